Context: an optimization exercise on an open-source flow, tuned for small area, a short achievable clock period and few clock cycles. The choices shown serve that exercise and are no tape-out recipe. Where RTL was checked, it was by simulation tests only, not by an equivalence proof against the original. Runs are listed by start time; runs that overlapped did not see each other's results, and the first one shown may already differ from the original design. The series may have gaps, and a smaller design here may also do less where the tests do not look. Function not checked in run 1: the RTL went through the layout flow alone. Power and IR drop assume default switching activity.

==> flow/config.mk <==
export PLATFORM = sky130hd
export DESIGN_NAME = top
export DESIGN_NICKNAME = top
export VERILOG_FILES = /design/flow/design.v
export SDC_FILE = /design/flow/constraint.sdc
export NUM_CORES = 4
export LEC_CHECK = 0
export CAP_MARGIN = 20
export CORE_MARGIN = 2
export CORE_UTILIZATION = 40
export SLEW_MARGIN = 20
==> flow/constraint.sdc <==
create_clock -name core_clock -period 10.0 [get_ports {clk}]
set_input_delay 2.0000 -clock core_clock [delete_from_list [all_inputs] [get_ports {clk}]]
set_output_delay 2.0000 -clock core_clock [all_outputs]
set_load 0.01 [all_outputs]
==> flow/design.v <==
`timescale 1ns/1ps
module compress_utility #(
    parameter SUM_WIDTH = 20
)(
    input signed [SUM_WIDTH-1:0] sum_accum,
    output reg signed [7:0] ans
);
    wire gt,lt;
    assign gt = ($signed(sum_accum[SUM_WIDTH-1:8]) > 127);
    assign lt = ($signed(sum_accum[SUM_WIDTH-1:8]) < -128);
    always @(*) begin
        case ({gt, lt})
            {1'd1, 1'd0}: ans =  8'd127;
            {1'd0, 1'd1}: ans =  -8'd128;
            default: ans = $signed(sum_accum[15:8]);
        endcase
    end
endmodule
`timescale 1ns/1ps
module inner_dot_T2_utility #(
    parameter SUM_WIDTH = 20
)(
    input clk,
    input rst_n,
    input in_vld,
    input signed [7:0] data0,
    input signed [7:0] data1,
    input signed [7:0] data2,
    input signed [7:0] data3,
    input signed [7:0] data4,
    input signed [7:0] data5,
    input signed [7:0] data6,
    input signed [7:0] data7,
    input signed [7:0] data8,
    input signed [7:0] weight0,
    input signed [7:0] weight1,
    input signed [7:0] weight2,
    input signed [7:0] weight3,
    input signed [7:0] weight4,
    input signed [7:0] weight5,
    input signed [7:0] weight6,
    input signed [7:0] weight7,
    input signed [7:0] weight8,
    output signed [SUM_WIDTH-1:0] ans
);
    wire signed [15:0] product0,product1,product2,product3,product4,product5,product6,product7,product8;
    assign product0 = data0 * weight0;
    assign product1 = data1 * weight1;
    assign product2 = data2 * weight2;
    assign product3 = data3 * weight3;
    assign product4 = data4 * weight4;
    assign product5 = data5 * weight5;
    assign product6 = data6 * weight6;
    assign product7 = data7 * weight7;
    assign product8 = data8 * weight8;
    reg signed [15:0] product8_reg;
    always @(posedge clk, negedge rst_n) begin
        if(~rst_n) begin
            product8_reg <= 0;
        end
        else if(in_vld)begin
            product8_reg <= product8;
        end
    end
    wire signed [SUM_WIDTH-1:0] sum0,sum1,sum2,sum3;
    assign sum0 = product0 + product1;
    assign sum1 = product2 + product3;
    assign sum2 = product4 + product5;
    assign sum3 = product6 + product7;
    reg signed [SUM_WIDTH-1:0] sum0_reg;
    reg signed [SUM_WIDTH-1:0] sum1_reg;
    reg signed [SUM_WIDTH-1:0] sum2_reg;
    reg signed [SUM_WIDTH-1:0] sum3_reg;
    always @(posedge clk, negedge rst_n) begin
        if(~rst_n) begin
            sum0_reg <= 0;
            sum1_reg <= 0;
            sum2_reg <= 0;
            sum3_reg <= 0;
        end
        else if(in_vld) begin
            sum0_reg <= sum0;
            sum1_reg <= sum1;
            sum2_reg <= sum2;
            sum3_reg <= sum3;
        end
    end
    wire signed [SUM_WIDTH-1:0] sum00,sum11;
    assign sum00 = sum0_reg + sum1_reg;
    assign sum11 = sum2_reg + sum3_reg;
    wire signed [SUM_WIDTH-1:0] sum000;
    assign sum000 = sum00 + sum11;
    assign ans = sum000 + product8_reg;
endmodule
`timescale 1ns/1ps
module inner_dot_T9_utility #(
    parameter SUM_WIDTH = 20
)(
    input clk,
    input rst_n,
    input en,
    input accum_clr,
    input signed [7:0] data,
    input signed [7:0] weight,
    output signed [SUM_WIDTH-1:0] ans
);
    wire signed [15:0] product;
    assign product = data * weight;
    reg signed [SUM_WIDTH-1:0] sum_accum;
    always @(posedge clk, negedge rst_n) begin
        if(~rst_n)
            sum_accum <= 0;
        else if(en) begin
            if(accum_clr)   
                sum_accum <= product;
            else
                sum_accum <= sum_accum + product;
        end
    end
    assign ans = sum_accum;
endmodule
`timescale 1ns/1ps
module conv_storage (
    input clk,
    input rst_n,
    input in_vld,
    input [$clog2(68)-1:0] cnt,
    input [7:0] ans_D1,
    input [7:0] ans_D2,
    input [7:0] ans_D3,
    output reg [7:0] conv_D1_reg,
    output reg [7:0] conv_D2_reg,
    output reg [7:0] conv_D3_reg
);
    always @(posedge clk, negedge rst_n) begin
        if(~rst_n) begin
            conv_D1_reg <= 0;
            conv_D2_reg <= 0;
            conv_D3_reg <= 0;
        end
        else if(((cnt>=20 && cnt<=25) ||
                (cnt>=28 && cnt<=33) ||
                (cnt>=36 && cnt<=41) ||
                (cnt>=44 && cnt<=49) ||
                (cnt>=52 && cnt<=57) ||
                (cnt>=60 && cnt<=65)) && in_vld) begin
            conv_D1_reg <= ans_D1;
            conv_D2_reg <= ans_D2;
            conv_D3_reg <= ans_D3;
        end
    end
endmodule
`timescale 1ns/1ps
module pool_2x2(
    input clk,
    input rst_n,
    input in_vld,
    input [$clog2(68)-1:0] cnt,
    input signed [7:0] conv,
    output [3*8-1:0] pool_lin_reg
);
    reg signed [7:0] data0;
    reg signed [7:0] data1;
    reg signed [7:0] data2;
    always @(posedge clk, negedge rst_n) begin
        if(~rst_n) begin
            data0 <= 0;
            data1 <= 0;
            data2 <= 0;
        end
        else if(in_vld)begin
            case (cnt)
                21,37,53: data0 <= conv;
                22,29,30, 38,45,46, 54,61,62: data0 <= (conv > data0) ? conv : data0;
                23,39,55: data1 <= conv;
                24,31,32, 40,47,48, 56,63,64: data1 <= (conv > data1) ? conv : data1;
                25,41,57: data2 <= conv;
                26,33,34, 42,49,50, 58,65,66: data2 <= (conv > data2) ? conv : data2;
            endcase
        end
    end
    assign pool_lin_reg[0*8 +: 8] = $unsigned(data0);
    assign pool_lin_reg[1*8 +: 8] = $unsigned(data1);
    assign pool_lin_reg[2*8 +: 8] = $unsigned(data2);
endmodule
`timescale 1ns/1ps
module pool_module (
    input clk,
    input rst_n,
    input in_vld,
    input [$clog2(68)-1:0] cnt,
    input [7:0] conv_D1,
    input [7:0] conv_D2,
    input [7:0] conv_D3,
    output [3*8-1:0] pool_lin_D1,
    output [3*8-1:0] pool_lin_D2,
    output [3*8-1:0] pool_lin_D3
);
    pool_2x2 u_pool_2x2_D1(
        .clk(clk),
        .rst_n(rst_n),
        .in_vld(in_vld),
        .cnt(cnt),
        .conv(conv_D1),
        .pool_lin_reg(pool_lin_D1)
    );
    pool_2x2 u_pool_2x2_D2(
        .clk(clk),
        .rst_n(rst_n),
        .in_vld(in_vld),
        .cnt(cnt),
        .conv(conv_D2),
        .pool_lin_reg(pool_lin_D2)
    );
    pool_2x2 u_pool_2x2_D3(
        .clk(clk),
        .rst_n(rst_n),
        .in_vld(in_vld),
        .cnt(cnt),
        .conv(conv_D3),
        .pool_lin_reg(pool_lin_D3)
    );
endmodule
`timescale 1ns/1ps
module connect_inner_dot (
    input clk,
    input rst_n,
    input in_vld,
    input [$clog2(68)-1:0] cnt,
    input [7:0] data_c0,
    input [7:0] data_c1,
    input [7:0] data_c2,
    input [7:0] weight0,
    input [7:0] weight1,
    input [7:0] weight2,
    input [7:0] weight3,
    input [7:0] weight4,
    input [7:0] weight5,
    input [7:0] weight6,
    input [7:0] weight7,
    input [7:0] weight8,
    output [20:0] dot
);
    wire accum_clr;
    assign accum_clr = (cnt == 31);
    wire en;
    assign en = (cnt==31 || cnt==33 || cnt==35 || cnt==47 || cnt==49 || cnt==51 || cnt==63  || cnt==65 || cnt==67) && in_vld;
    reg [7:0] data_in;
    always @(*) begin
        case (cnt)
            31,47,63: data_in = data_c0;
            33,49,65: data_in = data_c1;
            35,51,67: data_in = data_c2;
            default: data_in = 0;
        endcase
    end
    reg [7:0] weight_in;
    always @(*) begin
        case (cnt)
            31: weight_in = weight0;
            33: weight_in = weight1;
            35: weight_in = weight2;
            47: weight_in = weight3;
            49: weight_in = weight4;
            51: weight_in = weight5;
            63: weight_in = weight6;
            65: weight_in = weight7;
            67: weight_in = weight8;
            default: weight_in = 0;
        endcase
    end
    inner_dot_T9_utility #(
        .SUM_WIDTH(21)
    ) u_connect_inner_dot_T9 (
        .clk(clk),
        .rst_n(rst_n),
        .en(en),
        .accum_clr(accum_clr),
        .data(data_in),
        .weight(weight_in),
        .ans(dot)
    );
endmodule
`timescale 1ns/1ps
module connect_sum_all (
    input clk,
    input rst_n,
    input [$clog2(68)-1:0] cnt,
    input signed [20:0] dot_D1,
    input signed [20:0] dot_D2,
    input signed [20:0] dot_D3,
    output reg [7:0] ans_reg
);
    wire signed [20:0] sum_all;
    assign sum_all = dot_D1 + dot_D2 + dot_D3;
    wire [7:0] compress;
    compress_utility #(
        .SUM_WIDTH(21)
    ) u_conv_3x3_compress_D3(
        .sum_accum(sum_all),
        .ans(compress)
    );
    always @(posedge clk, negedge rst_n) begin
        if(~rst_n)
            ans_reg <= 0;
        else if(cnt == 68)
            ans_reg <= compress;
    end
endmodule
`timescale 1ns/1ps
module control (
    input clk,
    input rst_n,
    input in_vld,
    output reg [$clog2(68)-1:0] cnt,
    output reg out_data_flag
);
    reg [2:0] cnt_side;
    always @(posedge clk, negedge rst_n) begin
        if(~rst_n)
            cnt <= 0;
        else if(cnt == 68) begin
            if(in_vld)
                cnt <= cnt_side + 1;
            else
                cnt <= {4'b0000, cnt_side};
        end
        else if(cnt >= 64)
            cnt <= cnt + 1;
        else if(in_vld)
            cnt <= cnt + 1;
    end
    always @(posedge clk, negedge rst_n) begin
        if(~rst_n)
            cnt_side <= 0;
        else if(cnt >= 64) begin
            if(in_vld)
                cnt_side <= cnt_side + 1;
            else
                cnt_side <= cnt_side;
        end
        else
            cnt_side <= 0;
    end
    always @(posedge clk, negedge rst_n) begin
        if(~rst_n)
            out_data_flag <= 0;
        else if(cnt == 68)
            out_data_flag <= 1;
        else
            out_data_flag <= 0;
    end
endmodule
`timescale 1ns/1ps
module data_ram (
    input clk,
    input rst_n,
    input wen,
    input [7:0] din,
    output reg [19*8-1:0] dout
);
    integer j,k;
    reg [7:0] mem [19-1:0];
    always @(posedge clk, negedge rst_n) begin
        if(~rst_n) begin
            for(k = 0; k <= 18; k = k + 1)
                mem[k] <= 0;
        end
        else if(wen) begin
            for(j = 0; j <= 17; j = j + 1)
                mem[j] <= mem[j + 1];    
            mem[18] <= din;
        end
    end
    integer i;
    always @(*) begin
        for(i = 0; i <= (19-1); i = i + 1) begin
            dout[(i*8) +: 8] = mem[i];
        end
    end
endmodule
`timescale 1ns/1ps
module weight_ram (
    input clk,
    input rst_n,
    input wen,
    input [7:0] din,
    output reg [3*3*3*2*8-1:0] dout
);
    integer j,k;
    reg [7:0] mem [3*3*3*2-1:0];
    always @(posedge clk, negedge rst_n) begin
        if(~rst_n) begin
            for(k = 0; k <= 3*3*3*2-1; k = k + 1)
                mem[k] <= 0;
        end
        else if(wen) begin
            for(j = 0; j <= 3*3*3*2-2; j = j + 1)
                mem[j] <= mem[j + 1];    
            mem[3*3*3*2-1] <= din;
        end
    end
    integer i;
    always @(*) begin
        for(i = 0; i <= (3*3*3*2-1); i = i + 1) begin
            dout[(i*8) +: 8] = mem[i];
        end
    end
endmodule
`timescale 1ns/1ps
module ram_mux (
    input mode,
    input ram_en,
    output weight_ram_en,
    output data_ram_en
);
    assign data_ram_en = ram_en & ~mode;
    assign weight_ram_en = ram_en & mode;
endmodule
`timescale 1ns/1ps
module top (
    input clk,
    input rst_n,
    input mode,
    input [7:0] din,
    input ram_en,
    output [7:0] dout,
    output out_data_flag
);
    wire weight_ram_en;
    wire data_ram_en;
    ram_mux u_ram_mux (
        .mode(mode),
        .ram_en(ram_en),
        .weight_ram_en(weight_ram_en),
        .data_ram_en(data_ram_en)
    );
    wire [19*8-1:0] data_mem;
    data_ram u_data_ram(
        .clk(clk),
        .rst_n(rst_n),
        .wen(data_ram_en),
        .din(din),
        .dout(data_mem)
    );
    wire [3*3*3*2*8-1:0] weight_mem;
    weight_ram u_weight_ram(
        .clk(clk),
        .rst_n(rst_n),
        .wen(weight_ram_en),
        .din(din),
        .dout(weight_mem)
    );
    wire [$clog2(68)-1:0] cnt;
    control u_control(
        .clk(clk),
        .rst_n(rst_n),
        .in_vld(data_ram_en),
        .cnt(cnt),
        .out_data_flag(out_data_flag)
    );
    wire in_vld;
    assign in_vld = (data_ram_en || cnt >= 64);
    wire [19:0] conv_dot_D1;
    wire [19:0] conv_dot_D2;
    wire [19:0] conv_dot_D3;
    inner_dot_T2_utility #(
        .SUM_WIDTH(20)
    ) u_conv_inner_dot_D1 (
        .clk(clk),
        .rst_n(rst_n),
        .in_vld(in_vld),
        .data0(data_mem[ 0*8 +: 8]),
        .data1(data_mem[ 1*8 +: 8]),
        .data2(data_mem[ 2*8 +: 8]),
        .data3(data_mem[ 8*8 +: 8]),
        .data4(data_mem[ 9*8 +: 8]),
        .data5(data_mem[10*8 +: 8]),
        .data6(data_mem[16*8 +: 8]),
        .data7(data_mem[17*8 +: 8]),
        .data8(data_mem[18*8 +: 8]),
        .weight0(weight_mem[(0*9+0)*8 +: 8]),
        .weight1(weight_mem[(0*9+1)*8 +: 8]),
        .weight2(weight_mem[(0*9+2)*8 +: 8]),
        .weight3(weight_mem[(0*9+3)*8 +: 8]),
        .weight4(weight_mem[(0*9+4)*8 +: 8]),
        .weight5(weight_mem[(0*9+5)*8 +: 8]),
        .weight6(weight_mem[(0*9+6)*8 +: 8]),
        .weight7(weight_mem[(0*9+7)*8 +: 8]),
        .weight8(weight_mem[(0*9+8)*8 +: 8]),
        .ans(conv_dot_D1)
    );
    inner_dot_T2_utility #(
        .SUM_WIDTH(20)
    ) u_conv_inner_dot_D2 (
        .clk(clk),
        .rst_n(rst_n),
        .in_vld(in_vld),
        .data0(data_mem[ 0*8 +: 8]),
        .data1(data_mem[ 1*8 +: 8]),
        .data2(data_mem[ 2*8 +: 8]),
        .data3(data_mem[ 8*8 +: 8]),
        .data4(data_mem[ 9*8 +: 8]),
        .data5(data_mem[10*8 +: 8]),
        .data6(data_mem[16*8 +: 8]),
        .data7(data_mem[17*8 +: 8]),
        .data8(data_mem[18*8 +: 8]),
        .weight0(weight_mem[(1*9+0)*8 +: 8]),
        .weight1(weight_mem[(1*9+1)*8 +: 8]),
        .weight2(weight_mem[(1*9+2)*8 +: 8]),
        .weight3(weight_mem[(1*9+3)*8 +: 8]),
        .weight4(weight_mem[(1*9+4)*8 +: 8]),
        .weight5(weight_mem[(1*9+5)*8 +: 8]),
        .weight6(weight_mem[(1*9+6)*8 +: 8]),
        .weight7(weight_mem[(1*9+7)*8 +: 8]),
        .weight8(weight_mem[(1*9+8)*8 +: 8]),
        .ans(conv_dot_D2)
    );
    inner_dot_T2_utility #(
        .SUM_WIDTH(20)
    ) u_conv_inner_dot_D3 (
        .clk(clk),
        .rst_n(rst_n),
        .in_vld(in_vld),
        .data0(data_mem[ 0*8 +: 8]),
        .data1(data_mem[ 1*8 +: 8]),
        .data2(data_mem[ 2*8 +: 8]),
        .data3(data_mem[ 8*8 +: 8]),
        .data4(data_mem[ 9*8 +: 8]),
        .data5(data_mem[10*8 +: 8]),
        .data6(data_mem[16*8 +: 8]),
        .data7(data_mem[17*8 +: 8]),
        .data8(data_mem[18*8 +: 8]),
        .weight0(weight_mem[(2*9+0)*8 +: 8]),
        .weight1(weight_mem[(2*9+1)*8 +: 8]),
        .weight2(weight_mem[(2*9+2)*8 +: 8]),
        .weight3(weight_mem[(2*9+3)*8 +: 8]),
        .weight4(weight_mem[(2*9+4)*8 +: 8]),
        .weight5(weight_mem[(2*9+5)*8 +: 8]),
        .weight6(weight_mem[(2*9+6)*8 +: 8]),
        .weight7(weight_mem[(2*9+7)*8 +: 8]),
        .weight8(weight_mem[(2*9+8)*8 +: 8]),
        .ans(conv_dot_D3)
    );
    wire [7:0] conv_compress_D1;
    wire [7:0] conv_compress_D2;
    wire [7:0] conv_compress_D3;
    compress_utility #(
        .SUM_WIDTH(20)
    ) u_conv_3x3_compress_D1(
        .sum_accum(conv_dot_D1),
        .ans(conv_compress_D1)
    );
    compress_utility #(
        .SUM_WIDTH(20)
    ) u_conv_3x3_compress_D2(
        .sum_accum(conv_dot_D2),
        .ans(conv_compress_D2)
    );
    compress_utility #(
        .SUM_WIDTH(20)
    ) u_conv_3x3_compress_D3(
        .sum_accum(conv_dot_D3),
        .ans(conv_compress_D3)
    );
    wire [7:0] conv_D1;
    wire [7:0] conv_D2;
    wire [7:0] conv_D3;
    conv_storage u_conv_storage(
        .clk(clk),
        .rst_n(rst_n),
        .in_vld(in_vld),
        .cnt(cnt),
        .ans_D1(conv_compress_D1),
        .ans_D2(conv_compress_D2),
        .ans_D3(conv_compress_D3),
        .conv_D1_reg(conv_D1),
        .conv_D2_reg(conv_D2),
        .conv_D3_reg(conv_D3)
    );
    wire [3*8-1:0] pool_lin_D1;
    wire [3*8-1:0] pool_lin_D2;
    wire [3*8-1:0] pool_lin_D3;
    pool_module u_pool_module(
        .clk(clk),
        .rst_n(rst_n),
        .in_vld(in_vld),
        .cnt(cnt),
        .conv_D1(conv_D1),
        .conv_D2(conv_D2),
        .conv_D3(conv_D3),
        .pool_lin_D1(pool_lin_D1),
        .pool_lin_D2(pool_lin_D2),
        .pool_lin_D3(pool_lin_D3)
    );
    wire [20:0] connect_dot_D1;
    wire [20:0] connect_dot_D2;
    wire [20:0] connect_dot_D3;
    connect_inner_dot u_connect_inner_dot_D1(
        .clk(clk),
        .rst_n(rst_n),
        .in_vld(in_vld),
        .cnt(cnt),
        .data_c0(pool_lin_D1[0*8 +: 8]),
        .data_c1(pool_lin_D1[1*8 +: 8]),
        .data_c2(pool_lin_D1[2*8 +: 8]),
        .weight0(weight_mem[(27+0*9+0)*8 +: 8]),
        .weight1(weight_mem[(27+0*9+1)*8 +: 8]),
        .weight2(weight_mem[(27+0*9+2)*8 +: 8]),
        .weight3(weight_mem[(27+0*9+3)*8 +: 8]),
        .weight4(weight_mem[(27+0*9+4)*8 +: 8]),
        .weight5(weight_mem[(27+0*9+5)*8 +: 8]),
        .weight6(weight_mem[(27+0*9+6)*8 +: 8]),
        .weight7(weight_mem[(27+0*9+7)*8 +: 8]),
        .weight8(weight_mem[(27+0*9+8)*8 +: 8]),
        .dot(connect_dot_D1)
    );
    connect_inner_dot u_connect_inner_dot_D2(
        .clk(clk),
        .rst_n(rst_n),
        .in_vld(in_vld),
        .cnt(cnt),
        .data_c0(pool_lin_D2[0*8 +: 8]),
        .data_c1(pool_lin_D2[1*8 +: 8]),
        .data_c2(pool_lin_D2[2*8 +: 8]),
        .weight0(weight_mem[(27+1*9+0)*8 +: 8]),
        .weight1(weight_mem[(27+1*9+1)*8 +: 8]),
        .weight2(weight_mem[(27+1*9+2)*8 +: 8]),
        .weight3(weight_mem[(27+1*9+3)*8 +: 8]),
        .weight4(weight_mem[(27+1*9+4)*8 +: 8]),
        .weight5(weight_mem[(27+1*9+5)*8 +: 8]),
        .weight6(weight_mem[(27+1*9+6)*8 +: 8]),
        .weight7(weight_mem[(27+1*9+7)*8 +: 8]),
        .weight8(weight_mem[(27+1*9+8)*8 +: 8]),
        .dot(connect_dot_D2)
    );
    connect_inner_dot u_connect_inner_dot_D3(
        .clk(clk),
        .rst_n(rst_n),
        .in_vld(in_vld),
        .cnt(cnt),
        .data_c0(pool_lin_D3[0*8 +: 8]),
        .data_c1(pool_lin_D3[1*8 +: 8]),
        .data_c2(pool_lin_D3[2*8 +: 8]),
        .weight0(weight_mem[(27+2*9+0)*8 +: 8]),
        .weight1(weight_mem[(27+2*9+1)*8 +: 8]),
        .weight2(weight_mem[(27+2*9+2)*8 +: 8]),
        .weight3(weight_mem[(27+2*9+3)*8 +: 8]),
        .weight4(weight_mem[(27+2*9+4)*8 +: 8]),
        .weight5(weight_mem[(27+2*9+5)*8 +: 8]),
        .weight6(weight_mem[(27+2*9+6)*8 +: 8]),
        .weight7(weight_mem[(27+2*9+7)*8 +: 8]),
        .weight8(weight_mem[(27+2*9+8)*8 +: 8]),
        .dot(connect_dot_D3)
    );
    connect_sum_all u_connect_sum_all(
        .clk(clk),
        .rst_n(rst_n),
        .cnt(cnt),
        .dot_D1(connect_dot_D1),
        .dot_D2(connect_dot_D2),
        .dot_D3(connect_dot_D3),
        .ans_reg(dout)
    );
endmodule
==> flow/run.sh <==
#!/bin/bash
# synth_recipe.tcl (not shown) runs the flow's synth.tcl, then flattens the netlist and writes it again
# the make line also repeats each setting of config.mk as NAME=value (left out here)
make -C /OpenROAD-flow-scripts/flow DESIGN_CONFIG=/design/flow/config.mk WORK_HOME=/design/flow/orfs CLKGATE_MAP_FILE= SYNTH_SCRIPT=/design/flow/synth_recipe.tcl finish
==> results of run 1 <==
-- cell families after synthesis --
logic type,after synthesis,share of synthesized area [%]
XOR/XNOR,492,3.351
AND/OR/NAND/NOR,3547,13.13
flip-flops,1014,19.73
AO/OA/AOI/OAI,1250,6.178
buffers and inverters,2856,8.390
multiplexers,516,4.484
adder cells (fa/ha/maj),3262,44.74
-- area by class of cell --
cell class | count | area [µm²]
antenna | 6 | 15.01
clock buffer | 175 | 3909
clock inverter | 67 | 744.5
fill | 30880 | 182000
inverter | 2409 | 9042
multi-input combinational | 9067 | 92510
sequential | 1014 | 25380
tap | 4305 | 5386
timing repair buffer | 160 | 1369
-- per-stage QoR --
| stage | hold WS, ns | worst slack (ns) | instance area [µm²] |
|---|---|---|---|
| after floorplan | 0.4315 | 2.025 | 128600 |
| after global placement | 0.4465 | 1.224 | 133700 |
| after detailed placement | 0.4476 | 1.215 | 133700 |
| after CTS | 0.4633 | 1.140 | 138300 |
| after global routing | 0.4878 | 0.4653 | 138300 |
| final | 0.4599 | 1.144 | 138400 |
-- worst min-delay path by stage --
| stage | cells after the start | end | start |
|---|---|---|---|
| 2_1_floorplan | 2 | u_conv_inner_dot_D2.product8_reg[0]$_DFFE_PN0P_ | u_conv_inner_dot_D2.product8_reg[0]$_DFFE_PN0P_ |
| 3_3_place_gp | 2 | u_data_ram.mem[6][7]$_DFFE_PN0P_ | u_data_ram.mem[7][7]$_DFFE_PN0P_ |
| 3_5_place_dp | 2 | u_data_ram.mem[6][3]$_DFFE_PN0P_ | u_data_ram.mem[7][3]$_DFFE_PN0P_ |
| 4_1_cts | 2 | u_data_ram.mem[6][6]$_DFFE_PN0P_ | u_data_ram.mem[7][6]$_DFFE_PN0P_ |
| 5_1_grt | 2 | u_data_ram.mem[11][2]$_DFFE_PN0P_ | u_data_ram.mem[12][2]$_DFFE_PN0P_ |
| 6_report | 2 | u_data_ram.mem[3][6]$_DFFE_PN0P_ | u_data_ram.mem[4][6]$_DFFE_PN0P_ |
-- worst register-to-register path: cells and delay by family, from the launching register on --
family / cells / cell delay [ns]
DFF: 1 / 0.57
xor gates and xnor gates: 1 / 0.30
buffers and inverters: 5 / 0.75
adders and majority gates: 6 / 2.60
and+or+nand+nor: 8 / 2.91
AOI/OAI and AO/OA: 9 / 1.58
-- layer usage --
metal	routed length, µm	track usage (%)	part of all wire, %	vias up
li1	-	-	-	39750
met1	155200	31.24	46	44850
met2	154000	34.36	46	2000
met3	21270	3.395	6.3	353
met4	7604	4.443	2.2	2
met5	8	0	0.0024	-
-- synth_stat cells (20+ instances only) --
cell type	instances	area share (%)
and2_1	981	4.8
nand4_1	21	0.10
ha_1	1035	10
a221oi_1	25	0.17
xnor2_1	364	2.5
nor3_1	68	0.26
nor2b_1	25	0.12
clkbuf_1	396	1.2
fa_1	2227	35
nand2b_1	123	0.60
o211ai_1	21	0.12
nand3_1	96	0.37
nor2_1	569	1.7
o21bai_1	50	0.29
a211oi_1	38	0.22
a222oi_1	48	0.37
or2_1	23	0.11
dfrtp_1	1014	20
buf_1	20	0.058
mux2i_1	35	0.27
xor2_1	128	0.87
and3_1	44	0.21
mux2_1	24	0.21
a22oi_1	23	0.13
o21ai_0	251	0.98
o21a_1	49	0.29
inv_1	2386	7.0
a21oi_1	435	1.7
a31oi_1	40	0.19
nand2_1	1502	4.4
buf_2	25	0.097
a21o_1	103	0.60
or3_1	39	0.19
mux2_2	457	4.0
-- power breakdown --
part	switching [mW]	internal, mW
Clock	2.10	3.07
Combinational	8.85	6.02
Sequential	1.37	5.07
Total	12.3	14.2
==> results_dict.tcl, run 1 <==
set metrics [dict create \
    skew_ns 0.07677 \
    startpoint_type "flip-flop" \
    slowest_delay_ns 0.86 \
    critPathMaxFanout 18 \
    cts_setup_buffers 0 \
    crit_buf_inv 5 \
    start_util_pct 40.14 \
    fp.dieH_um 571.0 \
    io_buffers 20 \
    clock.fmax_ghz 0.1129 \
    path_class "flip-flop to flip-flop" \
    ff2ff_setup_slack_ns 1.14 \
    post_cts_resized 0 \
    drive_gt1_share_pct 7.105 \
    insertion_delay_ns 0.83 \
    synth-seq-cells 1014 \
    reg2reg_depth 29 \
    die_w_um 571.0 \
    synthCells 12940 \
    synth-edff-count 0 \
    synthArstFlopShare_pct 100.0 \
    final_util_pct 43.19 \
    path_delay_family "simple AND/OR/NAND/NOR gates" \
    post-place-cells 16960 \
    firstDrtPassIters 8 \
    p_total_mw 26.48 \
    ys_seq_area_share_pct 19.73 \
    cts_tree "built" \
    min_period_ns 8.856 \
    grt_max_degree 194 \
    period_share_pct 88.56 \
    drv_slew 0 \
    ctsLongestPathBuffers 4 \
    clock-sinks 1014 \
    end_kind "flip-flop" \
    grt_use_total_pct 21.63 \
    crit_arrival_ns 9.54 \
    finalHoldViolations 0 \
    first_iter_violations 6049 \
    worst_pin_slew_ns 1.081 \
    path_depth 29 \
    reg2reg_from "u_control.cnt[6]$_DFFE_PN0P_" \
    slew-limit-headroom_pct 27.91 \
    grt_pass1_vias 92400 \
    required_ns 10.68 \
    final_cell_mix "inv_1 (2386), fa_1 (2227), nand2_1 (1501)" \
    cp_slowest_cell "and3_1" \
    antenna_left 0 \
    drv_cap 0 \
    vdd_drop_max_mv 0.7004 \
    startpoint "u_control.cnt[6]$_DFFE_PN0P_" \
    core_mm2 0.3204 \
    status "timing/DRC/antenna clean" \
    reg_top3 "u_weight_ram.mem (432), u_data_ram.mem (152)" \
    synth_ff_type "dfrtp_1" \
    finalSetupViolCount 0 \
    fp-row-count 208 \
    yosys.cell_types.count 92 \
    avgSynthCellArea_um2 9.941 \
    vias_per_cell 5.055 \
    fin_setup_tns_ns 0 \
    die_area_mm2 0.3261 \
    htree_levels 4 \
    top_register "u_weight_ram.mem" \
    final_cells 17200 \
    cts_root_buf "clkbuf_16" \
    netlist_area_mm2 0.1286 \
    rsz0062_at_grt "false" \
    clkTransAtPathRegs_ns 0.06 \
    wl_per_cell_um 19.65 \
    ioPinCount 21 \
    routed_wl_um 338000 \
    final_common_cell "inv_1" \
    grt_pass1_wl_um 547400 \
    largest_reg_flops 432 \
    nets 16070 \
    antenna_found_initial 17 \
    leakage_nw 65.83 \
    finalWeightedCongestion 0.8829 \
    synth_nets 16210 \
    synth_warnings 13 \
    num_vias 86960 \
    hp-class "flip-flop to flip-flop" \
    syn_to_final_growth_pct 7.586 \
    power.density_mw_per_mm2 191.4 \
    hpwlAfterDp_um 265800 \
    cts_buffers 141 \
    gr-total-overflow 0 \
    drc_errors 0 \
    postCtsHoldBufs 0 \
]
## Run 2: large edit since run 1, in outline
flow/design.v: 665 -> 6457 lines; modules unchanged: 0
  fa: new, 10 lines
  top: edited, 245 -> 6445 lines, shown in part
  removed: compress_utility, inner_dot_T2_utility, inner_dot_T9_utility, conv_storage, pool_2x2, pool_module, connect_inner_dot, connect_sum_all, control, data_ram, weight_ram, ram_mux
  code outside the modules changed too, not shown
==> module fa as of run 2 <==
module fa (
    input a,
    input b,
    input c,
    output s,
    output co
);
    assign s = a ^ b ^ c;
    assign co = (a & b) | (a & c) | (b & c);
endmodule
==> module top as of run 2, first 83 of 6445 lines <==
module top (
    input clk,
    input rst_n,
    input mode,
    input [7:0] din,
    input ram_en,
    output reg [7:0] dout,
    output reg out_data_flag
);
    reg [7:0] din_q;
    reg pwe_q, wwe_q;
    always @(posedge clk) din_q <= din;
    always @(posedge clk, negedge rst_n) begin
        if (~rst_n) begin pwe_q <= 1'b0; wwe_q <= 1'b0; end
        else begin pwe_q <= ram_en & ~mode; wwe_q <= ram_en & mode; end
    end
    reg [7:0] lb0;
    reg [7:0] lb1;
    reg [7:0] lb2;
    reg [7:0] lb3;
    reg [7:0] lb4;
    reg [7:0] lb5;
    reg [7:0] lb6;
    reg [7:0] lb7;
    reg [7:0] lb8;
    reg [7:0] lb9;
    reg [7:0] lb10;
    reg [7:0] lb11;
    reg [7:0] lb12;
    reg [7:0] lb13;
    reg [7:0] lb14;
    reg [7:0] lb15;
    reg [7:0] lb16;
    reg [7:0] lb17;
    reg [7:0] lb18;
    always @(posedge clk) if (pwe_q) begin
        lb0 <= lb1;
        lb1 <= lb2;
        lb2 <= lb3;
        lb3 <= lb4;
        lb4 <= lb5;
        lb5 <= lb6;
        lb6 <= lb7;
        lb7 <= lb8;
        lb8 <= lb9;
        lb9 <= lb10;
        lb10 <= lb11;
        lb11 <= lb12;
        lb12 <= lb13;
        lb13 <= lb14;
        lb14 <= lb15;
        lb15 <= lb16;
        lb16 <= lb17;
        lb17 <= lb18;
        lb18 <= din_q;
    end
    reg [7:0] wm0;
    reg [7:0] wm1;
    reg [7:0] wm2;
    reg [7:0] wm3;
    reg [7:0] wm4;
    reg [7:0] wm5;
    reg [7:0] wm6;
    reg [7:0] wm7;
    reg [7:0] wm8;
    reg [7:0] wm9;
    reg [7:0] wm10;
    reg [7:0] wm11;
    reg [7:0] wm12;
    reg [7:0] wm13;
    reg [7:0] wm14;
    reg [7:0] wm15;
    reg [7:0] wm16;
    reg [7:0] wm17;
    reg [7:0] wm18;
    reg [7:0] wm19;
    reg [7:0] wm20;
    reg [7:0] wm21;
    reg [7:0] wm22;
    reg [7:0] wm23;
    reg [7:0] wm24;
    reg [7:0] wm25;
    reg [7:0] wm26;
--- a/flow/config.mk
+++ b/flow/config.mk
@@ -11 +11,2 @@
 export SLEW_MARGIN = 20
+export SYNTH_HIERARCHICAL = 1
==> results_dict.tcl, run 2 <==
set metrics [dict create \
    reg_top3 "acc_c (20), acc_s (20)" \
    fin_area_mm2 0.08613 \
    power.density_mw_per_mm2 344.2 \
    path_class "flip-flop to flip-flop" \
    synthArstFlopShare_pct 2.024 \
    antenna_left 0 \
    syn_to_final_growth_pct 8.888 \
    required_ns 10.68 \
    ff2ff_setup_slack_ns 4.87 \
    status "timing/DRC/antenna clean" \
    reg2reg_depth 15 \
    synth_common_cells "nand2_1 (1757), fa_1 (1676), edfxtp_1 (656)" \
    ctsLongestPathBuffers 3 \
    clkTransAtPathRegs_ns 0.07 \
    core_mm2 0.1970 \
    finalHoldViolations 0 \
    whs_ns 0.3250 \
    netlist_area_mm2 0.07910 \
    gr-total-overflow 0 \
    routed_wl_um 233000 \
    fp.dieH_um 448.7 \
    yosys.cell_types.count 69 \
    cts_tree "built" \
    insertion_delay_ns 0.82 \
    final_common_cell "nand2_1" \
    power.switching_mw 13.23 \
    p_total_mw 29.65 \
    synth_warnings 7 \
    fill_cells 17930 \
    slew-limit-headroom_pct 26.91 \
    antenna_found_initial 4 \
    yosysTopAreaCellShare_pct 42.42 \
    synthCells 6197 \
    vdd_drop_max_mv 0.6181 \
    final_util_pct 43.72 \
    firstDrtPassIters 8 \
    cts_root_buf "clkbuf_16" \
    drv_slew 0 \
    slowest_delay_ns 0.64 \
    end_kind "flip-flop" \
    clock.fmax_ghz 0.1950 \
    hpwlAfterDp_um 178500 \
    synth_ff_type "edfxtp_1" \
    crit_arrival_ns 5.81 \
    synth-seq-cells 1087 \
    cp_slowest_cell "o211ai_1" \
    cts_setup_buffers 0 \
    path_cells "inv_1 > fa_1 > fa_1 > inv_1 > fa_1 > inv_1 > ha_1 > and3_1 > or3b_1 > o22ai_1 > nor3_1 > o21bai_1 > mux2_2 > o211ai_1 > a21o_1" \
    die_area_mm2 0.2013 \
    critPathMaxFanout 7 \
    worst_pin_slew_ns 1.096 \
    internal_power_mw 16.42 \
    seqCellArea_mm2 0.02844 \
    post-place-cells 8573 \
    finalWeightedCongestion 0.9630 \
    min_period_ns 5.128 \
    fp-row-count 163 \
    hp-start "c1[1]$_DFF_P_" \
    reg2reg_from "k0_ra1189$_DFF_P_" \
    grt_pass1_vias 53100 \
    power_switching_share_pct 44.63 \
    start_util_pct 40.15 \
    p_comb_share_pct 62.1 \
    htree_levels 3 \
    grt_use_total_pct 23.77 \
    placed_cell_area_mm2 0.08191 \
    nets 7986 \
    wl_per_cell_um 26.49 \
    startpoint_type "flip-flop" \
    pwr-share-clk_pct 15.8 \
    ioPinCount 21 \
    avgSynthCellArea_um2 12.76 \
    synth_top_cell_by_area "fa_1" \
    fin_setup_tns_ns 0 \
    skew_ns 0.09460 \
    finalWorstSetupSlack_ns 4.872 \
    whs_path_depth 0 \
    pre_cts_ws_ns 4.895 \
    clock-sinks 1087 \
    final_cell_mix "nand2_1 (1757), fa_1 (1676), edfxtp_1 (656)" \
    multi_input_area_mm2 0.04779 \
    drc_errors 0 \
    leakage_nw 31.27 \
    final_cells 8798 \
    io_buffers 20 \
    die_w_um 448.7 \
    finalSetupViolCount 0 \
    drv_cap 0 \
    rsz0062_at_grt "false" \
    cts_buffers 117 \
    holdPathEnd "c2[1]$_DFF_P_" \
    period_share_pct 51.28 \
    ys_seq_area_share_pct 35.95 \
    r2r_end "cv0[6]$_SDFF_PP1_" \
    vias_per_cell 5.447 \
    yosysMostFrequentCell "nand2_1" \
    synth-edff-count 656 \
    grt_max_degree 127 \
    synth_nets 8130 \
    postCtsHoldBufs 0 \
    ys_top_cells_by_area "fa_1 (42%), edfxtp_1 (25%), dfxtp_1 (10%)" \
    grt_pass1_wl_um 352700 \
    num_vias 47920 \
    drive_gt1_share_pct 5.588 \
    p_seq_share_pct 22.1 \
    hp-class "flip-flop to flip-flop" \
    post_cts_resized 0 \
    first_iter_violations 4736 \
]
-- run 2: power groups by stage --
stage | Clock, mW | Combinational [mW] | Sequential [mW]
after global routing | 4.95 | 21.1 | 6.64
after CTS | 4.77 | 18.7 | 6.56
after global placement | 0 | 18.2 | 6.64
after floorplan | 0 | 13.3 | 6.27
final | 4.67 | 18.4 | 6.56
after detailed placement | 0 | 18.5 | 6.66
-- run 2: worst max path at each step --
stage,end,depth (start not counted),from,slack [ns]
after floorplan,wm36[0]$_DFFE_PP_,3,wwe_q$_DFF_PN0_,2.19
after global placement,cv0[6]$_SDFF_PP1_,15,k0_ra1189$_DFF_P_,4.91
after detailed placement,cv0[6]$_SDFF_PP1_,15,k0_ra1189$_DFF_P_,4.90
after CTS,cv0[6]$_SDFF_PP1_,15,k0_ra1189$_DFF_P_,4.91
after global routing,cv0[5]$_SDFF_PP1_,15,k0_ra1189$_DFF_P_,4.64
final,cv0[6]$_SDFF_PP1_,15,k0_ra1189$_DFF_P_,4.87
-- run 2: cell families (layout without fill, tap and decap cells) --
kind of cell | Yosys count | after routing | share of synthesized area [%]
xor+xnor | 45 | 45 | 0.4982
mux | 50 | 50 | 0.6944
other cells | 0 | 2 | 0
compound gates | 274 | 274 | 2.395
simple gates | 2051 | 2051 | 10.52
fa+ha+maj | 1921 | 1921 | 46.29
buf+inv | 769 | 728 | 3.649
flops | 1087 | 1087 | 35.95
-- run 2: routing by layer --
metal	global-route usage (%)	wire (µm)	vias up
met5	0	20	-
met3	5.079	22860	543
met4	10.79	12160	2
met1	32.50	92080	25640
met2	36.50	105900	2575
li1	-	-	19160
-- run 2: worst max-delay path, delay by kind of cell, from the launching register on --
family	cells	cell delay, ns
adder cells (fa/ha/maj)	4	1.86
multiplexers	1	0.38
AO/OA/AOI/OAI	4	1.63
AND/OR/NAND/NOR	3	0.68
buffers and inverters	3	0.17
flip-flops	1	0.32
-- run 2: cell type report --
cell class	count	area share, %
antenna	2	0.005810
clock buffer	143	3.716
clock inverter	79	1.166
inverter	396	1.726
multi-input combinational	4341	55.49
sequential	1087	33.02
tap	2640	3.835
timing repair buffer	110	1.040
-- run 2: modules after synthesis (local to each module, per instance) --
module	copies in the design	cell area [µm²]	flip-flops and latches	cells
fa	1676	20.02	0	1
top	1	45550	1087	4521
Testbench counts for the RTL of run 2, summed over its fixed seeds: cycles 12,376.
==> run 3: too many edits to list; what changed since run 2 <==
flow/design.v: 6457 -> 5658 lines; modules unchanged: 1
  sel3: new, 11 lines
  top: edited, 6445 -> 5635 lines, shown in part
==> module sel3 as of run 3 <==
module sel3 (
    input e1,
    input e2,
    input e3,
    input x1,
    input x2,
    input x3,
    output y
);
    assign y = ~((e1 & x1) | (e2 & x2) | (e3 & x3));
endmodule
==> module top as of run 3, first 83 of 5635 lines <==
module top (
    input clk,
    input rst_n,
    input mode,
    input [7:0] din,
    input ram_en,
    output reg [7:0] dout,
    output reg out_data_flag
);
    reg [7:0] din_q;
    reg pwe_q, wwe_q;
    always @(posedge clk) din_q <= din;
    always @(posedge clk, negedge rst_n) begin
        if (~rst_n) begin pwe_q <= 1'b0; wwe_q <= 1'b0; end
        else begin pwe_q <= ram_en & ~mode; wwe_q <= ram_en & mode; end
    end
    reg [7:0] lb0;
    reg [7:0] lb1;
    reg [7:0] lb2;
    reg [7:0] lb3;
    reg [7:0] lb4;
    reg [7:0] lb5;
    reg [7:0] lb6;
    reg [7:0] lb7;
    reg [7:0] lb8;
    reg [7:0] lb9;
    reg [7:0] lb10;
    reg [7:0] lb11;
    reg [7:0] lb12;
    reg [7:0] lb13;
    reg [7:0] lb14;
    reg [7:0] lb15;
    reg [7:0] lb16;
    reg [7:0] lb17;
    reg [7:0] lb18;
    always @(posedge clk) if (pwe_q) begin
        lb0 <= lb1;
        lb1 <= lb2;
        lb2 <= lb3;
        lb3 <= lb4;
        lb4 <= lb5;
        lb5 <= lb6;
        lb6 <= lb7;
        lb7 <= lb8;
        lb8 <= lb9;
        lb9 <= lb10;
        lb10 <= lb11;
        lb11 <= lb12;
        lb12 <= lb13;
        lb13 <= lb14;
        lb14 <= lb15;
        lb15 <= lb16;
        lb16 <= lb17;
        lb17 <= lb18;
        lb18 <= din_q;
    end
    reg [7:0] wm0;
    reg [7:0] wm1;
    reg [7:0] wm2;
    reg [7:0] wm3;
    reg [7:0] wm4;
    reg [7:0] wm5;
    reg [7:0] wm6;
    reg [7:0] wm7;
    reg [7:0] wm8;
    reg [7:0] wm9;
    reg [7:0] wm10;
    reg [7:0] wm11;
    reg [7:0] wm12;
    reg [7:0] wm13;
    reg [7:0] wm14;
    reg [7:0] wm15;
    reg [7:0] wm16;
    reg [7:0] wm17;
    reg [7:0] wm18;
    reg [7:0] wm19;
    reg [7:0] wm20;
    reg [7:0] wm21;
    reg [7:0] wm22;
    reg [7:0] wm23;
    reg [7:0] wm24;
    reg [7:0] wm25;
    reg [7:0] wm26;
--- a/flow/config.mk
+++ b/flow/config.mk
@@ -7,2 +7,3 @@
 export LEC_CHECK = 0
+export ABC_CLOCK_PERIOD_IN_PS = 3000
 export CAP_MARGIN = 20
==> results_dict.tcl, run 3 <==
set metrics [dict create \
    path_class "flip-flop to flip-flop" \
    finalSetupViolCount 0 \
    reg2reg_depth 14 \
    avgSynthCellArea_um2 13.94 \
    grt_pass1_vias 55220 \
    drc_errors 0 \
    synth_warnings 7 \
    synthArstFlopShare_pct 1.805 \
    start_util_pct 40.35 \
    netlist_area_mm2 0.07411 \
    final_common_cell "fa_1" \
    synth-edff-count 656 \
    cp_slowest_cell "xor2_1" \
    yosys.cell_types.count 72 \
    required_ns 10.66 \
    die_area_mm2 0.1887 \
    fp-row-count 157 \
    synth_common_cells "fa_1 (1022), a222oi_1 (864), edfxtp_1 (656)" \
    end_kind "flip-flop" \
    first_iter_violations 13450 \
    ys_top_cells_by_area "fa_1 (28%), edfxtp_1 (27%), dfxtp_1 (15%)" \
    ff2ff_setup_slack_ns 4.44 \
    path_delay_family "adder cells" \
    cts_setup_buffers 0 \
    finalHoldViolations 0 \
    vias_per_cell 6.578 \
    io_buffers 20 \
    yosysTopAreaCellShare_pct 27.61 \
    period_share_pct 55.60 \
    placed_cell_area_mm2 0.07843 \
    clock-sinks 1219 \
    hp-start "c1[1]$_DFF_P_" \
    firstDrtPassIters 22 \
    insertion_delay_ns 0.85 \
    synth_top_cell_by_area "fa_1" \
    cts_tree "built" \
    worst_pin_slew_ns 1.165 \
    synth-seq-cells 1219 \
    r2r_end "k0_ra792$_DFF_P_" \
    startpoint "wm1[0]$_DFFE_PP_" \
    synth_ff_type "edfxtp_1" \
    wl_per_cell_um 31.97 \
    status "timing/DRC/antenna clean" \
    holdPathEnd "c2[1]$_DFF_P_" \
    drv_cap 0 \
    antenna_found_initial 8 \
    rsz0062_at_grt "false" \
    cts_root_buf "clkbuf_16" \
    fill_cells 16270 \
    num_vias 53500 \
    post_cts_resized 0 \
    crit_buf_inv 2 \
    grt_max_degree 143 \
    whs_ns 0.3247 \
    synth_nets 6679 \
    cts_buffers 141 \
    hpwlAfterDp_um 180900 \
    slew-limit-headroom_pct 22.19 \
    finalWeightedCongestion 0.9616 \
    startpoint_type "flip-flop" \
    pre_cts_ws_ns 4.701 \
    min_period_ns 5.560 \
    drive_gt1_share_pct 8.863 \
    gr-total-overflow 0 \
    whs_path_depth 0 \
    clock.fmax_ghz 0.1799 \
    path_cells "ha_1 > inv_1 > fa_1 > inv_1 > a21oi_1 > o21ai_0 > a21oi_1 > o21bai_1 > xor2_1 > a222oi_1 > fa_1 > fa_1 > fa_1 > fa_1" \
    slowest_delay_ns 0.68 \
    critPathMaxFanout 10 \
    hp-class "flip-flop to flip-flop" \
    drv_slew 0 \
    clkTransAtPathRegs_ns 0.06 \
    grt_use_total_pct 27.44 \
    routed_wl_um 260000 \
    skew_ns 0.04848 \
    syn_to_final_growth_pct 12.49 \
    fin_setup_tns_ns 0 \
    nets 6906 \
    finalWorstSetupSlack_ns 4.440 \
    antenna_left 0 \
    fp.dieH_um 434.4 \
    core_mm2 0.1837 \
    postCtsHoldBufs 0 \
    ioPinCount 21 \
    reg2reg_from "wm1[0]$_DFFE_PP_" \
    reg_top3 "acc_c (20), acc_s (20)" \
    ys_seq_area_share_pct 41.94 \
    crit_arrival_ns 6.22 \
    final_cell_mix "fa_1 (1022), a222oi_1 (864), edfxtp_1 (656)" \
    synthCells 5318 \
    grt_pass1_wl_um 376100 \
    yosysMostFrequentCell "fa_1" \
    cp_common_cell "fa_1" \
    htree_levels 4 \
    fin_area_mm2 0.08337 \
    die_w_um 434.4 \
    ctsLongestPathBuffers 3 \
]
-- run 3: changes by cell type after synthesis, moves of 53 or more --
| cell | previous run | this run |
|---|---|---|
| fa_1 | 1676 | 1022 |
| inv_1 | 396 | 550 |
| nor2_1 | 56 | 109 |
| a21oi_1 | 54 | 133 |
| buf_1 | 85 | 14 |
| dfxtp_1 | 409 | 541 |
| a222oi_1 | 1 | 864 |
| clkbuf_1 | 288 | 72 |
| ha_1 | 245 | 327 |
| nor2b_1 | 57 | 118 |
| nand2_1 | 1757 | 307 |
-- run 3: how the worst max path moves through the flow --
stage	cells after the start	slack [ns]	endpoint
4_1_cts	14	4.68	k0_ra774$_DFF_P_
5_1_grt	14	4.33	k2_ra661$_DFF_P_
3_5_place_dp	14	4.70	k2_ra661$_DFF_P_
3_3_place_gp	14	4.76	k1_ra661$_DFF_P_
6_report	14	4.44	k0_ra792$_DFF_P_
2_1_floorplan	3	3.13	wm36[0]$_DFFE_PP_
-- run 3: logic make-up after synthesis --
family | after synthesis | share of synthesized area, %
multiplexers | 45 | 0.6770
AND/OR/NAND/NOR | 693 | 4.472
AO/OA/AOI/OAI | 1248 | 15.03
XOR/XNOR | 126 | 1.524
buffers and inverters | 638 | 3.235
adder cells (fa/ha/maj) | 1349 | 33.13
flip-flops | 1219 | 41.94
-- run 3: Yosys stat by module, one instance, submodules excluded --
module  cell area, µm²  cells  copies in the design
fa               20.02      1                  1010
sel3             10.01      1                   864
top              45240   3444                     1
-- run 3: stage by stage --
stage                     cells  util [%]
after floorplan            5318         -
after global placement     7865     42.70
after detailed placement   7866     42.70
after CTS                  8128     45.38
after global routing       8129     45.39
final                      8133     45.39
-- run 3: per-layer routing --
metal	part of all wire, %	vias to the layer above	global-route usage, %
met5	0.022	-	0.2049
met4	7.6	4	17.49
met3	14	996	9.464
met2	41	4512	38.63
met1	37	26860	36.00
li1	-	21130	-
-- run 3: area by class of cell --
class                           count  area (µm²)  area share, %
Antenna cell                        5       12.51        0.01501
Clock buffer                      178        3844          4.610
Clock inverter                     84        1081          1.297
Inverter                          550        2064          2.476
Multi-Input combinational cell   3461       40840          48.99
Sequential cell                  1219       31090          37.29
Tap cell                         2464        3083          3.698
Timing Repair Buffer              172        1351          1.621
Testbench counts for the RTL of run 3, summed over its fixed seeds: cycles 12,376.
Power of run 3 is not shown: the default activity estimate is doubtful for this run.
--- run 4: outline of the changes from run 3 ---
flow/design.v: 5658 -> 5858 lines; modules unchanged: 2
  top: edited, 5635 -> 5835 lines, shown in part
==> module top, changes in run 4, first 55 of 8882 lines <==
@@ -56,2 +56,12 @@
     end
+    reg [8:0] ps0;
+    reg [8:0] ps1;
+    reg [8:0] ps2;
+    reg [8:0] ps3;
+    always @(posedge clk) if (pwe_q) begin
+        ps0 <= {lb1[7], lb1} + {lb2[7], lb2};
+        ps1 <= {lb9[7], lb9} + {lb10[7], lb10};
+        ps2 <= {lb17[7], lb17} + {lb18[7], lb18};
+        ps3 <= {lb3[7], lb3} + {lb11[7], lb11};
+    end
     reg [7:0] wm0;
@@ -181,2 +191,4 @@
     end
+    always @(posedge clk) begin
+    end
     reg [2:0] prow, pcol;
@@ -189,6 +201,6 @@
     end
-    reg v0, v1, v2;
-    reg [2:0] r0, c0, r1, c1, r2, c2;    
+    reg v0, v1, v2, v3;
+    reg [2:0] r0, c0, r1, c1, r2, c2, r3, c3;    
     always @(posedge clk, negedge rst_n) begin
-        if (~rst_n) begin v0 <= 1'b0; v1 <= 1'b0; v2 <= 1'b0; end
+        if (~rst_n) begin v0 <= 1'b0; v1 <= 1'b0; v2 <= 1'b0; v3 <= 1'b0; end
         else begin
@@ -197,2 +209,3 @@
             v2 <= v1;
+            v3 <= v2;
         end
@@ -201,3412 +214,3600 @@
         r0 <= prow - 3'd2; c0 <= pcol - 3'd2;
-        r1 <= r0; c1 <= c0; r2 <= r1; c2 <= c1;
+        r1 <= r0; c1 <= c0; r2 <= r1; c2 <= c1; r3 <= r2; c3 <= c2;
     end
-    wire k0_e1 = lb0[0] & ~lb1[0];
-    wire k0_e2 = ~lb0[0] & lb1[0];
-    wire k0_e3 = lb0[0] & lb1[0];
-    wire k0_e4 = lb0[1] & ~lb1[1];
-    wire k0_e5 = ~lb0[1] & lb1[1];
-    wire k0_e6 = lb0[1] & lb1[1];
-    wire k0_e7 = lb0[2] & ~lb1[2];
-    wire k0_e8 = ~lb0[2] & lb1[2];
-    wire k0_e9 = lb0[2] & lb1[2];
-    wire k0_e10 = lb0[3] & ~lb1[3];
-    wire k0_e11 = ~lb0[3] & lb1[3];
-    wire k0_e12 = lb0[3] & lb1[3];
-    wire k0_e13 = lb0[4] & ~lb1[4];
-    wire k0_e14 = ~lb0[4] & lb1[4];
-    wire k0_e15 = lb0[4] & lb1[4];
-    wire k0_e16 = lb0[5] & ~lb1[5];
-    wire k0_e17 = ~lb0[5] & lb1[5];
-    wire k0_e18 = lb0[5] & lb1[5];
removed: flow/run.sh
==> flow/flow/run.sh (new file) <==
#!/bin/bash
# The standard layout, except that the port buffers are plain buffers
# (buffer_ports would otherwise pick a delay buffer, which slows the paths to
# the outputs). Every port still gets its buffer.
set -euo pipefail
export BUFFER_PORTS_ARGS="-buffer_cell sky130_fd_sc_hd__buf_4"
bash standard.sh > standard.log 2>&1
==> flow/standard.sh (new file) <==
#!/bin/bash
# synth_recipe.tcl (not shown) runs the flow's synth.tcl, then flattens the netlist and writes it again
# the make line also repeats each setting of config.mk as NAME=value (left out here)
make -C /OpenROAD-flow-scripts/flow DESIGN_CONFIG=/design/flow/config.mk WORK_HOME=/design/flow/orfs CLKGATE_MAP_FILE= SYNTH_SCRIPT=/design/flow/synth_recipe.tcl "${@:-finish}"
--- a/flow/config.mk
+++ b/flow/config.mk
@@ -9,4 +9,7 @@
 export CAP_MARGIN = 20
+export CELL_PAD_IN_SITES_DETAIL_PLACEMENT = 1
+export CELL_PAD_IN_SITES_GLOBAL_PLACEMENT = 1
 export CORE_MARGIN = 2
 export CORE_UTILIZATION = 40
+export CTS_BUF_LIST = sky130_fd_sc_hd__clkbuf_4 sky130_fd_sc_hd__clkbuf_8
 export SLEW_MARGIN = 20
==> results_dict.tcl, run 4 <==
set metrics [dict create \
    status "timing/DRC/antenna clean" \
    p_total_mw 24.70 \
    slew-limit-headroom_pct 16.75 \
    power_switching_share_pct 39.47 \
    slowest_delay_ns 0.72 \
    ys_seq_area_share_pct 44.23 \
    avgSynthCellArea_um2 14.20 \
    fin_setup_tns_ns 0 \
    internal_power_mw 14.95 \
    p_seq_share_pct 31.5 \
    fp.dieH_um 438.5 \
    whs_ns 0.3015 \
    ctsLongestPathBuffers 3 \
    ff2ff_setup_slack_ns 5.98 \
    hpwlAfterDp_um 204400 \
    synthArstFlopShare_pct 1.746 \
    core_mm2 0.1876 \
    cp_common_cell "fa_1" \
    start_util_pct 40.26 \
    final_common_cell "fa_1" \
    hp-class "flip-flop to flip-flop" \
    r2r_end "k0_ra801$_DFF_P_" \
    drive_gt1_share_pct 11.29 \
    synthCells 5320 \
    fill_cells 18780 \
    crit_buf_inv 1 \
    wl_per_cell_um 34.20 \
    critPathMaxFanout 29 \
    reg2reg_from "lb1[7]$_DFFE_PP_" \
    grt_max_degree 157 \
    gr-total-overflow 0 \
    finalHoldViolations 0 \
    worst_pin_slew_ns 1.249 \
    postCtsHoldBufs 0 \
    final_util_pct 45.38 \
    rsz0062_at_grt "false" \
    final_cell_mix "fa_1 (1020), a222oi_1 (864), edfxtp_1 (692)" \
    end_kind "flip-flop" \
    startpoint_type "flip-flop" \
    cts_tree "built" \
    die_area_mm2 0.1923 \
    post_cts_resized 0 \
    fp-row-count 159 \
    synth_top_cell_by_area "edfxtp_1" \
    syn_to_final_growth_pct 12.74 \
    power.switching_mw 9.749 \
    finalSetupViolCount 0 \
    die_w_um 438.5 \
    path_cells "buf_4 > a222oi_1 > fa_1 > fa_1 > fa_1 > fa_1" \
    path_delay_family "adder cells" \
    startpoint "lb1[7]$_DFFE_PP_" \
    multi_input_area_mm2 0.03984 \
    period_share_pct 40.20 \
    path_class "flip-flop to flip-flop" \
    whs_path_depth 0 \
    skew_ns 0.07821 \
    drc_errors 0 \
    synth_ff_type "edfxtp_1" \
    clock-sinks 1317 \
    cts_setup_buffers 0 \
    io_buffers 20 \
    grt_pass1_vias 58120 \
    synth_common_cells "fa_1 (1020), a222oi_1 (864), edfxtp_1 (692)" \
    yosysTopAreaCellShare_pct 27.51 \
    vias_per_cell 6.484 \
    ys_top_cells_by_area "edfxtp_1 (28%), fa_1 (27%), dfxtp_1 (16%)" \
    vdd_drop_max_mv 0.3968 \
    crit_arrival_ns 4.89 \
    cts_buffers 229 \
    yosys.cell_types.count 76 \
    synth_warnings 7 \
    hp-start "c2[1]$_DFF_P_" \
    antenna_found_initial 16 \
    seqCellArea_mm2 0.03341 \
    holdPathEnd "c3[1]$_DFF_P_" \
    clkTransAtPathRegs_ns 0.06 \
    synth-seq-cells 1317 \
    power.density_mw_per_mm2 290.1 \
    cp_slowest_cell "a222oi_1" \
    synth-edff-count 692 \
    grt_use_total_pct 29.80 \
    min_period_ns 4.020 \
    nets 6953 \
    antenna_left 0 \
    firstDrtPassIters 17 \
    clock.fmax_ghz 0.2488 \
    first_iter_violations 12180 \
    yosysMostFrequentCell "fa_1" \
    finalWeightedCongestion 0.9944 \
    drv_slew 0 \
    ioPinCount 21 \
    synth_nets 6611 \
    pwr-share-clk_pct 22.8 \
    p_comb_share_pct 45.7 \
    reg_top3 "acc_c (20), acc_s (20)" \
    leakage_nw 31.23 \
    grt_pass1_wl_um 413400 \
    htree_levels 4 \
    num_vias 54220 \
    insertion_delay_ns 1.07 \
    reg2reg_depth 6 \
    required_ns 10.87 \
    netlist_area_mm2 0.07552 \
    drv_cap 0 \
    routed_wl_um 286000 \
    cts_root_buf "clkbuf_8" \
]
-- run 4: changes by cell type in the layout (fill, tap and decap cells not counted), sizes merged, moves of 39 or more --
cell,change
xnor2,-41
nor2b,+133
and2,+73
ha,-68
a21oi,-67
nor2,-39
clkbuf,+169
dfxtp,+61
-- run 4: final cells by class --
type	count	area share (%)
Antenna cell	4	0.01176
Clock buffer	347	5.102
Clock inverter	85	1.074
Inverter	533	2.350
Multi-Input combinational cell	3393	46.80
Sequential cell	1317	39.25
Tap cell	2495	3.667
Timing Repair Buffer	188	1.752
-- run 4: Yosys stat by module, one instance, submodules excluded --
module  cells inside  times used
fa                 1        1010
sel3               1         864
top             3446           1
-- run 4: metrics by stage --
stage | setup slack, ns | instance area, µm² | cells
after floorplan | 2.186 | 75520 | 5320
after global placement | 6.171 | 79780 | 7922
after detailed placement | 6.125 | 79780 | 7922
after CTS | 6.124 | 85040 | 8354
after global routing | 5.928 | 85130 | 8359
final | 5.980 | 85140 | 8362
-- run 4: worst reg2reg max path, stage by stage, from the launching register on --
cell and delay (ns):
edfxtp_1 0.70, buf_4 0.38, a222oi_1 0.74, fa_1 0.59, fa_1 0.52, fa_1 0.46, fa_1 0.48
-- run 4: how the worst max path moves through the flow --
stage	slack, ns	endpoint	cells after the start
3_5_place_dp	6.12	k2_ra801$_DFF_P_	6
3_3_place_gp	6.17	k2_ra801$_DFF_P_	6
4_1_cts	6.12	k0_ra801$_DFF_P_	6
2_1_floorplan	2.19	wm36[0]$_DFFE_PP_	3
6_report	5.98	k0_ra801$_DFF_P_	6
5_1_grt	5.93	k0_ra801$_DFF_P_	6
-- run 4: per-layer routing --
layer | track usage (%) | share of wire (%) | up-vias
li1 | - | - | 21310
met4 | 15.09 | 5.8 | 4
met2 | 44.81 | 43 | 3887
met1 | 39.23 | 39 | 28040
met3 | 8.693 | 12 | 978
met5 | 0 | 0.0073 | -
-- run 4: power by group through the flow --
stage | clock (mW) | sequential (mW) | combinational, mW
2_1_floorplan | 0 | 7.59 | 7.66
3_3_place_gp | 0 | 7.86 | 11.1
3_5_place_dp | 0 | 7.89 | 11.5
4_1_cts | 5.78 | 7.79 | 11.6
5_1_grt | 6.02 | 7.89 | 13.2
6_report | 5.64 | 7.78 | 11.3
-- run 4: cell families after synthesis --
group	Yosys count	share of synthesized area (%)
adder cells (fa/ha/maj)	1279	31.33
AO/OA/AOI/OAI	1181	14.30
flip-flops	1317	44.23
XOR/XNOR	69	0.8201
multiplexers	41	0.6229
AND/OR/NAND/NOR	823	5.643
buffers and inverters	610	3.047
Testbench counts for the RTL of run 4, summed over its fixed seeds: cycles 12,384.
==> run 5: changes to the inputs <==
==> flow/flow/run.sh (replaced) <==
#!/bin/bash
# The standard layout with two changes to how it is made (the clock period
# and the constraints are the standard flow's own):
#  - the port buffers are plain buffers (buffer_ports would otherwise pick a
#    delay buffer, which slows the paths to the outputs); every port still gets
#    its buffer;
#  - timing repair aims for 6.7 ns of setup slack, so the resizer sizes the
#    cells on the longest paths as if the clock were 3.3 ns.
set -euo pipefail
export BUFFER_PORTS_ARGS="-buffer_cell sky130_fd_sc_hd__buf_4"
export SETUP_SLACK_MARGIN=6.7
bash standard.sh > standard.log 2>&1
==> results_dict.tcl, run 5 <==
set metrics [dict create \
    synthArstFlopShare_pct 1.746 \
    grt_pass1_vias 58860 \
    synth_warnings 7 \
    first_iter_violations 12010 \
    antenna_found_initial 27 \
    vdd_drop_max_mv 0.2961 \
    start_util_pct 40.26 \
    min_period_ns 3.780 \
    drc_errors 0 \
    ys_seq_area_share_pct 44.23 \
    firstDrtPassIters 16 \
    netlist_area_mm2 0.07552 \
    antenna_left 0 \
    insertion_delay_ns 1.05 \
    finalHoldViolations 0 \
    synth_ff_type "edfxtp_1" \
    ioPinCount 21 \
    worst_pin_slew_ns 1.265 \
    synth_common_cells "fa_1 (1020), a222oi_1 (864), edfxtp_1 (692)" \
    hpwlAfterDp_um 208000 \
    grt_max_degree 132 \
    syn_to_final_growth_pct 15.58 \
    nets 7100 \
    final_cell_mix "fa_1 (965), a222oi_1 (864), edfxtp_1 (692)" \
    fp-row-count 159 \
    cts_root_buf "clkbuf_8" \
    clkTransAtPathRegs_ns 0.07 \
    drive_gt1_share_pct 17.29 \
    whs_ns 0.3237 \
    htree_levels 4 \
    finalSetupViolCount 0 \
    final_util_pct 46.53 \
    reg_top3 "acc_c (20), acc_s (20)" \
    ctsLongestPathBuffers 3 \
    period_share_pct 37.80 \
    power.density_mw_per_mm2 285.1 \
    vias_per_cell 6.508 \
    crit_arrival_ns 4.76 \
    final_common_cell "fa_1" \
    path_class "flip-flop to flip-flop" \
    grt_pass1_wl_um 424300 \
    wl_per_cell_um 35.15 \
    die_w_um 438.5 \
    num_vias 55410 \
    drv_cap 0 \
    yosysMostFrequentCell "fa_1" \
    synth_nets 6611 \
    synth_top_cell_by_area "edfxtp_1" \
    end_kind "flip-flop" \
    p_total_mw 24.89 \
    fp.dieH_um 438.5 \
    cts_tree "built" \
    die_area_mm2 0.1923 \
    clock.fmax_ghz 0.2645 \
    cts_buffers 230 \
    critPathMaxFanout 4 \
    yosysTopAreaCellShare_pct 27.51 \
    final_cells 8515 \
    clock-sinks 1317 \
    finalWeightedCongestion 0.9675 \
    synth-seq-cells 1317 \
    post-place-cells 7926 \
    status "timing/DRC/antenna clean" \
    io_buffers 20 \
    skew_ns 0.07681 \
    ys_top_cells_by_area "edfxtp_1 (28%), fa_1 (27%), dfxtp_1 (16%)" \
    core_mm2 0.1876 \
    avgSynthCellArea_um2 14.20 \
    yosys.cell_types.count 76 \
    synthCells 5320 \
    leakage_nw 32.32 \
    fin_setup_tns_ns 0 \
    gr-total-overflow 0 \
    required_ns 10.97 \
    hp-class "flip-flop to flip-flop" \
    startpoint_type "flip-flop" \
    rsz0062_at_grt "true" \
    drv_slew 0 \
    grt_use_total_pct 30.83 \
    routed_wl_um 299300 \
    synth-edff-count 692 \
    slew-limit-headroom_pct 15.69 \
]
[run 5: cell count changes in the layout (fill, tap and decap cells not counted), sizes merged]
cell | before | now
buf | 188 | 324
clkbuf | 347 | 365
bufinv | 15 | 7
diode | 4 | 11
clkinv | 60 | 54
bufbuf | 0 | 3
inv | 540 | 543
[run 5: timing repair]
item	in CTS	in global routing
hold buffers	0	0
endpoints found under the setup margin	98	244
cloned	4	6
endpoints found under the hold margin	0	0
pin swaps	65	92
gates resized for setup	230	114
setup buffers	85	51
[run 5: where the power goes]
group	total (mW)	internal, mW	switching, mW
Sequential	7.80	6.98	0.815
Clock	5.48	3.03	2.46
Combinational	11.6	4.97	6.64
Total	24.9	15.0	9.91
[run 5: path summary, 6_finish.rpt]
kind | endpoint | cells after the start | slack [ns] | from
hold reg to reg | r2$_DFF_P_ | 0 | 0.32 | r1$_DFF_P_
max in group asynchronous | pwe_q$_DFF_PN0_ | 1 | 8.78 | rst_n
min in group asynchronous | fin_v$_DFF_PN0_ | 1 | 0.90 | rst_n
hold / removal | r2$_DFF_P_ | 0 | 0.32 | r1$_DFF_P_
setup / recovery | k1_ra801$_DFF_P_ | 7 | 6.22 | wm10[3]$_DFFE_PP_
setup reg to reg | k1_ra801$_DFF_P_ | 7 | 6.22 | wm10[3]$_DFFE_PP_
[run 5: per-module statistics from Yosys (local to each module, per instance)]
| module | cells | copies in the design | flip-flops and latches | cell area (µm²) |
|---|---|---|---|---|
| top | 3446 | 1 | 1317 | 46650 |
| sel3 | 1 | 864 | 0 | 10.01 |
| fa | 1 | 1010 | 0 | 20.02 |
[run 5: cell families after synthesis]
family / share of synthesized area, %
simple gates: 5.643
buf+inv: 3.047
fa+ha+maj: 31.33
mux: 0.6229
compound gates: 14.30
xor+xnor: 0.8201
flops: 44.23
[run 5: through the flow]
stage / cell area, µm² / worst slack, ns
final: 87290 / 6.220
after floorplan: 75560 / 6.640
after detailed placement: 79800 / 6.280
after CTS: 86350 / 6.371
after global routing: 87260 / 6.324
after global placement: 79790 / 6.199
[run 5: worst max-delay path, stage by stage (launching register included)]
cell	delay, ns
edfxtp_1	0.45
nor2b_1	0.16
buf_4	0.13
a222oi_1	0.78
fa_1	0.59
fa_2	0.56
fa_2	0.45
fa_2	0.58
[run 5: layout make-up]
class	instances	area, µm²
flip-flops and latches	1317	33430
clock buffers	358	4420
clock inverters	74	705.7
inverters	533	2001
multi-input cells	3393	40490
fillers	18720	100300
diodes	11	27.53
well taps	2495	3122
repair buffers	334	3088
[run 5: routing by layer]
metal	track usage (%)	part of all wire, %	vias up
li1	-	-	21630
met1	39.39	38	28520
met2	46.13	44	4145
met3	10.32	12	1116
met4	16.90	6.5	8
met5	0	0.020	-
==> run 6: too many edits to list; what changed since run 5 <==
flow/design.v: 5858 -> 6136 lines; modules unchanged: 2
  top: edited, 5835 -> 6113 lines, shown in part
==> module top, changes in run 6, first 33 of 3244 lines <==
@@ -1303,113 +1303,2 @@
     fa uk0_636 (.a(k0_nx87), .b(k0_nx95), .c(k0_nx183), .s(k0_s636), .co(k0_c636));
-    wire k0_s637 = k0_pp386 ^ k0_pp393;
-    wire k0_c638 = k0_pp386 | k0_pp393;
-    wire k0_s639, k0_c639;
-    fa uk0_639 (.a(k0_nx27), .b(k0_nx35), .c(k0_nx43), .s(k0_s639), .co(k0_c639));
-    wire k0_s640, k0_c640;
-    fa uk0_640 (.a(k0_nx123), .b(k0_nx131), .c(k0_nx139), .s(k0_s640), .co(k0_c640));
-    wire k0_s641 = k0_nx219 ^ k0_nx227;
-    wire k0_c642 = k0_nx219 | k0_nx227;
-    wire k0_s643, k0_c643;
-    fa uk0_643 (.a(k0_nx228), .b(k0_nx236), .c(k0_nx244), .s(k0_s643), .co(k0_c643));
-    wire k0_s644, k0_c644;
-    fa uk0_644 (.a(k0_nx316), .b(k0_nx324), .c(k0_nx332), .s(k0_s644), .co(k0_c644));
-    wire k0_s645, k0_c645;
-    fa uk0_645 (.a(k0_nx340), .b(k0_c569), .c(k0_s570), .s(k0_s645), .co(k0_c645));
-    wire k0_s646 = k0_s493 ^ k0_s573;
-    wire k0_c647 = k0_s493 & k0_s573;
-    wire k0_s648, k0_c648;
-    fa uk0_648 (.a(k0_s495), .b(k0_c574), .c(k0_c570), .s(k0_s648), .co(k0_c648));
-    wire k0_s649, k0_c649;
-    fa uk0_649 (.a(k0_s496), .b(k0_c571), .c(k0_c572), .s(k0_s649), .co(k0_c649));
-    wire k0_s650, k0_c650;
-    fa uk0_650 (.a(k0_s575), .b(k0_s576), .c(k0_s577), .s(k0_s650), .co(k0_c650));
-    wire k0_s651, k0_c651;
-    fa uk0_651 (.a(k0_s578), .b(k0_s579), .c(k0_s497), .s(k0_s651), .co(k0_c651));
-    wire k0_s652, k0_c652;
-    fa uk0_652 (.a(k0_c575), .b(k0_c576), .c(k0_c577), .s(k0_s652), .co(k0_c652));
-    wire k0_s653, k0_c653;
-    fa uk0_653 (.a(k0_c578), .b(k0_c579), .c(k0_s580), .s(k0_s653), .co(k0_c653));
-    wire k0_s654, k0_c654;
-    fa uk0_654 (.a(k0_s581), .b(k0_s504), .c(k0_s505), .s(k0_s654), .co(k0_c654));
-    wire k0_s655, k0_c655;
--- a/flow/config.mk
+++ b/flow/config.mk
@@ -13,3 +13,2 @@
 export CORE_UTILIZATION = 40
-export CTS_BUF_LIST = sky130_fd_sc_hd__clkbuf_4 sky130_fd_sc_hd__clkbuf_8
 export SLEW_MARGIN = 20
==> results_dict.tcl, run 6 <==
set metrics [dict create \
    crit_arrival_ns 4.10 \
    critPathMaxFanout 9 \
    slew-limit-headroom_pct 14.55 \
    final_cells 8613 \
    firstDrtPassIters 20 \
    slowest_delay_ns 0.79 \
    num_vias 55340 \
    synth_common_cells "fa_1 (1011), a222oi_1 (865), dfxtp_1 (794)" \
    clock.fmax_ghz 0.2950 \
    yosys.cell_types.count 75 \
    finalHoldViolations 0 \
    synth_warnings 7 \
    fin_area_mm2 0.08996 \
    synth_top_cell_by_area "edfxtp_1" \
    cp_common_cell "fa_1" \
    reg2reg_from "wm4[3]$_DFFE_PP_" \
    grt_max_degree 175 \
    fp-row-count 163 \
    antenna_found_initial 19 \
    path_class "flip-flop to flip-flop" \
    finalWeightedCongestion 0.9516 \
    fill_cells 19730 \
    skew_ns 0.06672 \
    drc_errors 0 \
    rsz0062_at_grt "true" \
    insertion_delay_ns 0.88 \
    path_cells "nor2b_1 > a222oi_1 > fa_1 > fa_1 > fa_1" \
    ioPinCount 21 \
    gr-total-overflow 0 \
    hp-start "c2[0]$_DFF_P_" \
    synth_xor_area_share_pct 0.8170 \
    die_area_mm2 0.2015 \
    netlist_area_mm2 0.07918 \
    fin_setup_tns_ns 0 \
    startpoint_type "flip-flop" \
    start_util_pct 40.19 \
    post-place-cells 8261 \
    final_cell_mix "fa_1 (1010), a222oi_1 (865), dfxtp_1 (786)" \
    antenna_left 0 \
    synthCells 5509 \
    yosysMostFrequentCell "fa_1" \
    vdd_drop_max_mv 0.3466 \
    drv_slew 0 \
    cts_tree "built" \
    worst_pin_slew_ns 1.282 \
    grt_use_total_pct 29.55 \
    synth_mux_area_share_pct 0.6700 \
    grt_pass1_wl_um 428500 \
    r2r_end "k0_ra780$_DFF_P_" \
    fp.dieH_um 448.9 \
    drive_gt1_share_pct 9.301 \
    cts_root_buf "clkbuf_16" \
    synth-compound-area-share_pct 13.51 \
    core_mm2 0.1970 \
    finalSetupViolCount 0 \
    cp_slowest_cell "nor2b_1" \
    synth_fa_ha_area_share_pct 29.80 \
    htree_levels 4 \
    path_delay_family "adder cells" \
    power.density_mw_per_mm2 308.7 \
    ctsLongestPathBuffers 3 \
    final_common_cell "fa_1" \
    vias_per_cell 6.425 \
    wl_per_cell_um 34.77 \
    clkTransAtPathRegs_ns 0.06 \
    leakage_nw 33.10 \
    p_total_mw 27.77 \
    status "timing/DRC/antenna clean" \
    routed_wl_um 299500 \
    hp-class "flip-flop to flip-flop" \
    crit_buf_inv 0 \
    synth_nets 6800 \
    end_kind "flip-flop" \
    reg_top3 "acc_c (20), acc_s (20)" \
    reg2reg_depth 5 \
    syn_to_final_growth_pct 13.61 \
    holdPathEnd "c3[0]$_DFF_P_" \
    synth_ff_type "dfxtp_1" \
    hpwlAfterDp_um 212100 \
    synth-edff-count 692 \
    cts_buffers 171 \
    placed_cell_area_mm2 0.08367 \
    min_period_ns 3.389 \
    ff2ff_setup_slack_ns 6.61 \
    yosysTopAreaCellShare_pct 26.25 \
    synth-simple-area-share_pct 5.277 \
    grt_pass1_vias 59130 \
    synth_top_family_by_area "adder cells" \
    avgSynthCellArea_um2 14.37 \
    nets 7110 \
    path_depth 5 \
    ys_top_cells_by_area "edfxtp_1 (26%), fa_1 (26%), dfxtp_1 (20%)" \
    io_buffers 20 \
    synthArstFlopShare_pct 1.524 \
    clock-sinks 1509 \
    drv_cap 0 \
    period_share_pct 33.89 \
    required_ns 10.71 \
    first_iter_violations 11880 \
    ys_seq_area_share_pct 47.05 \
    synth-seq-cells 1509 \
    postCtsHoldBufs 0 \
    die_w_um 448.9 \
    whs_path_depth 0 \
]
## run 6: changes by cell type after synthesis, moves of 8 or more
cell | before | now
o21a_1 | 24 | 40
fa_1 | 1020 | 1011
a21oi_1 | 63 | 72
nand2_1 | 276 | 293
o21ai_1 | 6 | 18
a22oi_1 | 11 | 3
nand2b_1 | 21 | 6
o21ai_0 | 81 | 72
dfxtp_1 | 602 | 794
ha_1 | 259 | 268
## run 6: kinds of logic (layout without fill, tap and decap cells)
logic type                 after synthesis  count (layout)
other                                    0               6
and+or+nand+nor                        817             817
xor gates and xnor gates                73              73
adders and majority gates             1279            1279
DFF                                   1509            1509
buffers and inverters                  607            1065
AOI/OAI and AO/OA                     1176            1176
muxes                                   48              48
## run 6: per-layer routing
metal	part of all wire, %	track usage (%)	wire length [µm]	up-vias
met3	13	10.81	38760	935
met4	6.5	15.72	19600	4
met1	39	39.07	116800	28600
li1	-	-	-	21770
met2	42	42.26	124300	4023
met5	0.0090	0	27	-
## run 6: metrics by stage
step | util (%) | worst slack [ns] | hold WS [ns]
after detailed placement | 42.47 | 6.469 | 0.3135
after CTS | 45.54 | 6.541 | 0.3173
final | 45.66 | 6.611 | 0.3150
after global placement | 42.44 | 6.453 | 0.3100
after global routing | 45.65 | 6.564 | 0.3233
after floorplan | - | 6.250 | 0.3096
## run 6: modules after synthesis (local to each module, per instance)
module  cells  flops+latches  times used  area, µm²
sel3        1              0         864      10.01
top      3638           1509           1      50370
fa          1              0        1007      20.02
## run 6: repair_timing
item | CTS | global route
pin swaps | 2 | 3
setup buffers | 3 | 20
resized for setup | 15 | 9
gates cloned | 0 | 0
endpoints found under the setup margin | 24 | 29
## run 6: how the worst max path moves through the flow
| stage | slack, ns | start | to |
|---|---|---|---|
| floorplan | 6.25 | wwe_q$_DFF_PN0_ | wm27[0]$_DFFE_PP_ |
| global placement | 6.45 | lb0[7]$_DFFE_PP_ | k2_ra779$_DFF_P_ |
| detailed placement | 6.47 | lb0[7]$_DFFE_PP_ | k2_ra779$_DFF_P_ |
| CTS | 6.54 | out_data_flag$_DFF_PN0_ | out_data_flag |
| global route | 6.56 | out_data_flag$_DFF_PN0_ | out_data_flag |
| finish | 6.61 | wm4[3]$_DFFE_PP_ | k0_ra780$_DFF_P_ |
## run 6: power breakdown
group	total, mW	internal [mW]	leakage, nW	switching (mW)
clock	6.65	3.90	2.91	2.75
combinational	12.4	5.39	16.8	6.97
sequential	8.75	7.89	13.4	0.861
total	27.8	17.2	33.1	10.6
## run 6: final cells by class
cell class	count	area, µm²	share of cell area, %
flip-flops and latches	1509	37270	41.43
repair buffers	213	1714	1.906
well taps	2640	3303	3.672
clock inverters	79	1005	1.117
clock buffers	242	4987	5.544
inverters	531	1993	2.216
diodes	6	15.01	0.01669
multi-input cells	3393	39670	44.10
Testbench counts for the RTL of run 6, summed over its fixed seeds: cycles 12,384.
==> run 7: changes to the inputs <==
--- a/flow/design.v
+++ b/flow/design.v
@@ -5861,3 +5861,3 @@
     always @(posedge clk, negedge rst_n) begin
-        if (~rst_n) begin mac_last_v <= 1'b0; fin_v <= 1'b0; out_data_flag <= 1'b0; end
+        if (~rst_n) begin mac_last_v <= 1'b0; fin_v <= 1'b0; end
         else begin
@@ -5865,5 +5865,5 @@
             fin_v <= mac_last_v;
-            out_data_flag <= fin_v;
         end
     end
+    always @(posedge clk) out_data_flag <= fin_v;
     reg [19:0] acc_s, acc_c;
==> results_dict.tcl, run 7 <==
set metrics [dict create \
    post-place-cells 8268 \
    nets 7105 \
    clkTransAtPathRegs_ns 0.06 \
    gr-total-overflow 0 \
    startpoint_type "flip-flop" \
    io_buffers 20 \
    cp_common_cell "fa_1" \
    synth_top_cell_by_area "edfxtp_1" \
    status "timing/DRC/antenna clean" \
    required_ns 10.70 \
    drive_gt1_share_pct 9.076 \
    rsz0062_at_grt "true" \
    core_mm2 0.1970 \
    final_cell_mix "fa_1 (1011), a222oi_1 (865), dfxtp_1 (786)" \
    finalHoldViolations 0 \
    path_delay_family "adder cells" \
    grt_pass1_wl_um 425100 \
    fill_cells 19740 \
    synth_warnings 7 \
    antenna_left 0 \
    clock-sinks 1509 \
    synth_top_family_by_area "adder cells" \
    routed_wl_um 299300 \
    final_common_cell "fa_1" \
    slowest_delay_ns 1.07 \
    yosysMostFrequentCell "fa_1" \
    avgSynthCellArea_um2 14.37 \
    ioPinCount 21 \
    netlist_area_mm2 0.07917 \
    synth-edff-count 692 \
    drc_errors 0 \
    syn_to_final_growth_pct 13.50 \
    whs_ns 0.3265 \
    worst_pin_slew_ns 1.326 \
    synth_nets 6800 \
    critPathMaxFanout 10 \
    final_cells 8616 \
    grt_max_degree 166 \
    synth_xor_area_share_pct 0.8171 \
    leakage_nw 33.04 \
    num_vias 55380 \
    start_util_pct 40.19 \
    ctsLongestPathBuffers 3 \
    wl_per_cell_um 34.74 \
    drv_slew 0 \
    synth_mux_area_share_pct 0.6701 \
    hp-class "flip-flop to flip-flop" \
    crit_arrival_ns 3.98 \
    reg2reg_depth 5 \
    cts_tree "built" \
    hpwlAfterDp_um 213500 \
    synth_ff_type "dfxtp_1" \
    yosysTopAreaCellShare_pct 26.25 \
    whs_path_depth 0 \
    end_kind "flip-flop" \
    reg_top3 "acc_c (20), acc_s (20)" \
    synth-seq-cells 1509 \
    skew_ns 0.04282 \
    fp.dieH_um 448.9 \
    path_class "flip-flop to flip-flop" \
    firstDrtPassIters 17 \
    path_cells "buf_4 > a222oi_1 > fa_1 > fa_1 > fa_1" \
    grt_pass1_vias 58850 \
    htree_levels 4 \
    crit_buf_inv 1 \
    power.density_mw_per_mm2 307.4 \
    ff2ff_setup_slack_ns 6.72 \
    drv_cap 0 \
    vias_per_cell 6.427 \
    finalSetupViolCount 0 \
    synth-compound-area-share_pct 13.51 \
    cp_slowest_cell "edfxtp_1" \
    die_w_um 448.9 \
    first_iter_violations 12620 \
    synth-simple-area-share_pct 5.277 \
    period_share_pct 32.85 \
    yosys.cell_types.count 75 \
    min_period_ns 3.285 \
    cts_buffers 170 \
    synthCells 5509 \
    fin_setup_tns_ns 0 \
    finalWeightedCongestion 0.9372 \
    insertion_delay_ns 0.86 \
    ys_top_cells_by_area "edfxtp_1 (26%), fa_1 (26%), dfxtp_1 (20%)" \
    cts_root_buf "clkbuf_16" \
    hp-start "c1[1]$_DFF_P_" \
    grt_use_total_pct 29.42 \
    synth_fa_ha_area_share_pct 29.80 \
    slew-limit-headroom_pct 11.57 \
    synthArstFlopShare_pct 1.458 \
    holdPathEnd "c2[1]$_DFF_P_" \
    r2r_end "k0_ra766$_DFF_P_" \
    die_area_mm2 0.2015 \
    vdd_drop_max_mv 0.3355 \
    reg2reg_from "lb16[5]$_DFFE_PP_" \
    synth_common_cells "fa_1 (1011), a222oi_1 (865), dfxtp_1 (795)" \
    path_depth 5 \
    antenna_found_initial 20 \
    ys_seq_area_share_pct 47.04 \
    clock.fmax_ghz 0.3045 \
    fp-row-count 163 \
    postCtsHoldBufs 0 \
]
## run 7: Yosys stat by module (local to each module, per instance)
module	copies in the design	cell area (µm²)	flip-flops and latches	cells
fa	1007	20.02	0	1
top	1	50360	1509	3638
sel3	864	10.01	0	1
## run 7: stage by stage
step / total power [mW] / utilization [%] / area, µm² / setup slack (ns)
global placement: 20.88 / 42.44 / 83610 / 6.385
CTS: 28.09 / 45.52 / 89670 / 6.667
floorplan: 17.18 / - / 79190 / 6.250
global route: 30.20 / 45.60 / 89830 / 6.660
detailed placement: 21.37 / 42.52 / 83760 / 6.700
finish: 27.62 / 45.61 / 89860 / 6.715
## run 7: cells by family (layout without fill, tap and decap cells)
family,count (synthesis),count (layout)
flip-flops,1509,1509
adder cells (fa/ha/maj),1279,1279
AO/OA/AOI/OAI,1176,1176
AND/OR/NAND/NOR,817,817
buffers and inverters,607,1059
XOR/XNOR,73,73
multiplexers,48,48
other,0,15
## run 7: metal layers
layer	part of all wire (%)	up-vias	track usage [%]
met5	0.0043	-	0.2604
met3	13	925	9.876
li1	-	21790	-
met1	39	28620	38.91
met2	42	4039	41.77
met4	7.0	2	17.61
## run 7: report_power, final
part / internal, mW / switching, mW / leakage (nW)
clock: 3.80 / 2.76 / 2.85
sequential: 7.89 / 0.859 / 13.4
combinational: 5.38 / 6.94 / 16.8
total: 17.1 / 10.6 / 33.0
## run 7: final cells by class
class	instances	area, µm²	area share, %
clock inverters	87	1056	1.175
inverters	531	1993	2.218
diodes	15	37.54	0.04177
multi-input cells	3393	39660	44.13
flip-flops and latches	1509	37260	41.47
well taps	2640	3303	3.676
repair buffers	209	1739	1.935
clock buffers	232	4807	5.350
## run 7: worst max path at each step
stage                             from                 to  slack [ns]
global route         wm10[3]$_DFFE_PP_   k1_ra779$_DFF_P_        6.66
detailed placement    ps0[8]$_DFFE_PP_   k1_ra779$_DFF_P_        6.70
global placement      ps0[8]$_DFFE_PP_   k2_ra779$_DFF_P_        6.39
CTS                 dout[3]$_SDFF_PP1_            dout[3]        6.67
floorplan              wwe_q$_DFF_PN0_  wm27[0]$_DFFE_PP_        6.25
finish               lb16[5]$_DFFE_PP_   k0_ra766$_DFF_P_        6.72
## run 7: timing repair
action                                  CTS  global route
pin swaps                                 0             3
endpoints found under the setup margin    9            15
buffers inserted                          0            11
resized for setup                        17             5
endpoints found under the hold margin     0             0
Testbench counts for the RTL of run 7, summed over its fixed seeds: cycles 12,384.
==> run 8: changes to the inputs <==
--- a/flow/flow/run.sh
+++ b/flow/flow/run.sh
@@ -6,7 +6,7 @@
 #    its buffer;
-#  - timing repair aims for 6.7 ns of setup slack, so the resizer sizes the
-#    cells on the longest paths as if the clock were 3.3 ns.
+#  - timing repair aims for 7.0 ns of setup slack, so the resizer sizes the
+#    cells on the longest paths as if the clock were 3.0 ns.
 set -euo pipefail
 export BUFFER_PORTS_ARGS="-buffer_cell sky130_fd_sc_hd__buf_4"
-export SETUP_SLACK_MARGIN=6.7
+export SETUP_SLACK_MARGIN=7.0
 bash standard.sh > standard.log 2>&1
==> results_dict.tcl, run 8 <==
set metrics [dict create \
    nets 7162 \
    gr-total-overflow 0 \
    yosysTopAreaCellShare_pct 26.25 \
    slew-limit-headroom_pct 12.77 \
    syn_to_final_growth_pct 15.27 \
    clock.fmax_ghz 0.2902 \
    drive_gt1_share_pct 14.25 \
    fp.dieH_um 448.9 \
    startpoint_type "flip-flop" \
    start_util_pct 40.19 \
    synth-seq-cells 1509 \
    synthArstFlopShare_pct 1.458 \
    grt_use_total_pct 30.42 \
    synth_top_cell_by_area "edfxtp_1" \
    final_cell_mix "fa_1 (874), a222oi_1 (865), dfxtp_1 (756)" \
    status "timing/DRC/antenna clean" \
    firstDrtPassIters 17 \
    insertion_delay_ns 0.88 \
    rsz0062_at_grt "true" \
    drc_errors 0 \
    worst_pin_slew_ns 1.308 \
    hpwlAfterDp_um 219500 \
    fp-row-count 163 \
    wl_per_cell_um 35.88 \
    cts_root_buf "clkbuf_16" \
    synth_nets 6800 \
    skew_ns 0.06103 \
    yosysMostFrequentCell "fa_1" \
    grt_pass1_wl_um 437900 \
    avgSynthCellArea_um2 14.37 \
    synthCells 5509 \
    antenna_left 0 \
    io_buffers 20 \
    end_kind "flip-flop" \
    path_class "flip-flop to flip-flop" \
    synth-edff-count 692 \
    leakage_nw 33.48 \
    grt_pass1_vias 59350 \
    cts_tree "built" \
    antenna_found_initial 18 \
    critPathMaxFanout 6 \
    power.density_mw_per_mm2 312.0 \
    synth_common_cells "fa_1 (1011), a222oi_1 (865), dfxtp_1 (795)" \
    drv_cap 0 \
    ctsLongestPathBuffers 3 \
    num_vias 56250 \
    htree_levels 4 \
    first_iter_violations 13900 \
    p_total_mw 28.47 \
    drv_slew 0 \
    period_share_pct 34.46 \
    min_period_ns 3.446 \
    ioPinCount 21 \
    core_mm2 0.1970 \
    synth_ff_type "dfxtp_1" \
    crit_arrival_ns 4.20 \
    synth_warnings 7 \
    final_common_cell "fa_1" \
    vdd_drop_max_mv 0.3555 \
    clock-sinks 1509 \
    netlist_area_mm2 0.07917 \
    required_ns 10.75 \
    ys_top_cells_by_area "edfxtp_1 (26%), fa_1 (26%), dfxtp_1 (20%)" \
    die_area_mm2 0.2015 \
    vias_per_cell 6.492 \
    routed_wl_um 310900 \
    seqCellArea_mm2 0.03731 \
    die_w_um 448.9 \
    grt_max_degree 158 \
    fin_setup_tns_ns 0 \
    reg_top3 "acc_c (20), acc_s (20)" \
    finalWeightedCongestion 0.9740 \
    multi_input_area_mm2 0.04031 \
    clkTransAtPathRegs_ns 0.07 \
    finalSetupViolCount 0 \
    cts_buffers 170 \
    fill_cells 19610 \
    ys_seq_area_share_pct 47.04 \
    hp-class "flip-flop to flip-flop" \
    finalHoldViolations 0 \
    yosys.cell_types.count 75 \
]
==> run 8: cell counts after synthesis <==
Identical to the previous run, type by type.
==> run 8: final cells by class <==
cell class              count  share of cell area (%)
flip-flops and latches   1509                   40.88
repair buffers            266                   2.713
multi-input cells        3393                   44.16
well taps                2640                   3.619
diodes                     10                 0.02742
inverters                 531                   2.184
clock inverters            74                   1.113
clock buffers             242                   5.295
==> run 8: routing by layer <==
layer	GRT usage (%)	wire (µm)
met1	40.40	120500
met3	10.56	40380
met2	42.88	128500
met5	0.4498	238
met4	17.91	21160
==> run 8: cells by family after synthesis <==
| kind of cell | count (synthesis) | share of synthesized area, % |
|---|---|---|
| AO/OA/AOI/OAI | 1176 | 13.51 |
| XOR/XNOR | 73 | 0.8171 |
| adder cells (fa/ha/maj) | 1279 | 29.80 |
| buffers and inverters | 607 | 2.878 |
| flip-flops | 1509 | 47.04 |
| multiplexers | 48 | 0.6701 |
| AND/OR/NAND/NOR | 817 | 5.277 |
==> run 8: per-stage QoR <==
step	cell area, µm²	hold WS (ns)	std cells	util [%]	worst slack, ns
floorplan	79200	0.3096	5509	-	6.603
global placement	83490	0.3105	8242	42.38	6.664
global route	91250	0.3372	8660	46.32	6.568
finish	91260	0.3257	8665	46.32	6.554
detailed placement	83510	0.3135	8244	42.39	6.671
CTS	90630	0.3247	8638	46.00	6.640
==> run 8: worst paths after layout <==
check | slack, ns | depth (start not counted) | to | start
setup / recovery | 6.55 | 10 | k2_ra780$_DFF_P_ | lb0[7]$_DFFE_PP_
hold / removal | 0.33 | 0 | r2$_DFF_P_ | r1$_DFF_P_
setup reg to reg | 6.55 | 10 | k2_ra780$_DFF_P_ | lb0[7]$_DFFE_PP_
hold reg to reg | 0.33 | 0 | r2$_DFF_P_ | r1$_DFF_P_
max in group asynchronous | 8.58 | 1 | pwe_q$_DFF_PN0_ | rst_n
min in group asynchronous | 1.07 | 1 | fc_c[1]$_DFFE_PN0P_ | rst_n
==> run 8: where the power goes <==
part | total (mW) | switching, mW | internal, mW
clock | 6.53 | 2.78 | 3.75
combinational | 13.2 | 7.37 | 5.81
sequential | 8.76 | 0.853 | 7.91
==> run 8: critical path, cell delays in order (launching register included) <==
cell	delay (ns)
edfxtp_1	0.44
buf_6	0.15
buf_6	0.11
buf_8	0.13
buf_16	0.15
buf_8	0.13
a222oi_1	0.85
fa_2	0.37
inv_2	0.04
fa_1	0.52
fa_2	0.45
==> run 8: modules after synthesis, one instance, submodules excluded <==
module / flops+latches / copies in the design
sel3: 0 / 864
fa: 0 / 1007
top: 1509 / 1
==> run 8: repair_timing <==
item / 4_1_cts / 5_1_grt
buffers inserted: 73 / 15
pin swaps: 70 / 93
hold buffers: 0 / 0
cloned: 5 / 0
gates resized for setup: 179 / 185
setup endpoints to repair: 271 / 247

==> what the ideal ports hide <==
The flow's constraints put no driver on any port. The routed layouts listed below were extracted and timed again, unchanged, in two steps. Step 1, drivers: a clkbuf_16 drives clk and a buf_2 each remaining input, both assumed. Step 2 moves the port delays by t, midway between the first and last clock arrival at a register: inputs arrive t later, outputs are due t later. That takes back most of the time a late clock gives input paths. Slacks: ideal ports / drivers / drivers and shift; pairs: ideal ports / drivers.
run | shift t [ns] | setup WS [ns] | worst setup path after step 2 | pins driven straight from the clock port
run 1 | 0.897 | 1.144 / 1.144 / 1.144 | register to register | 1
run 2 | 0.871 | 4.872 / 4.872 / 4.872 | register to register | 1
run 3 | 0.907 | 4.440 / 4.440 / 4.440 | register to register | 1
run 4 | 1.100 | 5.980 / 5.980 / 5.980 | register to register | 1
run 5 | 1.087 | 6.220 / 6.220 / 6.220 | register to register | 1
run 6 | 0.941 | 6.611 / 6.529 / 6.611 | register to register | 1
run 7 | 0.924 | 6.715 / 6.655 / 6.715 | register to register | 1
run 8 | 0.932 | 6.554 / 6.554 / 6.554 | register to register | 1
After both steps setup and hold are still met in every run listed.
